This design comes from an exercise in tuning for small area on the open sky130 flow, not from production work.
RTL that was checked went through simulation tests only; none was proved equivalent to the original.
Order is by start time. A run may have started before the one above it ended, and the first run may already hold edits.
The series may have gaps, and a smaller design here may also do less where the tests do not look.
The RTL of run 1 was laid out without a check of its function.
The flow treats the clock pin as an ideal source, which a real chip does not have.
Power and IR drop assume default switching activity.

==> constraint.sdc <==
create_clock -name core_clock -period 25.0 [get_ports {CLK}]
set_input_delay 5.0000 -clock core_clock [delete_from_list [all_inputs] [get_ports {CLK}]]
set_output_delay 5.0000 -clock core_clock [all_outputs]
set_load 0.01 [all_outputs]
==> config.mk <==
export PLATFORM = sky130hd
export DESIGN_NAME = Parking
export DESIGN_NICKNAME = Parking
export VERILOG_FILES = /design/flow/design.v
export SDC_FILE = /design/flow/constraint.sdc
export NUM_CORES = 4
export LEC_CHECK = 0
export CAP_MARGIN = 20
export CORE_MARGIN = 2
export CORE_UTILIZATION = 40
export SLEW_MARGIN = 20
==> design.v <==
module TimeHandler #(parameter n = 700) (input CLK, Start, output reg [4:0]hour);
    reg [31:0] counter;
    reg [31:0] next_count;
    always @(posedge CLK) begin
        if (Start) begin
            hour <= 5'd0;
            counter <= 32'd0;
        end else begin
            next_count = counter + 1;
            if (next_count % n == 0) begin
                counter <= 32'd0;
                if (hour == 5'd23)
                    hour <= 5'd0;
                else
                    hour <= hour + 5'd1;
            end else begin
                counter <= next_count;
            end
        end
    end
endmodule
module Parking(input CLK, Start, car_entered, is_uni_car_entered, car_exited, is_uni_car_exited,
        output reg [9:0]uni_parked_car, output reg [9:0]parked_car, output reg[9:0]uni_vacated_space, output reg[9:0]vacated_space,
        output reg uni_is_vacated_space, is_vacated_space, overflow_uni, overflow, rejected_uni, rejected, output wire [4:0] hour);
        reg [9:0]uni_space;
        reg [9:0]space;
        reg [4:0]last_hour;
        TimeHandler #(700) th(CLK, Start, hour);
        always @(posedge CLK) begin
            overflow = 0;
            overflow_uni = 0;
            if (hour == 8 && last_hour != hour) begin
                space = 10'd200;
                uni_space = 10'd500;
                if (space < parked_car) begin
                    overflow = 1;
                    parked_car = space;
                    vacated_space = 0;
                    uni_vacated_space = uni_space - uni_parked_car;
                end else begin
                    vacated_space = space - parked_car;
                    uni_vacated_space = uni_space - uni_parked_car;
                end
            end else if (hour >= 13 && hour < 16 && last_hour != hour) begin
                space = space + 50;
                uni_space = uni_space - 50;
                if (uni_space < uni_parked_car) begin
                    overflow_uni = 1;
                    uni_parked_car = uni_space;
                    vacated_space = space - parked_car;
                    uni_vacated_space = 0;
                end else begin
                    vacated_space = space - parked_car;
                    uni_vacated_space = uni_space - uni_parked_car;
                end
            end else if (hour == 16 && last_hour != hour) begin
                space = 500;
                uni_space = 200;
                if (uni_space < uni_parked_car) begin
                    overflow_uni = 1;
                    uni_parked_car = uni_space;
                    vacated_space = space - parked_car;
                    uni_vacated_space = 0;
                end else begin
                    vacated_space = space - parked_car;
                    uni_vacated_space = uni_space - uni_parked_car;
                end
            end
            last_hour = hour;
            if (Start) begin
                last_hour = 0;
                uni_parked_car = 0;
                parked_car = 0;
                uni_vacated_space = 10'd200;
                vacated_space = 10'd500;
                space = 10'd500;
                uni_space = 10'd200;
                rejected = 0;
                overflow = 0;
                rejected_uni = 0;
                overflow_uni = 0;
            end else if (car_entered == 1) begin
                if (is_uni_car_entered) begin
                    if (uni_vacated_space == 0) begin
                        rejected_uni = 1;
                    end else begin
                        rejected_uni = 0;
                        uni_vacated_space = uni_vacated_space - 1;
                        uni_parked_car = uni_parked_car + 1;
                    end
                end else begin
                    if (vacated_space == 0) begin
                        rejected = 1;
                    end else begin
                        rejected = 0;
                        vacated_space = vacated_space - 1;
                        parked_car = parked_car + 1;
                    end
                end
            end else if (car_exited == 1) begin
                if (is_uni_car_exited) begin
                    if (uni_parked_car == 0) begin
                        rejected_uni = 1;
                    end else begin
                        rejected_uni = 0;
                        uni_vacated_space = uni_vacated_space + 1;
                        uni_parked_car = uni_parked_car - 1;
                    end
                end else begin
                    if (parked_car == 0) begin
                        rejected = 1;
                    end else begin
                        rejected = 0;
                        vacated_space = vacated_space + 1;
                        parked_car = parked_car - 1;
                    end
                end
            end
            uni_is_vacated_space = (uni_vacated_space != 0);
            is_vacated_space = (vacated_space != 0);
        end
endmodule
==> run.sh <==
#!/bin/bash
# synth_recipe.tcl (not shown) runs the flow's synth.tcl, then flattens the netlist and writes it again
# the make line also repeats each setting of config.mk as NAME=value (left out here)
make -C /OpenROAD-flow-scripts/flow DESIGN_CONFIG=/design/flow/config.mk WORK_HOME=/design/flow/orfs CLKGATE_MAP_FILE= SYNTH_SCRIPT=/design/flow/synth_recipe.tcl finish
==> out/qor.csv, run 1 <==
stage;metric;value;unit
status;status;complete, no violations;
timing;Slew @ Worst Pin;1.07;ns
synth;Synth Flop Type;dfxtp_1;
synth;most instantiated cells after synthesis;nor2_1 (256), nand2_1 (224), a21oi_1 (152);
pwr;leakage;0.00617;µW
critical_path;worst-path fanout max;15;
global_route;initial antenna violation count;0;
floorplanning;Die Footprint;43300;µm²
clock_network;cts bufs inserted;9;
cells_and_area;Core Util, Final;43.3;%
place;GPL Wtd Cong;0.929;
timing;Period minus WS final;23.01;ns
timing;clk_skew;0.0197;ns
place;DP Worst Slack;2.17;ns
timing;Final Hold Fails;0;
critical_path;Worst path max stage delay;0.86;ns
route;residual DRC count;0;
critical_path;Crit Path Category;reg -> reg;
synth;Synth Instances;2315;
synth;Synth top area share;13.0;%
global_route;GRT Residual Overflow;0;
synth;Cell variety after synth;165;
synth;ys async rst share;0;%
clock_network;CTS root buf;clkbuf_16;
floorplanning;num ports;57;
route;Via density;6.25;
synth;Synth warnings;2;
timing;max_slew headroom;28.4;%
clock_network;Clk Latency, worst-skew pair;0.38;ns
synth;most numerous cell in the Yosys netlist;nor2_1;
flow_run;max cap viols;0;
critical_path;Worst setup EP type;flip-flop;
clock_network;clk buf depth;2;
clock_network;H-tree Lvls;3;
critical_path;R2R depth;70;
synth;mapped cell area;16700;µm²
cells_and_area;layout cells sized above 1;9.65;%
place;DP HPWL;38900;µm
route;Routed WL;50300;µm
place;buffers added on ports;56;
global_route;first-pass GRT wire length;82300;µm
timing;Tcrit/Tclk final;92.1;%
synth;synth top area cells;dfxtp_1 (13%), xnor2_1 (7.4%), nor2_1 (5.8%);
clock_network;CTS tree;built;
cells_and_area;sequential cell area;2160;µm²
hold_path;worst hold path class;reg -> reg;
pwr;PwrDens;26.6;nW/µm²
timing;setup TNS;0;ns
global_route;largest net degree at the start of global routing;67;
cells_and_area;area of the multi-input gates;13600;µm²
route;Routed Antenna Nets;0;
floorplanning;Die Y;208;µm
global_route;GRT Overall Usage;22.3;%
timing;worst hold slack;0.460;ns
cells_and_area;area grow syn2layout;6.46;%
timing;RSZ-0062 raised after global routing;no;
route;initial DRC count;1602;
synth;mean area per synthesized cell;7.20;µm²
timing;Fmax;43.5;MHz
route;total iterations of the first detailed-routing run;7;
route;wire per inst;17.8;µm
floorplanning;Die Width;208;µm
cells_and_area;# diodes;0;
critical_path;CP max-delay cell;nor4_1;
clock_network;postcts setup bufs;0;
hold_path;hold path depth;2;
clock_network;clk sinks;108;
floorplanning;Starting Density;40.6;%
clock_network;post_cts resized;0;
critical_path;data required time of the worst path;25.30;ns
route;Vias;17700;
synth;cell accounting for the most synthesized area;dfxtp_1;
synth;Synth Register Bits;108;
clock_network;Hold-fix buffers, CTS;0;
floorplanning;Core Area;41000;µm²
cells_and_area;nets@finish;2340;
global_route;vias in the first global route;16100;
cells_and_area;Layout fillers;4246;
synth;sequential-to-total area share from yosys stat;13.0;%
synth;EDFF count, synth;0;
timing;Final setup viols;0;
critical_path;Worst Path Arrival;23.31;ns
floorplanning;row count;74;
timing;setup ws final;1.99;ns
timing;Final Max Tran Viols;0;
clock_network;clock transition at the registers of the reported paths;0.09;ns
critical_path;CP Launch Type;flip-flop;
pwr;Max VDD drop;0.0298;mV
-- logic make-up after synthesis --
group | after synthesis | synth area share, %
muxes | 33 | 2.15
and+or+nand+nor | 973 | 29.9
buffers and inverters | 178 | 5.44
AOI/OAI and AO/OA | 771 | 34.8
xor gates and xnor gates | 205 | 11.2
DFF | 108 | 13.0
adders and majority gates | 47 | 3.49
-- cell type report --
cell class / instances / area share, %
clock inverters: 6 / 0.628
well taps: 532 / 3.75
flip-flops and latches: 108 / 12.2
multi-input cells: 2029 / 76.8
inverters: 78 / 1.65
clock buffers: 10 / 1.29
repair buffers: 70 / 3.72
-- through the flow --
stage	std cells	instance area [µm²]	total power [µW]
floorplan	2315	16700	265
global placement	2817	17400	299
detailed placement	2817	17400	300
CTS	2833	17700	473
global route	2833	17700	492
finish	2833	17700	471
-- worst paths after layout --
path,from,to,slack (ns)
min,space[0]$_SDFFE_PP0P_,space[0]$_SDFFE_PP0P_,0.46
min reg2reg,space[0]$_SDFFE_PP0P_,space[0]$_SDFFE_PP0P_,0.46
max reg2reg,th.counter[6]$_SDFF_PP0_,th.hour[4]$_SDFFE_PP0N_,1.99
max,th.counter[6]$_SDFF_PP0_,th.hour[4]$_SDFFE_PP0N_,1.99
-- power breakdown --
part | switching [µW] | internal, µW | total (µW)
clock | 73.7 | 98.3 | 172
combinational | 65.1 | 45.5 | 111
sequential | 10.2 | 178 | 188
-- worst max-delay path: cells and delay by family, from the launching register on --
| family | cells | cell delay, ns |
|---|---|---|
| AOI/OAI and AO/OA | 45 | 12.91 |
| and+or+nand+nor | 18 | 6.69 |
| muxes | 3 | 1.46 |
| xor gates and xnor gates | 4 | 1.39 |
| DFF | 1 | 0.46 |
-- layer usage --
| layer | part of all wire [%] | vias to the layer above | track usage [%] |
|---|---|---|---|
| li1 | - | 8684 | - |
| met1 | 49 | 8440 | 32.1 |
| met2 | 44 | 521 | 35.4 |
| met3 | 5.6 | 55 | 3.00 |
| met4 | 1.2 | 0 | 4.49 |
| met5 | 0 | - | 0 |
-- layout by cell type, fill, tap and decap left out, types with 18 or more instances in the layout --
master	instances
nor2_1	256
o21ai_1	19
ha_1	36
nand2_1	224
a22oi_1	19
clkdlybuf4s50_1	55
o21ai_0	113
nand2b_1	28
and2_1	26
and3_1	29
nand4_1	31
a21o_1	33
a211oi_1	28
o211ai_1	30
inv_1	72
dfxtp_1	108
o22ai_1	29
a31oi_1	37
or3_1	19
nand3_1	85
xor2_1	55
nor4_1	31
xnor2_1	138
a21oi_1	152
o21a_1	19
nor3_1	91
or2_2	18
nor2b_1	18
mux2i_1	18
-- flip-flops by register name (all words and copies together) (netlist names) --
register,count
th.counter,32
is_vacated_space,1
uni_space,10
last_hour,5
uni_parked_car,10
uni_is_vacated_space,1
rejected,1
space,10
parked_car,10
uni_vacated_space,10
overflow,1
vacated_space,10
overflow_uni,1
rejected_uni,1
th.hour,5
==> run 2, diff against run 1 <==
==> design.v (replaced) <==
module TimeHandler (input CLK, Start, output reg [4:0] hour, output first);
    reg [9:0] s;
    wire wrap = s == 10'b1100011010;
    assign first = s == 10'b0;
    wire clr = Start | wrap;
    wire fb = s[0] ^ s[9];
    wire [9:0] nxt = {s[8:0], fb} ^ 10'b1010101010;
    wire h23 = hour[4] & hour[2] & hour[1] & hour[0];
    always @(posedge CLK) begin
        s <= clr ? 10'd0 : nxt;
        if (Start | (wrap & h23))
            hour <= 5'd0;
        else if (wrap)
            hour <= hour + 5'd1;
    end
endmodule
module Parking(input CLK, Start, car_entered, is_uni_car_entered, car_exited, is_uni_car_exited,
        output reg [9:0] uni_parked_car, output reg [9:0] parked_car, output [9:0] uni_vacated_space, output [9:0] vacated_space,
        output uni_is_vacated_space, is_vacated_space, output reg overflow_uni, overflow, rejected_uni, rejected, output [4:0] hour);
    wire first;
    TimeHandler th(CLK, Start, hour, first);
    wire h8_12 = hour >= 5'd8 && hour <= 5'd12;
    wire h9_13 = hour >= 5'd9 && hour <= 5'd13;
    wire h8 = hour == 5'd8, h13 = hour == 5'd13, h14 = hour == 5'd14, h15 = hour == 5'd15, h16 = hour == 5'd16;
    wire c200 = first ? h9_13 : h8_12;
    wire c250 = first ? h14 : h13;
    wire c300 = first ? h15 : h14;
    wire c350 = first ? h16 : h15;
    wire [9:0] cap  = c200 ? 10'd200 : c250 ? 10'd250 : c300 ? 10'd300 : c350 ? 10'd350 : 10'd500;
    wire [9:0] ucap = c200 ? 10'd500 : c250 ? 10'd450 : c300 ? 10'd400 : c350 ? 10'd350 : 10'd200;
    wire [10:0] bp, bu;
    assign bp[0] = 1'b0;
    assign bu[0] = 1'b0;
    genvar i;
    generate for (i = 0; i < 10; i = i + 1) begin : sub
        assign vacated_space[i] = cap[i] ^ parked_car[i] ^ bp[i];
        assign bp[i+1] = (~cap[i] & parked_car[i]) | (~(cap[i] ^ parked_car[i]) & bp[i]);
        assign uni_vacated_space[i] = ucap[i] ^ uni_parked_car[i] ^ bu[i];
        assign bu[i+1] = (~ucap[i] & uni_parked_car[i]) | (~(ucap[i] ^ uni_parked_car[i]) & bu[i]);
    end endgenerate
    assign is_vacated_space = |vacated_space;
    assign uni_is_vacated_space = |uni_vacated_space;
    wire ev8 = first & h8;
    wire ev13_15 = first & (h13 | h14 | h15);
    wire ev16 = first & h16;
    wire [9:0] ucap_new = h13 ? 10'd450 : h14 ? 10'd400 : h15 ? 10'd350 : 10'd200;
    wire [9:0] uv = uni_vacated_space;
    wire ovf = ev8 & (parked_car > 10'd200);
    wire ovf_u = (ev13_15 & (uv < 10'd50)) | (ev16 & (uv < 10'd150));
    wire free = ev8 ? (parked_car < 10'd200) : (ev13_15 | ev16) ? 1'b1 : is_vacated_space;
    wire ufree = ev8 ? 1'b1 : ev13_15 ? (uv > 10'd50) : ev16 ? (uv > 10'd150) : uni_is_vacated_space;
    wire p_nz = |parked_car;
    wire u_nz = |uni_parked_car;
    wire req_p_in = car_entered & ~is_uni_car_entered;
    wire req_u_in = car_entered & is_uni_car_entered;
    wire req_p_out = ~car_entered & car_exited & ~is_uni_car_exited;
    wire req_u_out = ~car_entered & car_exited & is_uni_car_exited;
    wire p_up = req_p_in & free, p_dn = req_p_out & p_nz;
    wire u_up = req_u_in & ufree, u_dn = req_u_out & u_nz;
    wire [10:0] tp, tu;
    assign tp[0] = p_up | p_dn;
    assign tu[0] = u_up | u_dn;
    wire [9:0] p_nxt, u_nxt;
    generate for (i = 0; i < 10; i = i + 1) begin : cnt
        assign p_nxt[i] = parked_car[i] ^ tp[i];
        assign tp[i+1] = tp[i] & (parked_car[i] ^ p_dn);
        assign u_nxt[i] = uni_parked_car[i] ^ tu[i];
        assign tu[i+1] = tu[i] & (uni_parked_car[i] ^ u_dn);
    end endgenerate
    always @(posedge CLK) begin
        if (Start) begin
            parked_car <= 10'd0;
            uni_parked_car <= 10'd0;
            overflow <= 1'b0;
            overflow_uni <= 1'b0;
            rejected <= 1'b0;
            rejected_uni <= 1'b0;
        end else begin
            overflow <= ovf;
            overflow_uni <= ovf_u;
            parked_car <= ovf ? (req_p_out ? 10'd199 : 10'd200) : p_nxt;
            uni_parked_car <= ovf_u ? (req_u_out ? ucap_new - 10'd1 : ucap_new) : u_nxt;
            if (req_p_in | req_p_out) rejected <= req_p_in ? ~free : ~p_nz;
            if (req_u_in | req_u_out) rejected_uni <= req_u_in ? ~ufree : ~u_nz;
        end
    end
endmodule
==> out/qor.csv, run 2 <==
stage;metric;value;unit
status;status;complete, no violations;
flow_run;max cap viols;0;
cells_and_area;non-filler cells, final;541;
synth;Synth Flop Type;dfxtp_1;
global_route;met1 GRT Util;28.0;%
global_route;GRT Overall Usage;19.5;%
synth;Cell variety after synth;64;
timing;Final Max Tran Viols;0;
critical_path;Crit Path Category;reg -> out;
clock_network;H-tree Lvls;2;
synth;most instantiated cells after synthesis;dfxtp_1 (39), nor2_1 (39), inv_1 (37);
floorplanning;row count;32;
pwr;leakage;0.00143;µW
clock_network;post_cts resized;0;
clock_network;clk sinks;39;
route;Routed Antenna Nets;0;
critical_path;CP Launch Type;flip-flop;
cells_and_area;nets@finish;470;
floorplanning;Die Y;93.0;µm
critical_path;Worst Path Arrival;7.07;ns
route;residual DRC count;0;
route;initial DRC count;163;
clock_network;postcts setup bufs;0;
route;Via density;5.49;
critical_path;crit path buf inv count;6;
synth;Synth warnings;2;
critical_path;Critical Path, Cell by Cell;or4_4 -> nor4_2 -> a21oi_1 -> or3_1 -> o311ai_0 -> inv_1 -> fa_1 -> inv_1 -> fa_1 -> inv_1 -> fa_1 -> inv_1 -> fa_1 -> fa_1 -> inv_1 -> fa_1 -> fa_1 -> fa_1 -> or4b_2 -> or3_1 -> clkdlybuf4s50_1;
clock_network;clk buf depth;2;
global_route;GRT Residual Overflow;0;
pwr;Max VDD drop;0.0252;mV
place;Placed Area;3770;µm²
global_route;most used routing layer;met2;
synth;Synth top area share;24.6;%
timing;RSZ-0062 raised after global routing;no;
synth;synth top area cells;dfxtp_1 (25%), fa_1 (10%), xnor2_1 (5.2%);
critical_path;CP max-delay cell;nor4_2;
route;wire per inst;15.2;µm
critical_path;CP top delay family;simple AND/OR/NAND/NOR gates;
timing;setup TNS;0;ns
pwr;Pwr Total;156;µW
floorplanning;Starting Density;41.3;%
timing;Tcrit/Tclk final;48.3;%
cells_and_area;most common cell after layout, fill and taps aside;clkdlybuf4s50_1;
synth;Synth Register Bits;39;
critical_path;data required time of the worst path;20.00;ns
clock_network;clock transition at the registers of the reported paths;0.09;ns
pwr;PwrDens;40.0;nW/µm²
global_route;vias in the first global route;2761;
global_route;largest net degree at the start of global routing;35;
cells_and_area;biggest regs;parked_car (10), th.s (10), uni_parked_car (10);
route;total iterations of the first detailed-routing run;4;
cells_and_area;most frequent cells in the layout;clkdlybuf4s50_1 (56), nor2_1 (39), dfxtp_1 (39);
global_route;met2 track demand over resource;30.6;%
timing;clk_skew;0.00613;ns
clock_network;CTS root buf;clkbuf_8;
synth;sequential-to-total area share from yosys stat;24.6;%
timing;Final Hold Fails;0;
synth;mapped cell area;3170;µm²
clock_network;cts bufs inserted;5;
cells_and_area;design area;3910;µm²
place;buffers added on ports;56;
floorplanning;num ports;57;
place;GPL Wtd Cong;0.855;
route;Routed WL;8210;µm
cells_and_area;layout cells sized above 1;6.61;%
global_route;first-pass GRT wire length;13500;µm
global_route;met3 usage;2.82;%
cells_and_area;Layout fillers;771;
critical_path;Worst path max stage delay;0.66;ns
floorplanning;Die Footprint;8660;µm²
place;DP Worst Slack;13.26;ns
timing;Period minus WS final;12.07;ns
cells_and_area;# diodes;0;
timing;Slew @ Worst Pin;0.995;ns
clock_network;CTS tree;built;
timing;setup ws final;12.93;ns
hold_path;worst hold path class;reg -> reg;
route;Vias;2972;
synth;cell accounting for the most synthesized area;dfxtp_1;
place;DP HPWL;6290;µm
place;cell count after placement;533;
floorplanning;Die Width;93.0;µm
critical_path;CP most frequent cell;fa_1;
synth;ys async rst share;0;%
timing;Fmax;82.8;MHz
synth;Synth Instances;397;
cells_and_area;area grow syn2layout;23.2;%
critical_path;worst-path fanout max;9;
global_route;initial antenna violation count;0;
timing;max_slew headroom;32.8;%
synth;mean area per synthesized cell;7.99;µm²
critical_path;Worst setup EP type;output pin;
floorplanning;Core Area;7690;µm²
clock_network;Clk Latency, worst-skew pair;0.29;ns
clock_network;Hold-fix buffers, CTS;0;
timing;Final setup viols;0;
synth;EDFF count, synth;0;
critical_path;reg2reg setup slack;17.57;ns
[run 2: changes by cell type in the layout (fill, tap and decap cells not counted), sizes merged, moves of 55 or more]
cell / previous run / this run
nor2: 260 / 39
nand2: 229 / 25
a21oi: 165 / 25
xnor2: 148 / 19
o21ai: 144 / 16
nor3: 92 / 13
nand3: 90 / 13
dfxtp: 108 / 39
xor2: 57 / 2
[run 2: logic make-up after synthesis]
logic type                 share of synthesized area [%]
xor gates and xnor gates                            5.80
muxes                                               1.93
adders and majority gates                           14.0
and+or+nand+nor                                     27.1
buffers and inverters                               8.05
DFF                                                 24.6
AOI/OAI and AO/OA                                   18.5
[run 2: final timing paths]
path | start | end | depth (start not counted)
hold / removal | th.s[8]$_SDFF_PP0_ | th.s[9]$_SDFF_PP0_ | 1
hold reg to reg | th.s[8]$_SDFF_PP0_ | th.s[9]$_SDFF_PP0_ | 1
setup / recovery | th.s[0]$_SDFF_PP0_ | is_vacated_space | 21
setup reg to reg | th.s[0]$_SDFF_PP0_ | uni_parked_car[2]$_SDFF_PP0_ | 25
[run 2: cell type report]
type	count	area, µm²	share of cell area [%]
clock buffer	5	68.8	1.76
clock inverter	3	71.3	1.83
inverter	37	139	3.56
multi-input combinational	296	2140	54.7
sequential	39	781	20.0
tap	102	128	3.27
timing repair buffer	59	583	14.9
[run 2: metrics by stage]
step	hold slack [ns]	util [%]
6_report	0.429	50.8
5_1_grt	0.444	50.8
4_1_cts	0.431	50.8
3_5_place_dp	0.418	49.0
3_3_place_gp	0.411	49.0
2_1_floorplan	0.393	-
[run 2: metal layers]
layer,routed length [µm],up-vias
li1,-,1476
met1,4130,1412
met2,3650,80
met3,368,4
met4,61,0
met5,0,-
[run 2: worst register-to-register path: cells and delay by family (launching register included)]
kind	cells	cell delay [ns]
compound gates	3	0.60
xor+xnor	1	0.27
flops	1	0.34
fa+ha+maj	8	2.49
simple gates	8	3.32
buf+inv	5	0.35
[run 2: report_power, final]
group / internal [µW] / switching, µW
Clock: 40.5 / 24.7
Sequential: 64.1 / 2.89
Combinational: 11.9 / 11.9
Total: 117 / 39.5
==> run 3, diff against run 2 <==
==> design.v (replaced) <==
module TimeHandler (input CLK, Start, output reg [4:0] hour, output first);
    reg [9:0] s;
    wire wrap = s == 10'b1100011010;
    assign first = s == 10'b0;
    wire clr = Start | wrap;
    wire fb = s[0] ^ s[9];
    wire [9:0] nxt = {s[8:0], fb} ^ 10'b1010101010;
    wire h23 = hour[4] & hour[2] & hour[1] & hour[0];
    always @(posedge CLK) begin
        s <= clr ? 10'd0 : nxt;
        if (Start | (wrap & h23))
            hour <= 5'd0;
        else if (wrap)
            hour <= hour + 5'd1;
    end
endmodule
module Parking(input CLK, Start, car_entered, is_uni_car_entered, car_exited, is_uni_car_exited,
        output reg [9:0] uni_parked_car, output reg [9:0] parked_car, output [9:0] uni_vacated_space, output [9:0] vacated_space,
        output uni_is_vacated_space, is_vacated_space, output reg overflow_uni, overflow, rejected_uni, rejected, output [4:0] hour);
    wire first;
    TimeHandler th(CLK, Start, hour, first);
    wire h8    = hour[3] & ~hour[2] & ~hour[1] & ~hour[0];
    wire h13   = hour[3] &  hour[2] & ~hour[1] &  hour[0];
    wire h14   = hour[3] &  hour[2] &  hour[1] & ~hour[0];
    wire h15   = hour[3] &  hour[2] &  hour[1] &  hour[0];
    wire h16   = hour[4] & ~hour[2] & ~hour[1] & ~hour[0];
    wire h8_12 = hour[3] & ~(hour[2] & (hour[1] | hour[0]));
    wire h9_13 = hour[3] & (hour[2] ? ~hour[1] : (hour[1] | hour[0]));
    wire c200 = first ? h9_13 : h8_12;
    wire c250 = first ? h14 : h13;
    wire c300 = first ? h15 : h14;
    wire c350 = first ? h16 : h15;
    reg [9:0] cap, ucap;
    always @* begin
        cap = 10'd500; ucap = 10'd200;
        if (c200) begin cap = 10'd200; ucap = 10'd500; end
        if (c250) begin cap = 10'd250; ucap = 10'd450; end
        if (c300) begin cap = 10'd300; ucap = 10'd400; end
        if (c350) begin cap = 10'd350; ucap = 10'd350; end
    end
    wire [10:0] kp, ku;
    assign kp[0] = 1'b1;
    assign ku[0] = 1'b1;
    genvar i;
    generate for (i = 0; i < 10; i = i + 1) begin : sub
        assign vacated_space[i] = cap[i] ^ ~parked_car[i] ^ kp[i];
        assign kp[i+1] = (cap[i] & ~parked_car[i]) | (cap[i] & kp[i]) | (~parked_car[i] & kp[i]);
        assign uni_vacated_space[i] = ucap[i] ^ ~uni_parked_car[i] ^ ku[i];
        assign ku[i+1] = (ucap[i] & ~uni_parked_car[i]) | (ucap[i] & ku[i]) | (~uni_parked_car[i] & ku[i]);
    end endgenerate
    assign is_vacated_space = |vacated_space;
    assign uni_is_vacated_space = |uni_vacated_space;
    wire ev8 = first & h8;
    wire ev13_15 = first & hour[3] & hour[2] & (hour[1] | hour[0]);
    wire ev16 = first & h16;
    reg [9:0] ucap_new;
    always @* begin
        ucap_new = 10'd200;
        if (h13) ucap_new = 10'd450;
        if (h14) ucap_new = 10'd400;
        if (h15) ucap_new = 10'd350;
    end
    wire [9:0] p = parked_car, uv = uni_vacated_space;
    wire p_gt200 = p[9] | p[8] | (p[7] & p[6] & (p[5] | p[4] | (p[3] & (p[2] | p[1] | p[0]))));
    wire p_ge200 = p[9] | p[8] | (p[7] & p[6] & (p[5] | p[4] | p[3]));
    wire uv_hi = uv[9] | uv[8] | uv[7] | uv[6];
    wire uv_ge50 = uv_hi | (uv[5] & uv[4] & (uv[3] | uv[2] | uv[1]));
    wire uv_gt50 = uv_hi | (uv[5] & uv[4] & (uv[3] | uv[2] | (uv[1] & uv[0])));
    wire uv_ge150 = uv[9] | uv[8] | (uv[7] & (uv[6] | uv[5] | (uv[4] & (uv[3] | (uv[2] & uv[1])))));
    wire uv_gt150 = uv[9] | uv[8] | (uv[7] & (uv[6] | uv[5] | (uv[4] & (uv[3] | (uv[2] & uv[1] & uv[0])))));
    wire ovf = ev8 & p_gt200;
    wire ovf_u = (ev13_15 & ~uv_ge50) | (ev16 & ~uv_ge150);
    wire free = ev8 ? ~p_ge200 : (ev13_15 | ev16) ? 1'b1 : is_vacated_space;
    wire ufree = ev8 ? 1'b1 : ev13_15 ? uv_gt50 : ev16 ? uv_gt150 : uni_is_vacated_space;
    wire p_nz = |parked_car;
    wire u_nz = |uni_parked_car;
    wire req_p_in = car_entered & ~is_uni_car_entered;
    wire req_u_in = car_entered & is_uni_car_entered;
    wire req_p_out = ~car_entered & car_exited & ~is_uni_car_exited;
    wire req_u_out = ~car_entered & car_exited & is_uni_car_exited;
    wire p_up = req_p_in & free, p_dn = req_p_out & p_nz;
    wire u_up = req_u_in & ufree, u_dn = req_u_out & u_nz;
    wire [9:0] pc = ovf ? 10'd200 : parked_car;
    wire [9:0] uc = ovf_u ? ucap_new : uni_parked_car;
    wire [10:0] cp, cu;
    wire [9:0] p_nxt, u_nxt;
    assign p_nxt[0] = pc[0] ^ (p_up | p_dn);
    assign cp[1] = pc[0] & (p_up | p_dn);
    assign u_nxt[0] = uc[0] ^ (u_up | u_dn);
    assign cu[1] = uc[0] & (u_up | u_dn);
    generate for (i = 1; i < 10; i = i + 1) begin : cnt
        assign p_nxt[i] = pc[i] ^ p_dn ^ cp[i];
        assign cp[i+1] = (pc[i] & p_dn) | (pc[i] & cp[i]) | (p_dn & cp[i]);
        assign u_nxt[i] = uc[i] ^ u_dn ^ cu[i];
        assign cu[i+1] = (uc[i] & u_dn) | (uc[i] & cu[i]) | (u_dn & cu[i]);
    end endgenerate
    always @(posedge CLK) begin
        if (Start) begin
            parked_car <= 10'd0;
            uni_parked_car <= 10'd0;
            overflow <= 1'b0;
            overflow_uni <= 1'b0;
            rejected <= 1'b0;
            rejected_uni <= 1'b0;
        end else begin
            overflow <= ovf;
            overflow_uni <= ovf_u;
            parked_car <= p_nxt;
            uni_parked_car <= u_nxt;
            if (req_p_in | req_p_out) rejected <= ~(p_up | p_dn);
            if (req_u_in | req_u_out) rejected_uni <= ~(u_up | u_dn);
        end
    end
endmodule
==> flow/run.sh (new file) <==
#!/bin/bash
# Own layout flow: the standard flow, with three changes in how the layout is
# made:
#  - the combinational logic of the standard synthesis is re-mapped by ABC for
#    area (flip-flops, their names and cells unchanged; see resynth.tcl);
#  - port buffers use the smallest buffer cell;
#  - clock tree built from small clock buffers, without dummy loads.
# Each tool's output goes to a log file of its own in the work folder.
set -euo pipefail
W=$(pwd)
F=$W/flow
R=$W/orfs/results/$FLOW_PLATFORM/Parking/base
export BUFFER_PORTS_ARGS="-buffer_cell sky130_fd_sc_hd__buf_1"
if [[ -f $F/cts_args ]]; then export CTS_ARGS="$(cat $F/cts_args)"; fi

bash standard.sh synth > $W/log_1_synth.txt 2>&1
cp $R/1_2_yosys.v $W/synth_standard.v

export RS_LIB=$FLOW_HOME/platforms/$FLOW_PLATFORM/lib/sky130_fd_sc_hd__tt_025C_1v80.lib
export RS_IN=$W/synth_standard.v RS_OUT=$W/synth_resynth.v RS_ABC=$F/resynth.abc
if yosys -c $F/resynth.tcl > $W/log_2_resynth.txt 2>&1 \
   && [[ "$(grep -o 'dfxtp_1 [^ ]*' $W/synth_standard.v | sort)" == "$(grep -o 'dfxtp_1 [^ ]*' $W/synth_resynth.v | sort)" ]]; then
  cp $W/synth_resynth.v $R/1_2_yosys.v
  rm -f $R/1_synth.odb $R/1_synth.sdc
  echo "using the re-mapped netlist" >> $W/log_2_resynth.txt
else
  echo "re-mapping failed; using the standard netlist" >> $W/log_2_resynth.txt
fi

bash standard.sh > $W/log_3_layout.txt 2>&1
==> flow/resynth.abc (new file) <==
strash
&get -n
&deepsyn -T 30
&put
dch -f
map -a
topo
==> flow/resynth.tcl (new file) <==
# Re-map the combinational logic of the standard synthesis for area. The
# flip-flops are kept as they are (same instances, names and cells); only the
# gates between them are rebuilt by ABC.
yosys -import
set lib $::env(RS_LIB)
read_liberty -ignore_miss_func $lib
blackbox sky130_fd_sc_hd__dfxtp_1
read_verilog $::env(RS_IN)
hierarchy -top $::env(FLOW_TOP)
flatten
opt_clean
opt -fast
abc -liberty $lib -dont_use sky130_fd_sc_hd__probe_p_8 -dont_use sky130_fd_sc_hd__probec_p_8 -dont_use sky130_fd_sc_hd__lpflow_bleeder_1 -dont_use sky130_fd_sc_hd__lpflow_clkbufkapwr_1 -dont_use sky130_fd_sc_hd__lpflow_clkbufkapwr_16 -dont_use sky130_fd_sc_hd__lpflow_clkbufkapwr_2 -dont_use sky130_fd_sc_hd__lpflow_clkbufkapwr_4 -dont_use sky130_fd_sc_hd__lpflow_clkbufkapwr_8 -dont_use sky130_fd_sc_hd__lpflow_clkinvkapwr_1 -dont_use sky130_fd_sc_hd__lpflow_clkinvkapwr_16 -dont_use sky130_fd_sc_hd__lpflow_clkinvkapwr_2 -dont_use sky130_fd_sc_hd__lpflow_clkinvkapwr_4 -dont_use sky130_fd_sc_hd__lpflow_clkinvkapwr_8 -dont_use sky130_fd_sc_hd__lpflow_decapkapwr_12 -dont_use sky130_fd_sc_hd__lpflow_decapkapwr_3 -dont_use sky130_fd_sc_hd__lpflow_decapkapwr_4 -dont_use sky130_fd_sc_hd__lpflow_decapkapwr_6 -dont_use sky130_fd_sc_hd__lpflow_decapkapwr_8 -dont_use sky130_fd_sc_hd__lpflow_inputiso0n_1 -dont_use sky130_fd_sc_hd__lpflow_inputiso0p_1 -dont_use sky130_fd_sc_hd__lpflow_inputiso1n_1 -dont_use sky130_fd_sc_hd__lpflow_inputiso1p_1 -dont_use sky130_fd_sc_hd__lpflow_inputisolatch_1 -dont_use sky130_fd_sc_hd__lpflow_isobufsrc_1 -dont_use sky130_fd_sc_hd__lpflow_isobufsrc_16 -dont_use sky130_fd_sc_hd__lpflow_isobufsrc_2 -dont_use sky130_fd_sc_hd__lpflow_isobufsrc_4 -dont_use sky130_fd_sc_hd__lpflow_isobufsrc_8 -dont_use sky130_fd_sc_hd__lpflow_isobufsrckapwr_16 -dont_use sky130_fd_sc_hd__lpflow_lsbuf_lh_hl_isowell_tap_1 -dont_use sky130_fd_sc_hd__lpflow_lsbuf_lh_hl_isowell_tap_2 -dont_use sky130_fd_sc_hd__lpflow_lsbuf_lh_hl_isowell_tap_4 -dont_use sky130_fd_sc_hd__lpflow_lsbuf_lh_isowell_4 -dont_use sky130_fd_sc_hd__lpflow_lsbuf_lh_isowell_tap_1 -dont_use sky130_fd_sc_hd__lpflow_lsbuf_lh_isowell_tap_2 -dont_use sky130_fd_sc_hd__lpflow_lsbuf_lh_isowell_tap_4 -dont_use sky130_fd_sc_hd__fill_1 -dont_use sky130_fd_sc_hd__fill_2 -dont_use sky130_fd_sc_hd__fill_4 -dont_use sky130_fd_sc_hd__fill_8  -script $::env(RS_ABC)
opt_clean
hilomap -singleton -hicell sky130_fd_sc_hd__conb_1 HI -locell sky130_fd_sc_hd__conb_1 LO
splitnets
opt_clean -purge
write_verilog -noattr -noexpr -nohex -nodec $::env(RS_OUT)
read_liberty -lib $lib
stat -liberty $lib
==> standard.sh (new file) <==
#!/bin/bash
# synth_recipe.tcl (not shown) runs the flow's synth.tcl, then flattens the netlist and writes it again
# the make line also repeats each setting of config.mk as NAME=value (left out here)
make -C /OpenROAD-flow-scripts/flow DESIGN_CONFIG=/design/flow/config.mk WORK_HOME=/design/flow/orfs CLKGATE_MAP_FILE= SYNTH_SCRIPT=/design/flow/synth_recipe.tcl "${@:-finish}"
removed: run.sh
==> out/qor.csv, run 3 <==
stage;metric;value;unit
status;status;complete, no violations;
synth;mean area per synthesized cell;6.19;µm²
pwr;Internal;121;µW
route;Vias;2802;
place;DP Worst Slack;15.07;ns
floorplanning;Die Footprint;7000;µm²
pwr;Max VDD drop;0.0268;mV
cells_and_area;nets@finish;480;
cells_and_area;design area;2970;µm²
pwr;Gate power share;30.2;%
synth;Synth Instances;410;
timing;setup ws final;14.74;ns
route;Routed Antenna Nets;0;
timing;setup TNS;0;ns
timing;Fmax;97.5;MHz
clock_network;H-tree Lvls;2;
cells_and_area;most common cell after layout, fill and taps aside;nor2_1;
pwr;leakage;0.00114;µW
floorplanning;Die Y;83.7;µm
global_route;met3 usage;3.86;%
place;DP HPWL;5650;µm
clock_network;Clk Latency, worst-skew pair;0.30;ns
critical_path;data required time of the worst path;20.00;ns
route;residual DRC count;0;
timing;Slew @ Worst Pin;0.709;ns
pwr;Clock power frac;30.4;%
global_route;largest net degree at the start of global routing;20;
critical_path;Reg-to-Reg Start;th.s[3]$_SDFF_PP0_;
hold_path;hold path depth;2;
place;GPL Wtd Cong;0.905;
global_route;most used routing layer;met2;
route;wire per inst;12.7;µm
clock_network;clock transition at the registers of the reported paths;0.08;ns
global_route;GRT Overall Usage;20.5;%
clock_network;clk sinks;39;
critical_path;worst-path fanout max;6;
pwr;switching portion of total power;36.2;%
cells_and_area;non-filler cells, final;552;
cells_and_area;area of the multi-input gates;1510;µm²
clock_network;cts bufs inserted;5;
place;buffers added on ports;56;
hold_path;hold endpoint;th.s[8]$_SDFF_PP0_;
floorplanning;Die Width;83.7;µm
global_route;met2 track demand over resource;34.0;%
global_route;first-pass GRT wire length;11700;µm
pwr;PwrDens;63.7;nW/µm²
hold_path;worst hold path class;reg -> reg;
floorplanning;num ports;57;
clock_network;Hold-fix buffers, CTS;0;
global_route;initial antenna violation count;0;
route;Routed WL;7010;µm
route;initial DRC count;171;
route;Via density;5.08;
cells_and_area;most frequent cells in the layout;nor2_1 (95), clkinv_1 (65), buf_1 (56);
place;Placed Area;2850;µm²
clock_network;post_cts resized;0;
synth;Synth warnings;2;
clock_network;clk buf depth;2;
timing;clk_skew;0.00489;ns
timing;Tcrit/Tclk final;41.0;%
global_route;met1 GRT Util;27.1;%
floorplanning;Core Area;6240;µm²
global_route;vias in the first global route;2516;
critical_path;CP most frequent cell;nor2_1;
critical_path;CP Launch Type;flip-flop;
cells_and_area;Layout fillers;688;
critical_path;R2R depth;48;
pwr;Switching Power;68.6;µW
global_route;GRT Residual Overflow;0;
critical_path;reg2reg setup slack;17.32;ns
critical_path;Worst Path Arrival;5.26;ns
place;cell count after placement;544;
pwr;Pwr Total;189;µW
cells_and_area;biggest regs;parked_car (10), th.s (10), uni_parked_car (10);
synth;mapped cell area;2540;µm²
flow_run;max cap viols;0;
timing;max_slew headroom;52.4;%
clock_network;postcts setup bufs;0;
clock_network;CTS root buf;clkbuf_8;
timing;Final Hold Fails;0;
critical_path;CP max-delay cell;nor3_1;
critical_path;Worst path max stage delay;0.60;ns
cells_and_area;layout cells sized above 1;4.00;%
timing;Period minus WS final;10.26;ns
clock_network;CTS tree;built;
pwr;Reg power frac;39.4;%
floorplanning;row count;29;
critical_path;RR Endpoint;uni_parked_car[9]$_SDFF_PP0_;
floorplanning;Starting Density;40.7;%
timing;Final Max Tran Viols;0;
cells_and_area;sequential cell area;781;µm²
critical_path;Crit Path Category;reg -> out;
critical_path;Worst setup EP type;output pin;
cells_and_area;area grow syn2layout;17.2;%
timing;RSZ-0062 raised after global routing;no;
cells_and_area;# diodes;0;
hold_path;critical hold path startpoint;th.s[7]$_SDFF_PP0_;
route;total iterations of the first detailed-routing run;4;
timing;Final setup viols;0;
==> run 3: changes by cell type in the layout (fill, tap and decap cells not counted), moves of 29 or more <==
cell,change
inv_1,-37
nor2_1,+56
clkinv_1,+65
buf_1,+56
nand2_1,+29
clkdlybuf4s50_1,-56
==> run 3: power groups by stage <==
stage / Sequential (µW) / Clock [µW] / Combinational, µW
2_1_floorplan: 76.4 / 0 / 39.1
3_3_place_gp: 76.1 / 0 / 56.9
3_5_place_dp: 76.1 / 0 / 56.9
4_1_cts: 74.7 / 59.5 / 57.2
5_1_grt: 75.7 / 62.5 / 64.6
6_report: 74.6 / 57.7 / 57.2
==> run 3: critical path: cells and delay by family, from the launching register on <==
family | cells | cell delay (ns)
simple gates | 20 | 2.95
buf+inv | 7 | 0.89
flops | 1 | 0.33
xor+xnor | 1 | 0.18
compound gates | 4 | 0.60
==> run 3: worst max-delay path by stage <==
| stage | start | end | slack, ns | cells after the start |
|---|---|---|---|---|
| finish | th.s[3]$_SDFF_PP0_ | uni_is_vacated_space | 14.74 | 32 |
| global route | th.s[7]$_SDFF_PP0_ | uni_is_vacated_space | 14.00 | 31 |
| CTS | th.s[7]$_SDFF_PP0_ | uni_is_vacated_space | 14.72 | 32 |
| detailed placement | th.s[7]$_SDFF_PP0_ | uni_is_vacated_space | 15.07 | 32 |
| global placement | th.s[7]$_SDFF_PP0_ | uni_is_vacated_space | 15.18 | 32 |
| floorplan | th.s[3]$_SDFF_PP0_ | uni_is_vacated_space | 16.04 | 31 |
==> run 3: final cells by class <==
cell class / instances / area share, %
Clock buffer: 6 / 2.78
Clock inverter: 2 / 1.30
Inverter: 65 / 8.20
Multi-Input combinational cell: 306 / 50.9
Sequential cell: 39 / 26.3
Tap cell: 77 / 3.24
Timing Repair Buffer: 57 / 7.32
==> run 3: metrics by stage <==
stage / utilization [%] / hold slack (ns)
6_report: 47.7 / 0.417
5_1_grt: 47.7 / 0.437
4_1_cts: 47.7 / 0.418
3_5_place_dp: 45.7 / 0.406
3_3_place_gp: 45.7 / 0.404
2_1_floorplan: - / 0.393
==> run 3: per-layer routing <==
layer	part of all wire (%)	wire, µm	vias to the layer above
li1	-	-	1485
met5	0	0	-
met1	47	3320	1246
met2	47	3280	61
met4	1.4	99	0
met3	4.4	305	10
==> run 4, diff against run 3 <==
--- a/design.v
+++ b/design.v
@@ -17,5 +17,5 @@
 module Parking(input CLK, Start, car_entered, is_uni_car_entered, car_exited, is_uni_car_exited,
         output reg [9:0] uni_parked_car, output reg [9:0] parked_car, output [9:0] uni_vacated_space, output [9:0] vacated_space,
-        output uni_is_vacated_space, is_vacated_space, output reg overflow_uni, overflow, rejected_uni, rejected, output [4:0] hour);
+        output uni_is_vacated_space, is_vacated_space, output overflow_uni, overflow, output reg rejected_uni, rejected, output [4:0] hour);
     wire first;
     TimeHandler th(CLK, Start, hour, first);
@@ -73,12 +73,10 @@
     wire free = ev8 ? ~p_ge200 : (ev13_15 | ev16) ? 1'b1 : is_vacated_space;
     wire ufree = ev8 ? 1'b1 : ev13_15 ? uv_gt50 : ev16 ? uv_gt150 : uni_is_vacated_space;
-    wire p_nz = |parked_car;
-    wire u_nz = |uni_parked_car;
     wire req_p_in = car_entered & ~is_uni_car_entered;
     wire req_u_in = car_entered & is_uni_car_entered;
     wire req_p_out = ~car_entered & car_exited & ~is_uni_car_exited;
     wire req_u_out = ~car_entered & car_exited & is_uni_car_exited;
-    wire p_up = req_p_in & free, p_dn = req_p_out & p_nz;
-    wire u_up = req_u_in & ufree, u_dn = req_u_out & u_nz;
+    wire p_up = req_p_in & free, p_dn = req_p_out;
+    wire u_up = req_u_in & ufree, u_dn = req_u_out;
     wire [9:0] pc = ovf ? 10'd200 : parked_car;
     wire [9:0] uc = ovf_u ? ucap_new : uni_parked_car;
@@ -95,19 +93,22 @@
         assign cu[i+1] = (uc[i] & u_dn) | (uc[i] & cu[i]) | (u_dn & cu[i]);
     end endgenerate
+    wire p_nz = cp[10], u_nz = cu[10];
+    reg ovf_any;
+    wire hour_is_8 = hour[3] & ~hour[2];
+    assign overflow = ovf_any & hour_is_8;
+    assign overflow_uni = ovf_any & ~hour_is_8;
     always @(posedge CLK) begin
         if (Start) begin
             parked_car <= 10'd0;
             uni_parked_car <= 10'd0;
-            overflow <= 1'b0;
-            overflow_uni <= 1'b0;
+            ovf_any <= 1'b0;
             rejected <= 1'b0;
             rejected_uni <= 1'b0;
         end else begin
-            overflow <= ovf;
-            overflow_uni <= ovf_u;
-            parked_car <= p_nxt;
-            uni_parked_car <= u_nxt;
-            if (req_p_in | req_p_out) rejected <= ~(p_up | p_dn);
-            if (req_u_in | req_u_out) rejected_uni <= ~(u_up | u_dn);
+            ovf_any <= ovf | ovf_u;
+            parked_car <= (p_dn & ~p_nz) ? 10'd0 : p_nxt;
+            uni_parked_car <= (u_dn & ~u_nz) ? 10'd0 : u_nxt;
+            if (req_p_in | req_p_out) rejected <= req_p_in ? ~free : ~p_nz;
+            if (req_u_in | req_u_out) rejected_uni <= req_u_in ? ~ufree : ~u_nz;
         end
     end
--- a/flow/run.sh
+++ b/flow/run.sh
@@ -5,5 +5,5 @@
 #    area (flip-flops, their names and cells unchanged; see resynth.tcl);
 #  - port buffers use the smallest buffer cell;
-#  - clock tree built from small clock buffers, without dummy loads.
+#  - clock tree built from small clock buffers (cts_args), without dummy loads.
 # Each tool's output goes to a log file of its own in the work folder.
 set -euo pipefail
==> flow/cts_args (new file) <==
-sink_clustering_enable -repair_clock_nets -dont_use_dummy_load -buf_list sky130_fd_sc_hd__clkbuf_4 -root_buf sky130_fd_sc_hd__clkbuf_4
==> flow/resynth.abc (replaced) <==
strash
&get -n
&deepsyn -T 30
&put
dch -f
amap
--- a/config.mk
+++ b/config.mk
@@ -8,4 +8,4 @@
 export CAP_MARGIN = 20
 export CORE_MARGIN = 2
-export CORE_UTILIZATION = 40
+export CORE_UTILIZATION = 70
 export SLEW_MARGIN = 20
==> out/qor.csv, run 4 <==
stage;metric;value;unit
clock_network;post_cts resized;0;
critical_path;data required time of the worst path;20.00;ns
status;status;complete, no violations;
pwr;Max VDD drop;0.0518;mV
critical_path;crit path launch;th.s[1]$_SDFF_PP0_;
global_route;GRT Residual Overflow;0;
timing;Tcrit/Tclk final;43.2;%
cells_and_area;Layout fillers;253;
timing;Fmax;92.7;MHz
floorplanning;Die Y;62.6;µm
clock_network;Hold-fix buffers, CTS;0;
synth;Synth Instances;379;
global_route;GRT Overall Usage;37.2;%
floorplanning;Core Area;3310;µm²
pwr;Pwr Total;129;µW
timing;Final Hold Fails;0;
critical_path;Worst Path Arrival;5.79;ns
place;buffers added on ports;56;
critical_path;CP Launch Type;flip-flop;
pwr;Switching Power;44.3;µW
critical_path;CP max-delay cell;nor4_1;
place;GPL Wtd Cong;1.01;
clock_network;CTS root buf;clkbuf_4;
floorplanning;row count;21;
cells_and_area;# diodes;0;
timing;worst hold slack;0.427;ns
pwr;switching portion of total power;34.4;%
timing;clk_skew;0.0195;ns
critical_path;Worst setup endpoint;uni_is_vacated_space;
critical_path;CP most frequent cell;nand2_1;
synth;Synth warnings;2;
critical_path;R2R depth;42;
timing;max_slew headroom;29.6;%
route;Routed WL;7020;µm
route;wire per inst;14.4;µm
critical_path;Worst setup EP type;output pin;
critical_path;reg2reg setup slack;16.83;ns
clock_network;H-tree Lvls;2;
global_route;vias in the first global route;2514;
cells_and_area;biggest regs;parked_car (10), th.s (10), uni_parked_car (10);
clock_network;clk buf depth;2;
pwr;Internal;84.4;µW
clock_network;cts bufs inserted;5;
route;Routed Antenna Nets;0;
timing;Slew @ Worst Pin;1.05;ns
flow_run;max cap viols;0;
place;Placed Area;2670;µm²
timing;RSZ-0062 raised after global routing;no;
pwr;Gate power share;25.4;%
critical_path;crit path buf inv count;4;
synth;mapped cell area;2400;µm²
pwr;Clock power frac;21.9;%
timing;Period minus WS final;10.79;ns
clock_network;Clk Latency, worst-skew pair;0.35;ns
floorplanning;num ports;57;
cells_and_area;Core Util, Final;81.9;%
cells_and_area;most common cell after layout, fill and taps aside;nor2_1;
cells_and_area;nets@finish;449;
route;initial DRC count;456;
clock_network;clock transition at the registers of the reported paths;0.11;ns
global_route;initial antenna violation count;0;
timing;setup TNS;0;ns
floorplanning;Starting Density;72.5;%
cells_and_area;design area;2710;µm²
route;Via density;6.04;
route;Vias;2940;
critical_path;RR Endpoint;uni_parked_car[3]$_SDFF_PP0_;
cells_and_area;area grow syn2layout;12.9;%
critical_path;Crit Path Category;reg -> out;
clock_network;clk sinks;38;
global_route;largest net degree at the start of global routing;14;
cells_and_area;most frequent cells in the layout;nor2_1 (90), buf_1 (56), clkinv_1 (47);
critical_path;Reg-to-Reg Start;th.s[1]$_SDFF_PP0_;
route;residual DRC count;0;
critical_path;Worst path depth;29;
clock_network;postcts setup bufs;0;
pwr;leakage;0.000946;µW
pwr;Reg power frac;52.7;%
critical_path;Worst path max stage delay;0.57;ns
cells_and_area;layout cells sized above 1;1.36;%
global_route;first-pass GRT wire length;11600;µm
critical_path;CP top delay family;simple AND/OR/NAND/NOR gates;
timing;Final setup viols;0;
timing;Final Max Tran Viols;0;
floorplanning;Die Footprint;3910;µm²
place;DP HPWL;5460;µm
critical_path;worst-path fanout max;6;
pwr;PwrDens;47.5;nW/µm²
clock_network;CTS tree;built;
route;total iterations of the first detailed-routing run;5;
synth;mean area per synthesized cell;6.34;µm²
floorplanning;Die Width;62.6;µm
hold_path;worst hold path class;reg -> reg;
==> run 4: cell count changes in the layout (fill, tap and decap cells not counted), moves of 10 or more <==
cell / before / now
a211oi_1: 2 / 12
a22oi_1: 1 / 12
clkinv_1: 65 / 47
nand2_1: 54 / 44
nand3_1: 16 / 6
xor2_1: 18 / 1
==> run 4: layout make-up <==
| type | count | area [µm²] | area share, % |
|---|---|---|---|
| Multi-Input combinational cell | 294 | 1460 | 54.0 |
| Tap cell | 46 | 57.6 | 2.12 |
| Inverter | 47 | 176 | 6.51 |
| Sequential cell | 38 | 761 | 28.1 |
| Timing Repair Buffer | 57 | 215 | 7.94 |
| Clock buffer | 5 | 37.5 | 1.38 |
==> run 4: metal layers <==
layer,share of wire [%],track usage (%),vias to the layer above
met5,0,0,-
met4,3.5,13.6,0
met3,12,8.47,37
met2,45,60.2,200
met1,40,48.7,1257
li1,-,-,1446
==> run 4: worst min-delay path by stage <==
| stage | end | cells after the start | start |
|---|---|---|---|
| 2_1_floorplan | th.s[9]$_SDFF_PP0_ | 1 | th.s[8]$_SDFF_PP0_ |
| 3_3_place_gp | th.s[9]$_SDFF_PP0_ | 1 | th.s[8]$_SDFF_PP0_ |
| 3_5_place_dp | th.s[3]$_SDFF_PP0_ | 1 | th.s[2]$_SDFF_PP0_ |
| 4_1_cts | th.s[3]$_SDFF_PP0_ | 1 | th.s[2]$_SDFF_PP0_ |
| 5_1_grt | th.s[3]$_SDFF_PP0_ | 1 | th.s[2]$_SDFF_PP0_ |
| 6_report | th.s[3]$_SDFF_PP0_ | 1 | th.s[2]$_SDFF_PP0_ |
==> run 4: power by group through the flow <==
stage | Sequential, µW | Combinational, µW | Clock (µW)
floorplan | 69.3 | 21.4 | 0
global placement | 68.9 | 31.3 | 0
detailed placement | 69.0 | 31.6 | 0
CTS | 67.6 | 31.9 | 28.4
global route | 68.3 | 36.4 | 30.1
finish | 67.8 | 32.7 | 28.2
==> run 4: worst reg2reg max path: cells and delay by family (launching register included) <==
family          cells  cell delay [ns]
compound gates     17             3.00
flops               1             0.34
simple gates       20             3.67
buf+inv             5             1.04
==> run 4: per-stage QoR <==
| stage | cells | setup slack, ns |
|---|---|---|
| 2_1_floorplan | 379 | 15.48 |
| 3_3_place_gp | 481 | 14.93 |
| 3_5_place_dp | 481 | 14.75 |
| 4_1_cts | 486 | 14.31 |
| 5_1_grt | 487 | 13.45 |
| 6_report | 487 | 14.21 |
==> run 5, diff against run 4 <==
--- a/design.v
+++ b/design.v
@@ -1,12 +1,11 @@
 module TimeHandler (input CLK, Start, output reg [4:0] hour, output first);
     reg [9:0] s;
-    wire wrap = s == 10'b1100011010;
-    assign first = s == 10'b0;
+    wire wrap = s[9] & ~s[8] & s[6] & s[4] & s[3] & s[2] & s[1] & s[0];
+    assign first = ~|s[7:0];
     wire clr = Start | wrap;
     wire fb = s[0] ^ s[9];
-    wire [9:0] nxt = {s[8:0], fb} ^ 10'b1010101010;
     wire h23 = hour[4] & hour[2] & hour[1] & hour[0];
     always @(posedge CLK) begin
-        s <= clr ? 10'd0 : nxt;
+        s <= clr ? 10'd0 : {~s[8:0], fb};
         if (Start | (wrap & h23))
             hour <= 5'd0;
@@ -79,5 +78,5 @@
     wire p_up = req_p_in & free, p_dn = req_p_out;
     wire u_up = req_u_in & ufree, u_dn = req_u_out;
-    wire [9:0] pc = ovf ? 10'd200 : parked_car;
+    wire [9:0] pc = parked_car;
     wire [9:0] uc = ovf_u ? ucap_new : uni_parked_car;
     wire [10:0] cp, cu;
@@ -107,5 +106,5 @@
         end else begin
             ovf_any <= ovf | ovf_u;
-            parked_car <= (p_dn & ~p_nz) ? 10'd0 : p_nxt;
+            parked_car <= ovf ? (req_p_out ? 10'd199 : 10'd200) : (p_dn & ~p_nz) ? 10'd0 : p_nxt;
             uni_parked_car <= (u_dn & ~u_nz) ? 10'd0 : u_nxt;
             if (req_p_in | req_p_out) rejected <= req_p_in ? ~free : ~p_nz;
==> flow/run.sh (replaced) <==
#!/bin/bash
# Own layout flow: the standard flow, with three changes in how the layout is
# made:
#  - the combinational logic of the standard synthesis is re-mapped by ABC for
#    area (flip-flops, their names and cells unchanged; see resynth.tcl). ABC's
#    deepsyn is run with several seeds and the smallest netlist is kept;
#  - port buffers use the smallest buffer cell;
#  - clock tree built from small clock buffers (cts_args), without dummy loads.
# Each tool's output goes to a log file of its own in the work folder.
set -euo pipefail
W=$(pwd)
F=$W/flow
R=$W/orfs/results/$FLOW_PLATFORM/Parking/base
export BUFFER_PORTS_ARGS="-buffer_cell sky130_fd_sc_hd__buf_1"
if [[ -f $F/cts_args ]]; then export CTS_ARGS="$(cat $F/cts_args)"; fi

bash standard.sh synth > $W/log_1_synth.txt 2>&1
cp $R/1_2_yosys.v $W/synth_standard.v

export RS_LIB=$FLOW_HOME/platforms/$FLOW_PLATFORM/lib/sky130_fd_sc_hd__tt_025C_1v80.lib
export RS_IN=$W/synth_standard.v
regs() { grep -o 'dfxtp_1 [^ ]*' "$1" | sort; }
resynth() {
  local s=$1
  printf 'strash\n&get -n\n&deepsyn -T 60 -S %s\n&put\ndch -f\namap\n' $s > $W/resynth_s$s.abc
  RS_OUT=$W/synth_resynth_s$s.v RS_ABC=$W/resynth_s$s.abc \
    yosys -c $F/resynth.tcl > $W/log_2_resynth_s$s.txt 2>&1 || return 0
}
SEEDS="0 1 2 3 4 5 6 7"
for batch in "0 1 2 3" "4 5 6 7"; do
  for s in $batch; do resynth $s & done
  wait
done
best=""; best_area=""
for s in $SEEDS; do
  f=$W/synth_resynth_s$s.v
  [[ -f $f ]] || continue
  [[ "$(regs $f)" == "$(regs $W/synth_standard.v)" ]] || continue
  a=$(grep "Chip area" $W/log_2_resynth_s$s.txt | tail -1 | awk '{print $NF}')
  [[ -n "$a" ]] || continue
  if [[ -z "$best" ]] || awk "BEGIN{exit !($a < $best_area)}"; then best=$s; best_area=$a; fi
done
if [[ -n "$best" ]]; then
  cp $W/synth_resynth_s$best.v $R/1_2_yosys.v
  rm -f $R/1_synth.odb $R/1_synth.sdc
  echo "using the re-mapped netlist of seed $best, area $best_area" > $W/log_2_resynth.txt
else
  echo "re-mapping failed; using the standard netlist" > $W/log_2_resynth.txt
fi

bash standard.sh > $W/log_3_layout.txt 2>&1
removed: flow/resynth.abc
==> out/qor.csv, run 5 <==
stage;metric;value;unit
place;DP HPWL;5420;µm
route;Routed Antenna Nets;0;
critical_path;CP Launch Type;flip-flop;
critical_path;Crit Path Category;reg -> out;
timing;Final Max Tran Viols;0;
clock_network;Clk Latency, worst-skew pair;0.34;ns
critical_path;CP max-delay cell;or3_1;
clock_network;clock transition at the registers of the reported paths;0.12;ns
floorplanning;Die Width;62.0;µm
floorplanning;Die Footprint;3840;µm²
place;GPL Wtd Cong;0.909;
critical_path;Reg-to-Reg Start;th.s[4]$_SDFF_PP0_;
pwr;Max VDD drop;0.0428;mV
route;total iterations of the first detailed-routing run;6;
route;wire per inst;14.4;µm
floorplanning;num ports;57;
place;Placed Area;2630;µm²
timing;Tcrit/Tclk final;41.7;%
cells_and_area;most frequent cells in the layout;nor2_1 (87), buf_1 (56), clkinv_1 (49);
hold_path;hold path depth;1;
cells_and_area;sequential cell area;761;µm²
hold_path;worst hold path class;reg -> reg;
clock_network;clk buf depth;2;
pwr;leakage;0.000915;µW
place;buffers added on ports;56;
synth;mapped cell area;2350;µm²
critical_path;RR Endpoint;uni_parked_car[3]$_SDFF_PP0_;
hold_path;hold endpoint;th.s[6]$_SDFF_PP0_;
global_route;GRT Overall Usage;37.1;%
cells_and_area;layout cells sized above 1;1.63;%
global_route;initial antenna violation count;0;
timing;Slew @ Worst Pin;0.952;ns
cells_and_area;area of the multi-input gates;1410;µm²
place;cell count after placement;471;
cells_and_area;area grow syn2layout;13.6;%
critical_path;crit path buf inv count;5;
critical_path;Worst setup EP type;output pin;
clock_network;cts bufs inserted;5;
floorplanning;Die Y;62.0;µm
critical_path;R2R depth;48;
floorplanning;row count;21;
critical_path;Worst path max stage delay;0.38;ns
clock_network;post_cts resized;0;
floorplanning;Core Area;3280;µm²
critical_path;reg2reg setup slack;16.23;ns
hold_path;critical hold path startpoint;th.s[5]$_SDFF_PP0_;
critical_path;CP top delay family;simple AND/OR/NAND/NOR gates;
synth;Synth warnings;2;
clock_network;H-tree Lvls;2;
timing;RSZ-0062 raised after global routing;no;
timing;Final Hold Fails;0;
cells_and_area;Layout fillers;261;
clock_network;postcts setup bufs;0;
route;Via density;6.08;
global_route;first-pass GRT wire length;10400;µm
critical_path;Worst Path Arrival;5.41;ns
clock_network;clk sinks;38;
clock_network;CTS root buf;clkbuf_4;
cells_and_area;biggest regs;parked_car (10), th.s (10), uni_parked_car (10);
route;residual DRC count;0;
route;Vias;2892;
critical_path;worst-path fanout max;10;
route;initial DRC count;360;
timing;max_slew headroom;35.9;%
flow_run;max cap viols;0;
timing;setup TNS;0;ns
global_route;vias in the first global route;2298;
critical_path;Worst path depth;33;
global_route;GRT Residual Overflow;0;
synth;mean area per synthesized cell;6.41;µm²
cells_and_area;design area;2670;µm²
timing;Period minus WS final;10.41;ns
cells_and_area;# diodes;0;
cells_and_area;nets@finish;438;
timing;Fmax;96.0;MHz
cells_and_area;most common cell after layout, fill and taps aside;nor2_1;
floorplanning;Starting Density;71.6;%
critical_path;data required time of the worst path;20.00;ns
global_route;largest net degree at the start of global routing;14;
clock_network;CTS tree;built;
pwr;PwrDens;57.5;nW/µm²
cells_and_area;non-filler cells, final;476;
status;status;complete, no violations;
critical_path;CP most frequent cell;nor2_1;
timing;clk_skew;0.0154;ns
timing;Final setup viols;0;
synth;Synth Instances;367;
clock_network;Hold-fix buffers, CTS;0;
route;Routed WL;6870;µm
pwr;Pwr Total;154;µW
-- run 5: changes by cell type in the layout (fill, tap and decap cells not counted), moves of 3 or more --
| cell | change |
|---|---|
| nor2b_1 | -4 |
| o21a_1 | -5 |
| nor4_1 | -5 |
| nand2_1 | -5 |
| nand4_1 | +4 |
| o22ai_1 | +5 |
| nor2_1 | -3 |
| o21ai_0 | +9 |
| a31oi_1 | -3 |
| a22oi_1 | -5 |
| a211oi_1 | -3 |
| nor3_1 | -3 |
-- run 5: area by class of cell --
| type | instances | area share (%) |
|---|---|---|
| multi-input combinational | 280 | 52.6 |
| sequential | 38 | 28.5 |
| inverter | 49 | 6.89 |
| tap | 46 | 2.15 |
| timing repair buffer | 58 | 8.43 |
| clock buffer | 5 | 1.41 |
-- run 5: power breakdown --
| group | internal, µW | total, µW | leakage, µW | switching [µW] |
|---|---|---|---|---|
| logic | 18.1 | 54.0 | 0.000580 | 35.9 |
| clock network | 9.42 | 28.6 | 0.0000230 | 19.1 |
| registers | 65.4 | 71.2 | 0.000312 | 5.72 |
-- run 5: how the worst max path moves through the flow --
stage                       startpoint                    to  slack (ns)
5_1_grt             th.s[0]$_SDFF_PP0_  uni_is_vacated_space       14.03
3_5_place_dp        th.s[4]$_SDFF_PP0_  uni_is_vacated_space       15.10
4_1_cts             th.s[4]$_SDFF_PP0_  uni_is_vacated_space       14.69
3_3_place_gp        th.s[0]$_SDFF_PP0_  uni_is_vacated_space       15.41
6_report            th.s[4]$_SDFF_PP0_  uni_is_vacated_space       14.59
2_1_floorplan  th.hour[2]$_SDFFE_PP0P_  uni_is_vacated_space       15.45
-- run 5: per-layer routing --
layer | share of wire, % | vias to the layer above | global-route usage, %
met3 | 10 | 13 | 9.32
met2 | 46 | 174 | 58.6
met4 | 1.5 | 0 | 8.21
li1 | - | 1416 | -
met5 | 0 | - | 0
met1 | 42 | 1289 | 51.2
-- run 5: per-stage QoR --
stage          worst slack [ns]  util, %  hold slack [ns]
3_3_place_gp              15.41     80.2            0.402
6_report                  14.59     81.3            0.413
2_1_floorplan             15.45        -            0.393
4_1_cts                   14.69     81.3            0.424
5_1_grt                   14.03     81.3            0.426
3_5_place_dp              15.10     80.2            0.414
==> run 6, diff against run 5 <==
--- a/flow/run.sh
+++ b/flow/run.sh
@@ -6,5 +6,7 @@
 #    deepsyn is run with several seeds and the smallest netlist is kept;
 #  - port buffers use the smallest buffer cell;
-#  - clock tree built from small clock buffers (cts_args), without dummy loads.
+#  - clock tree built from small clock buffers (cts_args), without dummy loads;
+#    a clock buffer whose flip-flops would see a slow clock edge is upsized
+#    after CTS (cts_post.tcl).
 # Each tool's output goes to a log file of its own in the work folder.
 set -euo pipefail
@@ -14,4 +16,5 @@
 export BUFFER_PORTS_ARGS="-buffer_cell sky130_fd_sc_hd__buf_1"
 if [[ -f $F/cts_args ]]; then export CTS_ARGS="$(cat $F/cts_args)"; fi
+export POST_CTS_TCL=$F/cts_post.tcl
 
 bash standard.sh synth > $W/log_1_synth.txt 2>&1
@@ -23,5 +26,5 @@
 resynth() {
   local s=$1
-  printf 'strash\n&get -n\n&deepsyn -T 60 -S %s\n&put\ndch -f\namap\n' $s > $W/resynth_s$s.abc
+  printf 'strash\n&get -n\n&deepsyn -T 90 -S %s\n&put\ndch -f\namap\n' $s > $W/resynth_s$s.abc
   RS_OUT=$W/synth_resynth_s$s.v RS_ABC=$W/resynth_s$s.abc \
     yosys -c $F/resynth.tcl > $W/log_2_resynth_s$s.txt 2>&1 || return 0
==> flow/cts_post.tcl (new file) <==
set target 0.112
set bigger [dict create sky130_fd_sc_hd__clkbuf_2 sky130_fd_sc_hd__clkbuf_4 \
                        sky130_fd_sc_hd__clkbuf_4 sky130_fd_sc_hd__clkbuf_8 \
                        sky130_fd_sc_hd__clkbuf_8 sky130_fd_sc_hd__clkbuf_16]
for {set pass 0} {$pass < 2} {incr pass} {
  estimate_parasitics -placement
  set slow {}
  foreach pin [get_pins -hierarchical */CLK] {
    if {[get_property $pin slew_max] <= $target} continue
    set net [get_nets -of_objects $pin]
    foreach drv [get_pins -of_objects $net -filter "direction == output"] {
      set inst [get_cells -of_objects $drv]
      set name [get_full_name $inst]
      if {[lsearch $slow $name] < 0} { lappend slow $name }
    }
  }
  if {[llength $slow] == 0} break
  foreach name $slow {
    set inst [get_cells $name]
    set ref [get_property $inst ref_name]
    if {![dict exists $bigger $ref]} continue
    set to [dict get $bigger $ref]
    puts "cts_post: $name $ref -> $to"
    replace_cell $inst $to
  }
  detailed_placement
  check_placement -verbose
}
estimate_parasitics -placement
set m 0
foreach pin [get_pins -hierarchical */CLK] { set s [get_property $pin slew_max]; if {$s > $m} {set m $s} }
puts "cts_post: largest flip-flop clock pin slew $m"
==> out/qor.csv, run 6 <==
stage;metric;value;unit
status;status;complete, no violations;
timing;max_slew headroom;60.6;%
timing;Period minus WS final;10.31;ns
pwr;leakage;0.000894;µW
pwr;Max VDD drop;0.0549;mV
timing;Final Hold Fails;0;
timing;Fmax;97.0;MHz
global_route;initial antenna violation count;0;
critical_path;Worst Path Arrival;5.31;ns
synth;Synth warnings;2;
route;total iterations of the first detailed-routing run;6;
route;initial DRC count;387;
cells_and_area;area of the multi-input gates;1380;µm²
hold_path;worst hold path class;reg -> reg;
global_route;GRT Overall Usage;38.8;%
cells_and_area;design area;2650;µm²
pwr;switching portion of total power;36.0;%
cells_and_area;biggest regs;parked_car (10), th.s (10), uni_parked_car (10);
clock_network;CTS tree;built;
clock_network;clock transition at the registers of the reported paths;0.11;ns
place;buffers added on ports;56;
critical_path;Crit Path Category;reg -> out;
critical_path;CP max-delay cell;or3_1;
timing;clk_skew;0.0358;ns
clock_network;clk sinks;38;
flow_run;max cap viols;0;
critical_path;CP most frequent cell;nand2_1;
timing;RSZ-0062 raised after global routing;no;
global_route;largest net degree at the start of global routing;19;
hold_path;hold path depth;1;
floorplanning;row count;20;
floorplanning;Core Area;3100;µm²
pwr;Clock power frac;23.3;%
place;DP HPWL;5440;µm
critical_path;R2R depth;39;
place;Placed Area;2610;µm²
pwr;Gate power share;25.7;%
global_route;vias in the first global route;2476;
cells_and_area;Layout fillers;223;
floorplanning;num ports;57;
cells_and_area;most frequent cells in the layout;nor2_1 (74), buf_1 (56), clkinv_1 (52);
global_route;first-pass GRT wire length;11000;µm
timing;Slew @ Worst Pin;0.586;ns
global_route;GRT Residual Overflow;0;
cells_and_area;# diodes;0;
route;Routed Antenna Nets;0;
cells_and_area;layout cells sized above 1;1.42;%
pwr;Switching Power;48.5;µW
route;wire per inst;15.4;µm
cells_and_area;area grow syn2layout;13.5;%
critical_path;Worst path max stage delay;0.39;ns
critical_path;Worst setup EP type;output pin;
cells_and_area;most common cell after layout, fill and taps aside;nor2_1;
critical_path;worst-path fanout max;5;
pwr;Reg power frac;51.0;%
critical_path;CP Launch Type;flip-flop;
route;Vias;2960;
synth;mapped cell area;2340;µm²
timing;Final Max Tran Viols;0;
cells_and_area;nets@finish;430;
timing;Final setup viols;0;
floorplanning;Die Width;61.8;µm
pwr;Internal;86.2;µW
synth;mean area per synthesized cell;6.49;µm²
timing;setup TNS;0;ns
synth;Synth Instances;360;
critical_path;data required time of the worst path;20.00;ns
cells_and_area;sequential cell area;761;µm²
route;Via density;6.35;
floorplanning;Die Y;61.8;µm
route;Routed WL;7180;µm
critical_path;reg2reg setup slack;18.03;ns
floorplanning;Starting Density;75.3;%
timing;Tcrit/Tclk final;41.3;%
pwr;PwrDens;50.8;nW/µm²
route;residual DRC count;0;
place;GPL Wtd Cong;1.07;
cells_and_area;Core Util, Final;85.5;%
clock_network;Clk Latency, worst-skew pair;0.36;ns
floorplanning;Die Footprint;3820;µm²
[run 6: layout make-up]
type / count / share of cell area, %
clock buffers: 5 / 1.65
inverters: 52 / 7.36
repair buffers: 57 / 8.20
multi-input cells: 270 / 52.1
flip-flops and latches: 38 / 28.7
well taps: 44 / 2.07
[run 6: path summary, 6_finish.rpt]
kind,endpoint,from
min reg2reg,th.s[2]$_SDFF_PP0_,th.s[1]$_SDFF_PP0_
max,is_vacated_space,th.s[0]$_SDFF_PP0_
min,th.s[2]$_SDFF_PP0_,th.s[1]$_SDFF_PP0_
max reg2reg,uni_parked_car[8]$_SDFF_PP0_,th.s[0]$_SDFF_PP0_
[run 6: power groups by stage]
stage                     clock network [µW]  logic [µW]  registers [µW]
final                                   31.4        34.6            68.7
after global routing                    32.3        38.4            69.1
after detailed placement                   0        33.4            69.8
after global placement                     0        32.1            69.6
after floorplan                            0        21.5            70.3
[run 6: stage by stage]
step | total power, µW | hold slack [ns] | setup WS, ns | instances
after floorplan | 91.8 | 0.393 | 15.95 | 360
after global placement | 102 | 0.408 | 15.70 | 461
after detailed placement | 103 | 0.416 | 15.31 | 461
after global routing | 140 | 0.438 | 14.21 | 466
final | 135 | 0.401 | 14.69 | 466
[run 6: worst max-delay path, delay by kind of cell, from the launching register on]
family / cells / cell delay, ns
AO/OA/AOI/OAI: 8 / 1.07
flip-flops: 1 / 0.37
buffers and inverters: 4 / 0.60
AND/OR/NAND/NOR: 17 / 2.90
[run 6: routing by layer]
| metal | share of wire, % | wire (µm) | GRT usage, % | up-vias |
|---|---|---|---|---|
| li1 | - | - | - | 1403 |
| met3 | 11 | 808 | 7.45 | 33 |
| met2 | 46 | 3310 | 66.3 | 233 |
| met5 | 0 | 0 | 0 | - |
| met1 | 40 | 2860 | 49.6 | 1291 |
| met4 | 2.7 | 197 | 11.9 | 0 |
==> run 7, diff against run 6 <==
--- a/design.v
+++ b/design.v
@@ -68,8 +68,11 @@
     wire uv_ge150 = uv[9] | uv[8] | (uv[7] & (uv[6] | uv[5] | (uv[4] & (uv[3] | (uv[2] & uv[1])))));
     wire uv_gt150 = uv[9] | uv[8] | (uv[7] & (uv[6] | uv[5] | (uv[4] & (uv[3] | (uv[2] & uv[1] & uv[0])))));
+    wire cut_p = ev8 & p_ge200;
     wire ovf = ev8 & p_gt200;
+    wire cut_u = (ev13_15 & ~uv_gt50) | (ev16 & ~uv_gt150);
     wire ovf_u = (ev13_15 & ~uv_ge50) | (ev16 & ~uv_ge150);
-    wire free = ev8 ? ~p_ge200 : (ev13_15 | ev16) ? 1'b1 : is_vacated_space;
-    wire ufree = ev8 ? 1'b1 : ev13_15 ? uv_gt50 : ev16 ? uv_gt150 : uni_is_vacated_space;
+    wire ev = ev8 | ev13_15 | ev16;
+    wire free = ev ? ~cut_p : is_vacated_space;
+    wire ufree = ev ? ~cut_u : uni_is_vacated_space;
     wire req_p_in = car_entered & ~is_uni_car_entered;
     wire req_u_in = car_entered & is_uni_car_entered;
@@ -79,5 +82,5 @@
     wire u_up = req_u_in & ufree, u_dn = req_u_out;
     wire [9:0] pc = parked_car;
-    wire [9:0] uc = ovf_u ? ucap_new : uni_parked_car;
+    wire [9:0] uc = cut_u ? ucap_new : uni_parked_car;
     wire [10:0] cp, cu;
     wire [9:0] p_nxt, u_nxt;
@@ -106,5 +109,5 @@
         end else begin
             ovf_any <= ovf | ovf_u;
-            parked_car <= ovf ? (req_p_out ? 10'd199 : 10'd200) : (p_dn & ~p_nz) ? 10'd0 : p_nxt;
+            parked_car <= cut_p ? (req_p_out ? 10'd199 : 10'd200) : (p_dn & ~p_nz) ? 10'd0 : p_nxt;
             uni_parked_car <= (u_dn & ~u_nz) ? 10'd0 : u_nxt;
             if (req_p_in | req_p_out) rejected <= req_p_in ? ~free : ~p_nz;
==> out/qor.csv, run 7 <==
stage;metric;value;unit
route;wire per inst;14.6;µm
critical_path;Worst setup EP type;output pin;
route;Routed WL;6890;µm
floorplanning;Starting Density;74.8;%
clock_network;Clk Latency, worst-skew pair;0.35;ns
global_route;first-pass GRT wire length;10700;µm
cells_and_area;biggest regs;parked_car (10), th.s (10), uni_parked_car (10);
timing;setup TNS;0;ns
pwr;leakage;0.000895;µW
route;Routed Antenna Nets;0;
global_route;vias in the first global route;2417;
timing;Slew @ Worst Pin;0.898;ns
floorplanning;Core Area;3130;µm²
timing;max_slew headroom;40.0;%
floorplanning;Die Y;61.8;µm
hold_path;worst hold path class;reg -> reg;
cells_and_area;# diodes;0;
global_route;largest net degree at the start of global routing;17;
cells_and_area;layout cells sized above 1;1.64;%
timing;RSZ-0062 raised after global routing;no;
floorplanning;num ports;57;
global_route;initial antenna violation count;0;
floorplanning;Die Width;61.8;µm
timing;clk_skew;0.0297;ns
status;status;complete, no violations;
flow_run;max cap viols;0;
critical_path;Crit Path Category;reg -> out;
place;DP HPWL;5370;µm
timing;Fmax;89.4;MHz
pwr;PwrDens;52.0;nW/µm²
critical_path;data required time of the worst path;20.00;ns
timing;Final setup viols;0;
place;GPL Wtd Cong;1.03;
global_route;GRT Overall Usage;37.7;%
critical_path;CP Launch Type;flip-flop;
cells_and_area;most common cell after layout, fill and taps aside;nor2_1;
route;total iterations of the first detailed-routing run;7;
route;Vias;2944;
clock_network;CTS tree;built;
global_route;GRT Residual Overflow;0;
synth;Synth warnings;2;
clock_network;clock transition at the registers of the reported paths;0.08;ns
floorplanning;row count;20;
critical_path;CP max-delay cell;or4_1;
route;Via density;6.25;
route;residual DRC count;0;
floorplanning;Die Footprint;3820;µm²
critical_path;Worst Path Arrival;6.18;ns
cells_and_area;area grow syn2layout;13.9;%
timing;Period minus WS final;11.18;ns
cells_and_area;nets@finish;435;
timing;Tcrit/Tclk final;44.7;%
critical_path;CP most frequent cell;nor2_1;
synth;Synth Instances;364;
timing;Final Hold Fails;0;
place;buffers added on ports;56;
route;initial DRC count;407;
critical_path;Worst path max stage delay;0.47;ns
synth;mapped cell area;2340;µm²
timing;worst hold slack;0.426;ns
cells_and_area;most frequent cells in the layout;nor2_1 (89), buf_1 (56), clkinv_1 (50);
synth;mean area per synthesized cell;6.43;µm²
clock_network;clk sinks;38;
pwr;Max VDD drop;0.0575;mV
timing;Final Max Tran Viols;0;
critical_path;worst-path fanout max;6;
-- run 7: worst paths after layout --
path | from | end | slack [ns] | cells past startpoint
worst min-delay path | th.s[8]$_SDFF_PP0_ | th.s[9]$_SDFF_PP0_ | 0.43 | 1
worst min register to register | th.s[8]$_SDFF_PP0_ | th.s[9]$_SDFF_PP0_ | 0.43 | 1
worst max register to register | th.s[4]$_SDFF_PP0_ | uni_parked_car[5]$_SDFF_PP0_ | 16.34 | 45
worst max-delay path | th.s[4]$_SDFF_PP0_ | uni_is_vacated_space | 13.82 | 31
-- run 7: layout make-up --
type,instances,area (µm²)
sequential,38,761
multi-input combinational,276,1390
fill,206,462
tap,44,55.1
timing repair buffer,58,225
inverter,50,188
clock buffer,5,43.8
-- run 7: report_power, final --
part	switching (µW)	internal, µW
Sequential	4.80	64.4
Combinational	26.8	13.5
Clock	18.2	11.1
-- run 7: critical path: cells and delay by family, from the launching register on --
family | cells | cell delay (ns)
buf+inv | 4 | 0.60
simple gates | 17 | 3.33
flops | 1 | 0.34
compound gates | 10 | 1.59
-- run 7: per-stage QoR --
step | area (µm²) | power [µW] | cells | worst slack, ns | util [%]
after floorplan | 2340 | 96.9 | 364 | 15.00 | -
after global placement | 2620 | 108 | 466 | 14.73 | 83.8
after detailed placement | 2620 | 109 | 466 | 14.39 | 83.8
after global routing | 2670 | 145 | 471 | 13.14 | 85.2
final | 2670 | 139 | 471 | 13.82 | 85.2
-- run 7: layer usage --
layer  share of wire (%)  vias to the layer above  track usage, %
li1                    -                     1429               -
met1                  40                     1270            49.5
met2                  45                      207            58.8
met3                  11                       38            9.11
met4                 3.8                        0            16.7
met5                   0                        -               0
==> run 8, diff against run 7 <==
--- a/flow/run.sh
+++ b/flow/run.sh
@@ -30,6 +30,6 @@
     yosys -c $F/resynth.tcl > $W/log_2_resynth_s$s.txt 2>&1 || return 0
 }
-SEEDS="0 1 2 3 4 5 6 7"
-for batch in "0 1 2 3" "4 5 6 7"; do
+SEEDS="$(seq 0 15)"
+for batch in "0 1 2 3" "4 5 6 7" "8 9 10 11" "12 13 14 15"; do
   for s in $batch; do resynth $s & done
   wait
==> out/qor.csv, run 8 <==
stage;metric;value;unit
route;wire per inst;14.6;µm
clock_network;clock transition at the registers of the reported paths;0.08;ns
timing;RSZ-0062 raised after global routing;no;
cells_and_area;biggest regs;parked_car (10), th.s (10), uni_parked_car (10);
timing;Tcrit/Tclk final;44.7;%
pwr;Clock power frac;21.1;%
pwr;Switching Power;49.7;µW
pwr;leakage;0.000895;µW
route;total iterations of the first detailed-routing run;7;
critical_path;Crit Path Category;reg -> out;
floorplanning;Die Width;61.8;µm
place;DP Worst Slack;14.39;ns
pwr;Pwr Total;139;µW
critical_path;crit path launch;th.s[4]$_SDFF_PP0_;
timing;Final setup viols;0;
timing;Slew @ Worst Pin;0.898;ns
critical_path;Reg-to-Reg Start;th.s[4]$_SDFF_PP0_;
hold_path;worst hold path class;reg -> reg;
pwr;PwrDens;52.0;nW/µm²
synth;Synth warnings;2;
floorplanning;row count;20;
critical_path;Worst setup EP type;output pin;
floorplanning;num ports;57;
global_route;GRT Residual Overflow;0;
route;initial DRC count;407;
global_route;GRT Overall Usage;37.7;%
critical_path;CP Launch Type;flip-flop;
cells_and_area;nets@finish;435;
place;DP HPWL;5370;µm
timing;setup TNS;0;ns
synth;mapped cell area;2340;µm²
critical_path;data required time of the worst path;20.00;ns
clock_network;clk sinks;38;
status;status;complete, no violations;
global_route;initial antenna violation count;0;
cells_and_area;Core Util, Final;85.2;%
pwr;Max VDD drop;0.0575;mV
cells_and_area;most frequent cells in the layout;nor2_1 (89), buf_1 (56), clkinv_1 (50);
floorplanning;Die Footprint;3820;µm²
route;Vias;2944;
place;cell count after placement;466;
cells_and_area;area grow syn2layout;13.9;%
pwr;Gate power share;29.0;%
pwr;switching portion of total power;35.8;%
pwr;Internal;89.0;µW
floorplanning;Core Area;3130;µm²
timing;Final Hold Fails;0;
critical_path;CP most frequent cell;nor2_1;
route;Via density;6.25;
route;residual DRC count;0;
timing;clk_skew;0.0297;ns
cells_and_area;# diodes;0;
timing;Period minus WS final;11.18;ns
floorplanning;Starting Density;74.8;%
cells_and_area;Layout fillers;206;
cells_and_area;layout cells sized above 1;1.64;%
flow_run;max cap viols;0;
place;buffers added on ports;56;
route;Routed WL;6890;µm
critical_path;Worst path max stage delay;0.47;ns
place;GPL Wtd Cong;1.03;
floorplanning;Die Y;61.8;µm
critical_path;Worst Path Arrival;6.18;ns
synth;Synth Instances;364;
global_route;first-pass GRT wire length;10700;µm
timing;max_slew headroom;40.0;%
cells_and_area;most common cell after layout, fill and taps aside;nor2_1;
synth;mean area per synthesized cell;6.43;µm²
hold_path;critical hold path startpoint;th.s[8]$_SDFF_PP0_;
clock_network;CTS tree;built;
critical_path;worst-path fanout max;6;
timing;setup ws final;13.82;ns
route;Routed Antenna Nets;0;
critical_path;CP max-delay cell;or4_1;
clock_network;Clk Latency, worst-skew pair;0.35;ns
timing;Final Max Tran Viols;0;
cells_and_area;non-filler cells, final;471;
global_route;vias in the first global route;2417;
pwr;Reg power frac;49.9;%
global_route;largest net degree at the start of global routing;17;
timing;Fmax;89.4;MHz
-- run 8: metrics by stage --
stage | cell area [µm²] | hold slack (ns)
global placement | 2620 | 0.407
floorplan | 2340 | 0.393
detailed placement | 2620 | 0.415
global route | 2670 | 0.458
finish | 2670 | 0.426
-- run 8: worst paths after layout --
| kind | to | slack (ns) | depth (start not counted) |
|---|---|---|---|
| max | uni_is_vacated_space | 13.82 | 31 |
| min | th.s[9]$_SDFF_PP0_ | 0.43 | 1 |
| max reg2reg | uni_parked_car[5]$_SDFF_PP0_ | 16.34 | 45 |
| min reg2reg | th.s[9]$_SDFF_PP0_ | 0.43 | 1 |
-- run 8: worst max-delay path, delay by kind of cell (launching register included) --
| kind | cells | cell delay, ns |
|---|---|---|
| buffers and inverters | 4 | 0.60 |
| AO/OA/AOI/OAI | 10 | 1.59 |
| flip-flops | 1 | 0.34 |
| AND/OR/NAND/NOR | 17 | 3.33 |
-- run 8: layout make-up --
| type | count | area, µm² | share of cell area [%] |
|---|---|---|---|
| timing repair buffer | 58 | 225 | 8.45 |
| inverter | 50 | 188 | 7.04 |
| tap | 44 | 55.1 | 2.06 |
| clock buffer | 5 | 43.8 | 1.64 |
| multi-input combinational | 276 | 1390 | 52.3 |
| sequential | 38 | 761 | 28.5 |
-- run 8: power groups by stage --
| stage | Clock [µW] | Combinational, µW | Sequential, µW |
|---|---|---|---|
| after floorplan | 0 | 26.3 | 70.6 |
| after global placement | 0 | 37.9 | 70.1 |
| after detailed placement | 0 | 38.9 | 70.4 |
| after global routing | 31.0 | 44.4 | 69.5 |
| final | 29.3 | 40.3 | 69.2 |
-- run 8: metal layers --
metal	vias up	GRT usage [%]	share of wire, %
met5	-	0	0
met4	0	16.7	3.8
met3	38	9.11	11
met2	207	58.8	45
met1	1270	49.5	40
li1	1429	-	-
==> run 9, diff against run 8 <==
==> design.v (replaced) <==
module TimeHandler (input CLK, Start, output reg [4:0] hour, output first);
    reg [9:0] s;
    wire wrap = s[9] & ~s[8] & s[6] & s[4] & s[3] & s[2] & s[1] & s[0];
    assign first = ~|s[7:0];
    wire clr = Start | wrap;
    wire fb = s[0] ^ s[9];
    wire h23 = hour[4] & hour[2] & hour[1] & hour[0];
    always @(posedge CLK) begin
        s <= clr ? 10'd0 : {~s[8:0], fb};
        if (Start | (wrap & h23))
            hour <= 5'd0;
        else if (wrap)
            hour <= hour + 5'd1;
    end
endmodule
module Parking(input CLK, Start, car_entered, is_uni_car_entered, car_exited, is_uni_car_exited,
        output [9:0] uni_parked_car, output [9:0] parked_car, output [9:0] uni_vacated_space, output [9:0] vacated_space,
        output uni_is_vacated_space, is_vacated_space, output overflow_uni, overflow, output reg rejected_uni, rejected, output [4:0] hour);
    wire first;
    TimeHandler th(CLK, Start, hour, first);
    reg [8:0] p, u;
    wire [8:0] v, uv;
    assign parked_car = {1'b0, p};
    assign uni_parked_car = {1'b0, u};
    assign vacated_space = {1'b0, v};
    assign uni_vacated_space = {1'b0, uv};
    wire h8    = hour[3] & ~hour[2] & ~hour[1] & ~hour[0];
    wire h13   = hour[3] &  hour[2] & ~hour[1] &  hour[0];
    wire h14   = hour[3] &  hour[2] &  hour[1] & ~hour[0];
    wire h15   = hour[3] &  hour[2] &  hour[1] &  hour[0];
    wire h16   = hour[4] & ~hour[2] & ~hour[1] & ~hour[0];
    wire h8_12 = hour[3] & ~(hour[2] & (hour[1] | hour[0]));
    wire h9_13 = hour[3] & (hour[2] ? ~hour[1] : (hour[1] | hour[0]));
    wire c200 = first ? h9_13 : h8_12;
    wire c250 = first ? h14 : h13;
    wire c300 = first ? h15 : h14;
    wire c350 = first ? h16 : h15;
    reg [8:0] cap, ucap;
    always @* begin
        cap = 9'd500; ucap = 9'd200;
        if (c200) begin cap = 9'd200; ucap = 9'd500; end
        if (c250) begin cap = 9'd250; ucap = 9'd450; end
        if (c300) begin cap = 9'd300; ucap = 9'd400; end
        if (c350) begin cap = 9'd350; ucap = 9'd350; end
    end
    wire [9:0] kp, ku;
    assign kp[0] = 1'b1;
    assign ku[0] = 1'b1;
    genvar i;
    generate for (i = 0; i < 9; i = i + 1) begin : sub
        assign v[i] = cap[i] ^ ~p[i] ^ kp[i];
        assign kp[i+1] = (cap[i] & ~p[i]) | (cap[i] & kp[i]) | (~p[i] & kp[i]);
        assign uv[i] = ucap[i] ^ ~u[i] ^ ku[i];
        assign ku[i+1] = (ucap[i] & ~u[i]) | (ucap[i] & ku[i]) | (~u[i] & ku[i]);
    end endgenerate
    assign is_vacated_space = |v;
    assign uni_is_vacated_space = |uv;
    wire ev8 = first & h8;
    wire ev13_15 = first & hour[3] & hour[2] & (hour[1] | hour[0]);
    wire ev16 = first & h16;
    wire ev = ev8 | ev13_15 | ev16;
    reg [8:0] ucap_new;
    always @* begin
        ucap_new = 9'd200;
        if (h13) ucap_new = 9'd450;
        if (h14) ucap_new = 9'd400;
        if (h15) ucap_new = 9'd350;
    end
    wire p_gt200 = p[8] | (p[7] & p[6] & (p[5] | p[4] | (p[3] & (p[2] | p[1] | p[0]))));
    wire p_ge200 = p[8] | (p[7] & p[6] & (p[5] | p[4] | p[3]));
    wire uv_hi = uv[8] | uv[7] | uv[6];
    wire uv_ge50 = uv_hi | (uv[5] & uv[4] & (uv[3] | uv[2] | uv[1]));
    wire uv_gt50 = uv_hi | (uv[5] & uv[4] & (uv[3] | uv[2] | (uv[1] & uv[0])));
    wire uv_ge150 = uv[8] | (uv[7] & (uv[6] | uv[5] | (uv[4] & (uv[3] | (uv[2] & uv[1])))));
    wire uv_gt150 = uv[8] | (uv[7] & (uv[6] | uv[5] | (uv[4] & (uv[3] | (uv[2] & uv[1] & uv[0])))));
    wire cut_p = ev8 & p_ge200;
    wire ovf = ev8 & p_gt200;
    wire cut_u = (ev13_15 & ~uv_gt50) | (ev16 & ~uv_gt150);
    wire ovf_u = (ev13_15 & ~uv_ge50) | (ev16 & ~uv_ge150);
    wire free = ev ? ~cut_p : is_vacated_space;
    wire ufree = ev ? ~cut_u : uni_is_vacated_space;
    wire req_p_in = car_entered & ~is_uni_car_entered;
    wire req_u_in = car_entered & is_uni_car_entered;
    wire req_p_out = ~car_entered & car_exited & ~is_uni_car_exited;
    wire req_u_out = ~car_entered & car_exited & is_uni_car_exited;
    wire p_up = req_p_in & free, p_dn = req_p_out;
    wire u_up = req_u_in & ufree, u_dn = req_u_out;
    wire [8:0] uc = cut_u ? ucap_new : u;
    wire [9:0] cp, cu;
    wire [8:0] p_nxt, u_nxt;
    assign p_nxt[0] = p[0] ^ (p_up | p_dn);
    assign cp[1] = p[0] & (p_up | p_dn);
    assign u_nxt[0] = uc[0] ^ (u_up | u_dn);
    assign cu[1] = uc[0] & (u_up | u_dn);
    generate for (i = 1; i < 9; i = i + 1) begin : cnt
        assign p_nxt[i] = p[i] ^ p_dn ^ cp[i];
        assign cp[i+1] = (p[i] & p_dn) | (p[i] & cp[i]) | (p_dn & cp[i]);
        assign u_nxt[i] = uc[i] ^ u_dn ^ cu[i];
        assign cu[i+1] = (uc[i] & u_dn) | (uc[i] & cu[i]) | (u_dn & cu[i]);
    end endgenerate
    wire p_nz = cp[9], u_nz = cu[9];
    reg ovf_any;
    wire hour_is_8 = hour[3] & ~hour[2];
    assign overflow = ovf_any & hour_is_8;
    assign overflow_uni = ovf_any & ~hour_is_8;
    always @(posedge CLK) begin
        if (Start) begin
            p <= 9'd0;
            u <= 9'd0;
            ovf_any <= 1'b0;
            rejected <= 1'b0;
            rejected_uni <= 1'b0;
        end else begin
            ovf_any <= ovf | ovf_u;
            p <= cut_p ? (req_p_out ? 9'd199 : 9'd200) : (p_dn & ~p_nz) ? 9'd0 : p_nxt;
            u <= (u_dn & ~u_nz) ? 9'd0 : u_nxt;
            if (req_p_in | req_p_out) rejected <= req_p_in ? ~free : ~p_nz;
            if (req_u_in | req_u_out) rejected_uni <= req_u_in ? ~ufree : ~u_nz;
        end
    end
endmodule
==> out/qor.csv, run 9 <==
stage;metric;value;unit
timing;Fmax;91.5;MHz
global_route;first-pass GRT wire length;9800;µm
timing;Slew @ Worst Pin;0.903;ns
critical_path;Crit Path Category;reg -> out;
critical_path;crit path buf inv count;4;
place;GPL Wtd Cong;0.943;
cells_and_area;area grow syn2layout;14.2;%
synth;Synth Instances;331;
critical_path;Worst Path Arrival;5.93;ns
place;buffers added on ports;52;
cells_and_area;Core Util, Final;83.0;%
critical_path;worst-path fanout max;7;
global_route;GRT Overall Usage;35.9;%
floorplanning;num ports;57;
floorplanning;Die Y;60.1;µm
cells_and_area;layout cells sized above 1;1.53;%
route;Vias;2705;
flow_run;max cap viols;0;
pwr;Max VDD drop;0.0495;mV
synth;mean area per synthesized cell;6.65;µm²
timing;Period minus WS final;10.93;ns
timing;clk_skew;0.0254;ns
cells_and_area;most frequent cells in the layout;nor2_1 (71), buf_1 (52), o21ai_0 (45);
route;wire per inst;14.0;µm
clock_network;Clk Latency, worst-skew pair;0.35;ns
cells_and_area;most common cell after layout, fill and taps aside;nor2_1;
place;DP HPWL;4750;µm
cells_and_area;# diodes;0;
timing;worst hold slack;0.392;ns
route;initial DRC count;275;
critical_path;Worst setup EP type;output pin;
critical_path;data required time of the worst path;20.00;ns
timing;Final Hold Fails;0;
clock_network;clk sinks;36;
timing;RSZ-0062 raised after global routing;no;
status;status;complete, no violations;
critical_path;Reg-to-Reg Start;th.s[6]$_SDFF_PP0_;
global_route;initial antenna violation count;0;
clock_network;clock transition at the registers of the reported paths;0.10;ns
floorplanning;Die Width;60.1;µm
pwr;PwrDens;48.6;nW/µm²
floorplanning;Die Footprint;3610;µm²
critical_path;CP max-delay cell;or4_1;
critical_path;CP Launch Type;flip-flop;
cells_and_area;largest register by flop count;th.s;
route;residual DRC count;0;
cells_and_area;non-filler cells, final;436;
cells_and_area;nets@finish;400;
cells_and_area;number of flip-flops in the largest register;10;
synth;Synth warnings;2;
timing;Final Max Tran Viols;0;
pwr;leakage;0.000838;µW
timing;Final setup viols;0;
critical_path;CP most frequent cell;nand2_1;
floorplanning;row count;20;
clock_network;CTS tree;built;
synth;mapped cell area;2200;µm²
route;Via density;6.20;
cells_and_area;biggest regs;th.s (10), p (9), u (9);
route;Routed Antenna Nets;0;
global_route;GRT Residual Overflow;0;
route;Routed WL;6130;µm
place;cell count after placement;431;
timing;Tcrit/Tclk final;43.7;%
global_route;largest net degree at the start of global routing;22;
route;total iterations of the first detailed-routing run;7;
critical_path;Worst path max stage delay;0.51;ns
global_route;vias in the first global route;2221;
floorplanning;Starting Density;72.6;%
timing;setup TNS;0;ns
critical_path;CP top delay family;simple AND/OR/NAND/NOR gates;
critical_path;crit path launch;th.s[6]$_SDFF_PP0_;
timing;max_slew headroom;39.8;%
critical_path;reg2reg setup slack;16.48;ns
hold_path;worst hold path class;reg -> reg;
hold_path;critical hold path startpoint;th.s[5]$_SDFF_PP0_;
floorplanning;Core Area;3030;µm²
-- run 9: stage by stage --
step | cell area [µm²] | setup WS, ns | total power, µW
after floorplan | 2210 | 15.36 | 83.6
after global placement | 2470 | 14.97 | 92.0
after detailed placement | 2470 | 14.62 | 92.8
after global routing | 2510 | 13.43 | 127
final | 2510 | 14.07 | 122
-- run 9: final timing paths --
| kind | end | depth (start not counted) |
|---|---|---|
| setup / recovery | uni_is_vacated_space | 30 |
| hold reg to reg | th.s[6]$_SDFF_PP0_ | 1 |
| setup reg to reg | u[3]$_SDFF_PP0_ | 39 |
| hold / removal | th.s[6]$_SDFF_PP0_ | 1 |
-- run 9: worst reg2reg max path: cells and delay by family (launching register included) --
kind                   cells  cell delay [ns]
and+or+nand+nor           21             4.21
DFF                        1             0.34
buffers and inverters      3             0.46
AOI/OAI and AO/OA         15             3.40
-- run 9: metal layers --
layer,vias up,track usage (%),wire length (µm)
met5,-,0,0
met4,0,11.1,127
met3,18,6.71,503
met2,143,60.1,2920
met1,1226,46.5,2580
li1,1318,-,-
-- run 9: layout make-up --
type	count	area (µm²)
Inverter	36	135
Tap cell	44	55.1
Sequential cell	36	721
Timing Repair Buffer	53	203
Multi-Input combinational cell	262	1360
Fill cell	231	515
Clock buffer	5	43.8
-- run 9: report_power, final --
part | switching (µW) | internal, µW | total [µW]
sequential | 3.75 | 60.6 | 64.4
combinational | 18.6 | 9.18 | 27.8
clock | 18.7 | 11.1 | 29.8
==> run 10, diff against run 9 <==
--- a/design.v
+++ b/design.v
@@ -60,10 +60,10 @@
     wire ev16 = first & h16;
     wire ev = ev8 | ev13_15 | ev16;
-    reg [8:0] ucap_new;
+    reg [8:0] ucap_new, ucap_new_m1;
     always @* begin
-        ucap_new = 9'd200;
-        if (h13) ucap_new = 9'd450;
-        if (h14) ucap_new = 9'd400;
-        if (h15) ucap_new = 9'd350;
+        ucap_new = 9'd200; ucap_new_m1 = 9'd199;
+        if (h13) begin ucap_new = 9'd450; ucap_new_m1 = 9'd449; end
+        if (h14) begin ucap_new = 9'd400; ucap_new_m1 = 9'd399; end
+        if (h15) begin ucap_new = 9'd350; ucap_new_m1 = 9'd349; end
     end
     wire p_gt200 = p[8] | (p[7] & p[6] & (p[5] | p[4] | (p[3] & (p[2] | p[1] | p[0]))));
@@ -86,5 +86,5 @@
     wire p_up = req_p_in & free, p_dn = req_p_out;
     wire u_up = req_u_in & ufree, u_dn = req_u_out;
-    wire [8:0] uc = cut_u ? ucap_new : u;
+    wire [8:0] uc = u;
     wire [9:0] cp, cu;
     wire [8:0] p_nxt, u_nxt;
@@ -114,5 +114,5 @@
             ovf_any <= ovf | ovf_u;
             p <= cut_p ? (req_p_out ? 9'd199 : 9'd200) : (p_dn & ~p_nz) ? 9'd0 : p_nxt;
-            u <= (u_dn & ~u_nz) ? 9'd0 : u_nxt;
+            u <= cut_u ? (req_u_out ? ucap_new_m1 : ucap_new) : (u_dn & ~u_nz) ? 9'd0 : u_nxt;
             if (req_p_in | req_p_out) rejected <= req_p_in ? ~free : ~p_nz;
             if (req_u_in | req_u_out) rejected_uni <= req_u_in ? ~ufree : ~u_nz;
==> out/qor.csv, run 10 <==
stage;metric;value;unit
status;status;complete, no violations;
floorplanning;Die Footprint;3570;µm²
critical_path;Worst Path Arrival;5.18;ns
global_route;largest net degree at the start of global routing;17;
flow_run;max cap viols;0;
cells_and_area;biggest regs;th.s (10), p (9), u (9);
cells_and_area;largest register by flop count;th.s;
place;GPL Wtd Cong;1.06;
critical_path;Reg-to-Reg Start;th.s[2]$_SDFF_PP0_;
synth;Synth Instances;335;
clock_network;clock transition at the registers of the reported paths;0.10;ns
route;Via density;6.29;
critical_path;Crit Path Category;reg -> out;
route;wire per inst;15.1;µm
timing;RSZ-0062 raised after global routing;no;
route;Vias;2690;
floorplanning;Starting Density;72.5;%
synth;Synth warnings;2;
floorplanning;Core Area;3000;µm²
critical_path;CP Launch Type;flip-flop;
place;cell count after placement;423;
synth;mapped cell area;2180;µm²
timing;Final setup viols;0;
clock_network;Clk Latency, worst-skew pair;0.35;ns
place;buffers added on ports;52;
cells_and_area;Layout fillers;219;
global_route;vias in the first global route;2302;
timing;Fmax;98.3;MHz
global_route;GRT Residual Overflow;0;
floorplanning;row count;20;
hold_path;critical hold path startpoint;th.s[1]$_SDFF_PP0_;
route;Routed Antenna Nets;0;
global_route;first-pass GRT wire length;9990;µm
cells_and_area;area grow syn2layout;13.4;%
global_route;initial antenna violation count;0;
critical_path;Worst setup EP type;output pin;
cells_and_area;non-filler cells, final;428;
route;total iterations of the first detailed-routing run;6;
place;DP HPWL;5050;µm
clock_network;CTS tree;built;
route;initial DRC count;286;
critical_path;crit path launch;th.s[2]$_SDFF_PP0_;
timing;Slew @ Worst Pin;0.847;ns
route;Routed WL;6450;µm
timing;Final Hold Fails;0;
hold_path;worst hold path class;reg -> reg;
cells_and_area;most frequent cells in the layout;nor2_1 (66), buf_1 (52), clkinv_1 (45);
cells_and_area;# diodes;0;
cells_and_area;nets@finish;403;
cells_and_area;number of flip-flops in the largest register;10;
cells_and_area;most common cell after layout, fill and taps aside;nor2_1;
global_route;GRT Overall Usage;37.4;%
route;residual DRC count;0;
timing;Period minus WS final;10.18;ns
critical_path;worst-path fanout max;5;
timing;Tcrit/Tclk final;40.7;%
cells_and_area;layout cells sized above 1;1.27;%
pwr;Max VDD drop;0.0525;mV
floorplanning;num ports;57;
timing;setup TNS;0;ns
critical_path;data required time of the worst path;20.00;ns
timing;max_slew headroom;42.8;%
timing;Final Max Tran Viols;0;
clock_network;clk sinks;36;
timing;clk_skew;0.0310;ns
floorplanning;Die Width;59.8;µm
synth;mean area per synthesized cell;6.50;µm²
pwr;leakage;0.000883;µW
pwr;PwrDens;52.1;nW/µm²
floorplanning;Die Y;59.8;µm
## run 10: path summary, 6_finish.rpt
| check | depth (start not counted) | slack, ns | endpoint |
|---|---|---|---|
| worst min register to register | 1 | 0.40 | th.s[2]$_SDFF_PP0_ |
| worst min-delay path | 1 | 0.40 | th.s[2]$_SDFF_PP0_ |
| worst max-delay path | 25 | 14.82 | uni_is_vacated_space |
| worst max register to register | 41 | 16.59 | u[8]$_SDFF_PP0_ |
## run 10: per-stage QoR
| step | setup slack (ns) | total power, µW | utilization [%] | hold slack (ns) | area [µm²] |
|---|---|---|---|---|---|
| floorplan | 15.94 | 88.2 | - | 0.384 | 2190 |
| finish | 14.82 | 129 | 82.2 | 0.400 | 2470 |
| global route | 14.26 | 135 | 82.2 | 0.411 | 2470 |
| global placement | 15.60 | 98.4 | 80.8 | 0.402 | 2420 |
| detailed placement | 15.33 | 99.5 | 80.8 | 0.414 | 2420 |
## run 10: report_power, final
part | internal [µW] | total [µW] | switching (µW)
combinational | 11.2 | 33.9 | 22.7
sequential | 61.0 | 65.5 | 4.45
clock | 11.1 | 29.3 | 18.2
total | 83.3 | 129 | 45.3
## run 10: critical path, stage by stage (launching register included)
cell	delay, ns
dfxtp_1	0.34
or4_1	0.51
nor2_1	0.24
nand4_1	0.24
o21ai_0	0.39
clkinv_1	0.23
nor2_1	0.28
nor2_1	0.15
nor2_1	0.27
nor2_1	0.07
a21oi_1	0.15
nand2_1	0.08
o21ai_0	0.09
nand2_1	0.09
o21ai_0	0.11
nand2_1	0.09
o21ai_0	0.11
nand2_1	0.09
o21ai_0	0.10
nand2_1	0.11
nand2_1	0.08
o21ai_0	0.11
a21oi_1	0.26
o22ai_1	0.13
or3_1	0.35
buf_1	0.15
## run 10: final cells by class
cell class,count,area (µm²),area share (%)
clock buffer,5,43.8,1.77
inverter,45,169,6.84
multi-input combinational,257,1300,52.6
sequential,36,721,29.2
tap,33,41.3,1.67
timing repair buffer,52,195,7.91
## run 10: layer usage
layer	vias to the layer above	routed length [µm]	track usage (%)	part of all wire (%)
met4	0	192	15.2	3.0
met3	32	701	8.23	11
li1	1313	-	-	-
met2	180	3080	63.5	48
met5	-	0	0	0
met1	1165	2480	45.4	38

-- static timing again, ports no longer ideal --
How much do the figures lean on ideal ports? The routed layouts below were timed once more, with nothing changed but the port constraints.
Step 1: set_driving_cell puts a clkbuf_16 on CLK and a buf_2 on each other input, an assumption about the parent block.
Step 2 also shifts input and output timing later by t, the mid clock arrival at the registers, as if the neighbouring blocks saw the same clock.
a / b / c = ideal / step 1 / step 2; a / b = the first two.
run	t, ns	slack for setup (ns)	hold WS [ns]	worst setup path at the end	pins driven straight from the clock port
run 1	0.429	1.986 / 1.986 / 1.986	0.460 / 0.460 / 0.460	register to register	1
run 2	0.325	12.928 / 12.896 / 13.220	0.429 / 0.429 / 0.429	register to output	1
run 3	0.322	14.745 / 14.718 / 15.040	0.417 / 0.417 / 0.417	register to output	1
run 4	0.368	14.209 / 14.184 / 14.552	0.427 / 0.427 / 0.427	register to output	1
run 5	0.360	14.585 / 14.562 / 14.922	0.413 / 0.413 / 0.413	register to output	1
run 6	0.366	14.687 / 14.663 / 15.029	0.401 / 0.401 / 0.401	register to output	1
run 7	0.360	13.816 / 13.792 / 14.152	0.426 / 0.426 / 0.426	register to output	1
run 8	0.360	13.816 / 13.792 / 14.152	0.426 / 0.426 / 0.426	register to output	1
run 9	0.361	14.066 / 14.042 / 14.403	0.392 / 0.392 / 0.392	register to output	1
run 10	0.360	14.825 / 14.799 / 15.160	0.400 / 0.400 / 0.400	register to output	1
After both steps every run listed still meets setup and hold.
